From an optimization exercise on the open Yosys and OpenROAD flow, aimed at a short achievable clock period and few clock cycles; shortcuts taken in it are not production practice.
Only simulation tests tie the RTL to the original design; equivalence was not proved.
Order is by start time. A run may have started before the one above it ended, and the first run may already hold edits.
Some runs may be left out. An edit can pass the tests and still lose a function that they never use.
Power is estimated from default activity; no workload was simulated.

`run.sh`:
```
#!/bin/bash
# synth_recipe.tcl (not shown) runs the flow's synth.tcl, then flattens the netlist and writes it again
# the make line also repeats each setting of config.mk as NAME=value (left out here)
make -C /OpenROAD-flow-scripts/flow DESIGN_CONFIG=/design/flow/config.mk WORK_HOME=/design/flow/orfs CLKGATE_MAP_FILE= SYNTH_SCRIPT=/design/flow/synth_recipe.tcl finish
```
`config.mk`:
```
export PLATFORM = sky130hd
export DESIGN_NAME = control_unit
export DESIGN_NICKNAME = control_unit
export VERILOG_FILES = /design/flow/design.v
export SDC_FILE = /design/flow/constraint.sdc
export NUM_CORES = 4
export LEC_CHECK = 0
export CAP_MARGIN = 20
export CORE_MARGIN = 2
export CORE_UTILIZATION = 40
export PLACE_DENSITY = 0.6
export SLEW_MARGIN = 20
```
`constraint.sdc`:
```
create_clock -name core_clock -period 19.0 [get_ports {clk}]
set_input_delay 3.8000 -clock core_clock [delete_from_list [all_inputs] [get_ports {clk}]]
set_output_delay 3.8000 -clock core_clock [all_outputs]
set_load 0.01 [all_outputs]
```
`design.v`:
```
module left_shift(in1,in2,enable,out);   
    input [31:0]in1,in2;
    input enable;
    output [31:0] out;
    wire [31:0] out;
    assign out=enable?((in2[0]==1'b1)?{in1[30:0],1'b0}:in1):32'b0; 
endmodule
module right_shift_logical(in1,in2,enable,out); 
    input [31:0]in1,in2;
    input enable;
    output [31:0] out;
    wire [31:0] out;
    wire temp;
    assign temp=0;
    assign out=enable?((in2[0]==1)?{temp,in1[31:1]}:in1):32'b0; 
endmodule
module right_shift_arithmetic(in1,in2,enable,out); 
    input [31:0]in1,in2;
    input enable;
    output [31:0] out;
    wire [31:0] out;
    assign out=enable?((in2[0]==1)?{in1[31],in1[31:1]}:in1):32'b0; 
endmodule
module and_op(in1,in2,enable,out);   
    input [31:0]in1,in2;
    input enable;
    output [31:0] out;
    wire [31:0] out;
    assign out=enable?in1&in2:32'b0; 
endmodule
module or_op(in1,in2,enable,out); 
    input [31:0]in1,in2;
    input enable;
    output [31:0] out;
    wire [31:0] out;
    assign out=enable?in1|in2:32'b0; 
endmodule
module not_op(in1,in2,enable,out);   
    input [31:0]in1,in2;
    input enable;
    output [31:0] out;
    wire [31:0] out;
    assign out=enable?~in1:32'b0; 
endmodule
module cla(in1,in2,carry_in,carry_out,enable,sum_output); 
    input [7:0] in1;
    input [7:0] in2;
    output carry_out;
    input enable;
    input carry_in;
    output [7:0] sum_output;
    wire [7:0] sum_output;
    wire carry_out;
    wire [7:0] p; 
    wire [7:0] g; 
    assign p=in1^in2;
    assign g=in1&in2;
    wire [8:0] c; 
    assign c[0]=carry_in; 
    assign c[1]=g[0]|p[0]&carry_in;
        assign c[2]=g[1]|p[1]&(g[0]|p[0]&carry_in);
        assign c[3]=g[2]|p[2]&(g[1]|p[1]&(g[0]|p[0]&carry_in));
        assign c[4]=g[3]|p[3]&(g[2]|p[2]&(g[1]|p[1]&(g[0]|p[0]&carry_in)));
        assign c[5]=g[4]|p[4]&(g[3]|p[3]&(g[2]|p[2]&(g[1]|p[1]&(g[0]|p[0]&carry_in))));
        assign c[6]=g[5]|p[5]&(g[4]|p[4]&(g[3]|p[3]&(g[2]|p[2]&(g[1]|p[1]&(g[0]|p[0]&carry_in)))));
        assign c[7]=g[6]|p[6]&(g[5]|p[5]&(g[4]|p[4]&(g[3]|p[3]&(g[2]|p[2]&(g[1]|p[1]&(g[0]|p[0]&carry_in))))));
        assign c[8]=g[7]|p[7]&(g[6]|p[6]&(g[5]|p[5]&(g[4]|p[4]&(g[3]|p[3]&(g[2]|p[2]&(g[1]|p[1]&(g[0]|p[0]&carry_in)))))));
    assign sum_output=enable?p^c[7:0]:8'b0;
    assign carry_out=enable?c[8]:1'b0;
endmodule
module large_adder(input [31:0] in1,input [31:0] in2,output wire [31:0] out,input carry_in,input enable);
    wire [5:0]carry;
    cla C1(in1[7:0],in2[7:0],carry_in,carry[1],enable,out[7:0]);
    cla C2(in1[15:8],in2[15:8],carry[1],carry[2],enable,out[15:8]);
    cla C3(in1[23:16],in2[23:16],carry[2],carry[3],enable,out[23:16]);
    cla C4(in1[31:24],in2[31:24],carry[3],carry[4],enable,out[31:24]);
endmodule
module subtractor(in1,in2,enable,diff_output); 
    input [31:0] in1;
    input [31:0] in2;
    input enable;
    output [31:0] diff_output;
    wire [31:0] diff_output;
    wire [31:0] temp;
    wire carry_in;
    assign carry_in=1'b1;
    assign temp=~in2;
    large_adder A1 (in1,temp,diff_output,carry_in,enable); 
endmodule
module xor_op(in1,in2,enable,out); 
    input [31:0]in1,in2;
    input enable;
    output [31:0] out;
    wire [31:0] out;
    assign out=enable?in1^in2:32'b0; 
endmodule
module my_decoder(inp,outp); 
    input [3:0] inp; 
    output [8:0] outp; 
    reg [8:0] outp;
    always @(inp)
    begin
        case (inp) 
            4'b0000: outp=9'b000000001;
            4'b0001: outp=9'b000000010;
            4'b0010: outp=9'b000000100;
            4'b0011: outp=9'b000001000;
            4'b0100: outp=9'b000010000;
            4'b0101: outp=9'b000100000;
            4'b0110: outp=9'b001000000;
            4'b0111: outp=9'b010000000;
            4'b1000: outp=9'b100000000;
            default: outp=9'b000000000;
    endcase
    end
endmodule
module ALU(in1,in2,sel,out);
    input [31:0]in1,in2;
    output [31:0] out;
    input [3:0] sel;
    wire [8:0] enable;
    wire carry_in;
    wire [31:0] o0,o1,o2,o3,o4,o5,o6,o7,o8;
    assign carry_in=1'b0;
    my_decoder M(sel,enable); 
    large_adder M1(in1,in2,o0,carry_in,enable[0]); 
    subtractor M2(in1,in2,enable[1],o1);
    right_shift_arithmetic M3(in1,in2,enable[2],o2);
    left_shift M4(in1,in2,enable[3],o3);
    right_shift_logical M5(in1,in2,enable[4],o4);
    and_op M6(in1,in2,enable[5],o5);
    not_op M7(in1,in2,enable[6],o6);
    or_op M8(in1,in2,enable[7],o7);
    xor_op M9(in1,in2,enable[8],o8);
    assign out=o0|o1|o2|o3|o4|o5|o6|o7|o8;
endmodule
module reg_bank(read_addr1, read_addr2, write_addr, write_data, write_enable, read_data1, read_data2, clk);
    input [3:0] read_addr1, read_addr2, write_addr;
    input [31:0] write_data;
    input write_enable;
    output [31:0] read_data1, read_data2;
    wire [31:0] read_data1, read_data2;
    reg [31:0] reg_bank [0:15];
    input clk;
    always @(posedge clk)
    begin
        if(write_enable)
            reg_bank[write_addr] <= write_data;
    end
    assign read_data1 = reg_bank[read_addr1];
    assign read_data2 = reg_bank[read_addr2];
endmodule
module pos_edge_det (input sig,  
                     input clk,  
                     input rst,
                     output pe);  
   reg sig_dly;  
   always @ (posedge clk) begin
      if (rst)
         sig_dly <= 1'b1;
      else
         sig_dly <= sig;
   end
   assign pe = sig & ~sig_dly;
endmodule
module two_to_one_mux(in1, in2, sel, out);
    input [31:0] in1;
    input[31:0] in2;
    input sel;
    output wire[31:0] out;
    assign out = sel?in2:in1;
endmodule
module two_to_one_mux_small(in1, in2, sel, out);
    input [3:0] in1;
    input [3:0] in2;
    input sel;
    output wire[3:0] out;
    assign out = sel?in2:in1;
endmodule
module three_to_one_mux(
    input [31:0] in1, in2, in3,
    input [1:0] sel,
    output reg [31:0] out
);
    always @(in1 or in2 or in3 or sel)
    begin
        case(sel)
        0: out=in1;
        1: out=in2;
        2: out=in3;
        3: out=0;
        endcase
    end
endmodule
module three_to_one_mux_small(
    input [9:0] in1, in2, in3,
    input [1:0] sel,
    output reg [9:0] out
);
    always @(in1 or in2 or in3 or sel)
    begin
        case(sel)
        0: out=in1;
        1: out=in2;
        2: out=in3;
        3: out=0;
        endcase
    end
endmodule
module four_to_one_mux(
    input [31:0] in1, in2, in3,in4,
    input [1:0] sel,
    output reg [31:0] out
);
    always @(in1 or in2 or in3 or sel or in4)
    begin
        case(sel)
        0: out=in1;
        1: out=in2;
        2: out=in3;
        3: out=in4;
        endcase
    end
endmodule
module datapath(
    input wire clk,
    input wire rst,
    output wire [9:0] addra,
    output wire [31:0] dina,
    input wire [31:0] douta,
    input wire [3:0] read_addr1,read_addr2,
    input wire write_enable,
    output wire [31:0] read_data1, read_data2,
    input wire [3:0] sel,
    output wire [31:0] out,
    input wire [31:0] pc,
    output reg [31:0] stackpointer,
    input wire [1:0] alusrc_1,alusrc_2,memsrc,
    input wire [31:0] instruction,
    input wire reg_addr_src,
    input wire [1:0] reg_write_src,
    input wire [1:0] mem_addr_src,
    input wire stack_addr,
    input wire update_sp,
    input [31:0] immediate
);
    wire [31:0] in1,in2;
    wire [31:0] write_data;
    wire [3:0] write_addr;
    wire [31:0] temp;
    assign temp = 32'd1;
    reg_bank M1(read_addr1, read_addr2, write_addr, write_data, write_enable, read_data1, read_data2, clk);
    wire [31:0] stack_temp;
    three_to_one_mux mux1(read_data1, stackpointer, pc, alusrc_1, in1);
    three_to_one_mux mux2(read_data2, immediate, temp, alusrc_2, in2);
    four_to_one_mux mux3(read_data1,read_data2,pc,stackpointer,memsrc,dina);
    two_to_one_mux_small mux4(instruction[14:11],instruction[19:16],reg_addr_src,write_addr);
    four_to_one_mux mux5(out,read_data1,douta,immediate, reg_write_src, write_data);
    three_to_one_mux_small mux6(out[9:0],stackpointer[9:0],pc[9:0],mem_addr_src,addra);
    two_to_one_mux mux7 (out,douta,stack_addr,stack_temp);
    ALU M2 (in1,in2,sel,out);
    always @(posedge clk)
    begin
        if (rst)
            stackpointer <= 32'd0;
        else if (update_sp)
            stackpointer <= stack_temp;
    end
endmodule
module control_unit(
    input  wire        clk,
    input  wire        rst,
    input  wire        button1,
    output wire        mem_en,
    output wire        mem_we,
    output wire [9:0]  mem_addr,
    output wire [31:0] mem_wdata,
    input  wire [31:0] mem_rdata,
    output wire        halted
);
    reg [3:0] counter;
    reg [31:0] instruction;
    reg halt;
    reg [31:0] pc;
    wire [31:0] read_data1, read_data2;
    wire [31:0] stackpointer;
    wire [31:0] out;
    wire p1;
    wire [5:0] opcode = instruction[31:26];
    wire [5:0] func = instruction[5:0];
    wire [31:0] immediate = { {16{instruction[15]}}, instruction[15:0] };
    wire [3:0] read_addr1 = instruction[24:21];
    wire [3:0] read_addr2 = instruction[19:16];
    wire op_r    = (opcode == 6'd0);
    wire r_alu   = op_r && (func <= 6'd8);
    wire r_move  = op_r && (func == 6'd10);
    wire r_push  = op_r && (func == 6'd11);
    wire r_pop   = op_r && (func == 6'd12);
    wire r_ret   = op_r && (func == 6'd13);
    wire i_alu   = (opcode >= 6'd1) && (opcode <= 6'd9);
    wire i_br    = (opcode >= 6'd10) && (opcode <= 6'd13);
    wire i_ld    = (opcode == 6'd14);
    wire i_st    = (opcode == 6'd15);
    wire i_ldsp  = (opcode == 6'd16);
    wire i_stsp  = (opcode == 6'd17);
    wire i_call  = (opcode == 6'd18);
    wire i_li    = (opcode == 6'd19);
    reg [3:0] sel;
    reg [1:0] alusrc_1, alusrc_2;
    always @(*)
    begin
        sel = 4'd0;
        alusrc_1 = 2'd0;
        alusrc_2 = 2'd0;
        if (r_alu)
            sel = func[3:0];
        if (r_push)
        begin
            sel = 4'd1;
            alusrc_1 = 2'd1;
            alusrc_2 = 2'd2;
        end
        if (r_pop || r_ret)
        begin
            alusrc_1 = 2'd1;
            alusrc_2 = 2'd2;
        end
        case (opcode)
            6'd2: sel = 4'd1;
            6'd3: sel = 4'd5;
            6'd4: sel = 4'd7;
            6'd5: sel = 4'd8;
            6'd6: sel = 4'd6;
            6'd7: sel = 4'd3;
            6'd8: sel = 4'd4;
            6'd9: sel = 4'd2;
            default: ;
        endcase
        if (i_alu || i_ld || i_st || i_ldsp || i_stsp)
        begin
            alusrc_1 = 2'd0;
            alusrc_2 = 2'd1;
        end
        if (i_br)
        begin
            alusrc_1 = 2'd2;
            alusrc_2 = 2'd1;
        end
        if (i_call)
        begin
            alusrc_1 = 2'd1;
            alusrc_2 = 2'd2;
            sel = 4'd1;
        end
    end
    wire st_fetch = (counter == 4'd1);
    wire st_mem   = (counter == 4'd5);
    wire st_wb    = (counter == 4'd6);
    wire mem_op   = r_push | r_pop | r_ret | i_ld | i_st | i_ldsp | i_stsp | i_call;
    wire mem_wr   = r_push | i_st | i_stsp | i_call;
    wire [1:0] mem_addr_src = st_fetch ? 2'd2 : ((r_pop | r_ret) ? 2'd1 : 2'd0);
    wire [1:0] memsrc = i_st ? 2'd1 : (i_stsp ? 2'd3 : (i_call ? 2'd2 : 2'd0));
    wire reg_addr_src = ~op_r;
    wire [1:0] reg_write_src = (r_alu | i_alu) ? 2'd0 :
                               r_move ? 2'd1 :
                               (r_pop | i_ld) ? 2'd2 : 2'd3;
    wire write_enable = st_wb & ~halt & (r_alu | r_move | r_pop | i_alu | i_ld | i_li);
    wire stack_addr = i_ldsp;
    wire update_sp = ~halt & ((st_mem & (r_push | r_pop | r_ret | i_call)) | (st_wb & i_ldsp));
    assign mem_en = ~halt & (st_fetch | (st_mem & mem_op));
    assign mem_we = ~halt & st_mem & mem_wr;
    assign halted = halt;
    datapath M10 (clk, rst, mem_addr, mem_wdata, mem_rdata, read_addr1, read_addr2, write_enable,
                  read_data1, read_data2, sel, out, pc, stackpointer, alusrc_1, alusrc_2, memsrc,
                  instruction, reg_addr_src, reg_write_src, mem_addr_src, stack_addr, update_sp,
                  immediate);
    pos_edge_det P1(button1, clk, rst, p1);
    wire taken = (opcode == 6'd10) ||
                 ((opcode == 6'd11) && $signed(read_data1) < 0) ||
                 ((opcode == 6'd12) && $signed(read_data1) > 0) ||
                 ((opcode == 6'd13) && (read_data1 == 32'd0));
    always @(posedge clk)
    begin
        if (rst)
        begin
            counter <= 4'd0;
            pc <= 32'd0;
            halt <= 1'b0;
        end
        else if (halt)
        begin
            if (p1)
                halt <= 1'b0;
        end
        else
        begin
            case (counter)
            4'd0: counter <= 4'd1;
            4'd1: counter <= 4'd2;
            4'd2:
            begin
                counter <= 4'd3;
                instruction <= mem_rdata;
                if (mem_rdata[31:26] == 6'd62)
                    halt <= 1'b1;
            end
            4'd3: counter <= 4'd4;
            4'd4:
            begin
                counter <= 4'd5;
                if (i_br && taken)
                    pc <= out;
                else
                    pc <= pc + 32'd1;
            end
            4'd5: counter <= 4'd6;
            4'd6:
            begin
                counter <= 4'd8;
                if (r_ret)
                    pc <= mem_rdata;
                if (i_call)
                    pc <= pc + immediate;
            end
            4'd8: counter <= 4'd9;
            4'd9: counter <= 4'd7;
            4'd7: counter <= 4'd0;
            default: counter <= 4'd0;
            endcase
        end
    end
endmodule
```
==> results of run 1 <==
worst max path at each step:
| stage | slack [ns] | from | to |
|---|---|---|---|
| after floorplan | 1.33 | instruction[28]$_DFFE_PP_ | M10.M1.reg_bank[0][30]$_DFFE_PP_ |
| after global placement | 0.66 | instruction[30]$_DFFE_PP_ | M10.M1.reg_bank[6][30]$_DFFE_PP_ |
| after detailed placement | 0.65 | instruction[30]$_DFFE_PP_ | M10.M1.reg_bank[6][30]$_DFFE_PP_ |
| after CTS | 0.53 | instruction[30]$_DFFE_PP_ | M10.M1.reg_bank[1][30]$_DFFE_PP_ |
| after global routing | 0.01 | instruction[27]$_DFFE_PP_ | M10.M1.reg_bank[0][30]$_DFFE_PP_ |
| final | 0.69 | instruction[30]$_DFFE_PP_ | M10.M1.reg_bank[6][30]$_DFFE_PP_ |
cell type report:
class / count / area, µm² / share of cell area (%)
inverter: 102 / 383 / 0.886
tap: 1254 / 1570 / 3.63
sequential: 620 / 17900 / 41.3
multi-input combinational: 2015 / 19100 / 44.2
antenna: 4 / 10.0 / 0.0232
timing repair buffer: 229 / 1940 / 4.48
clock inverter: 47 / 478 / 1.11
clock buffer: 82 / 1870 / 4.33
state kept, by name, indices dropped and copies added (netlist names), named ones only:
| name | cells |
|---|---|
| M10.stackpointer | 32 |
| pc | 32 |
| instruction | 30 |
| counter | 4 |
| M10.M1.reg_bank | 512 |
| halt | 1 |
| P1.sig_dly | 1 |
power by group through the flow:
stage                     clock [W]  sequential [W]  combinational, W
final                       0.00139         0.00153           0.00104
after global routing        0.00146         0.00153           0.00110
after CTS                   0.00141         0.00153           0.00102
after detailed placement          0         0.00156           0.00102
after global placement            0         0.00156           0.00100
after floorplan                   0         0.00154          0.000614
critical path, delay by kind of cell, from the launching register on:
| family | cells | cell delay, ns |
|---|---|---|
| adders and majority gates | 31 | 13.55 |
| and+or+nand+nor | 6 | 1.94 |
| AOI/OAI and AO/OA | 5 | 1.14 |
| buffers and inverters | 5 | 0.63 |
| DFF | 1 | 0.52 |
| muxes | 1 | 0.13 |
synthesized netlist by cell type (20+ instances only):
| cell type | instances | area share [%] |
|---|---|---|
| a221oi_1 | 34 | 0.79 |
| and3_1 | 20 | 0.33 |
| and2_1 | 59 | 0.97 |
| xnor2_1 | 26 | 0.60 |
| clkbuf_1 | 175 | 1.7 |
| a2111oi_0 | 21 | 0.48 |
| a21oi_1 | 134 | 1.8 |
| edfxtp_1 | 542 | 43 |
| mux2i_1 | 55 | 1.5 |
| nor2_1 | 198 | 2.0 |
| mux4_2 | 287 | 17 |
| nor3_1 | 36 | 0.48 |
| nand2_1 | 233 | 2.3 |
| a222oi_1 | 32 | 0.84 |
| fa_1 | 61 | 3.2 |
| nand2b_1 | 27 | 0.45 |
| buf_1 | 24 | 0.24 |
| a32o_1 | 46 | 1.2 |
| a22o_1 | 29 | 0.67 |
| o211ai_1 | 38 | 0.75 |
| a221o_1 | 26 | 0.69 |
| buf_2 | 26 | 0.34 |
| dfxtp_1 | 78 | 4.1 |
| o21ai_0 | 85 | 1.1 |
| ha_1 | 98 | 3.2 |
| inv_1 | 102 | 1.0 |
| a211oi_1 | 31 | 0.61 |
| nand3_1 | 73 | 0.96 |
| a31oi_1 | 34 | 0.56 |
| xor2_1 | 22 | 0.51 |
| o21a_1 | 26 | 0.51 |
| a22oi_1 | 54 | 1.1 |
routing by layer:
metal | vias up | track usage (%)
li1 | 12100 | -
met1 | 15000 | 40.5
met2 | 1825 | 47.6
met3 | 359 | 6.04
met4 | 6 | 14.8
met5 | - | 0
through the flow:
stage	worst slack, ns	cell area, µm²	hold slack [ns]	util (%)	power [W]
after floorplan	1.33	37900	0.415	-	0.00216
after global placement	0.656	40800	0.437	43.5	0.00256
after detailed placement	0.647	40800	0.431	43.6	0.00258
after CTS	0.525	43100	0.448	46.1	0.00396
after global routing	0.0102	43200	0.480	46.1	0.00410
final	0.690	43200	0.448	46.2	0.00396
repair_timing:
action	in CTS	in global routing
resized for setup	0	3
hold endpoints to repair	0	0
setup endpoints to repair	0	32
kinds of logic (layout without fill, tap and decap cells):
group	count (synthesis)	count (layout)	share of synthesized area, %
AND/OR/NAND/NOR	755	755	9.51
adder cells (fa/ha/maj)	159	159	6.45
buffers and inverters	337	460	3.55
AO/OA/AOI/OAI	709	709	13.8
other	0	4	0
XOR/XNOR	48	48	1.11
multiplexers	344	344	18.6
flip-flops	620	620	47.0
cell usage in the layout (no fill, tap or decap), types with 71 or more instances in the layout:
| master | count |
|---|---|
| a21oi_1 | 124 |
| buf_4 | 146 |
| clkbuf_16 | 72 |
| clkdlybuf4s50_1 | 78 |
| dfxtp_1 | 71 |
| edfxtp_1 | 542 |
| ha_1 | 98 |
| inv_1 | 102 |
| mux4_2 | 287 |
| nand2_1 | 232 |
| nand3_1 | 71 |
| nor2_1 | 179 |
| o21ai_0 | 85 |
==> impl_metrics.yaml, run 1 <==
job:
  maxCapViolations: 0
placement:
  globalplace.congestion: 0.998
  numPortBuffers: 79
  place_inst: 4218
  dp_hpwl_um: 102000
clock_network:
  clock_latency_ns: 0.65
  htree_levels: 3
  cts_buffer_depth: 3
  cts_setup_buffers: 0
  clk_pin_slew_worst_paths_ns: 0.06
  cts_tree: "done"
  clk_root_buffer_cell: "clkbuf_16"
  cts_hold_buf: 0
  cts.sinks: 620
  numCtsBuffers: 71
floorplan:
  dieArea_um2: 97300
  coreArea_um2: 93600
  ios: 80
  fp.dieH_um: 312
  die_w_um: 312
  num_rows: 112
  start_util_pct: 40.5
critical_path:
  required_ns: 19.27
  critPathArrivalTime_ns: 18.58
  max_stage_delay_ns: 0.52
  worstReg2RegEnd: "M10.M1.reg_bank[6][30]$_DFFE_PP_"
  reg2reg_from: "instruction[30]$_DFFE_PP_"
  path_max_fanout: 16
  r2r_cells: 48
  worstSetupStartpointType: "register"
  crit_top_cell: "fa_1"
  endpoint_kind: "register"
  regToRegSetupSlack_ns: 0.69
  critical_path_class: "reg -> reg"
  cpMaxStageDelayCell: "edfxtp_1"
grt:
  grt_pass1_wl_um: 213000
  grt_overflow_total: 0
  grt_util_all_layers_pct: 30.4
  grt_max_degree: 79
  first_global_vias: 28500
  antenna_found_initial: 3
timing:
  clock_skew_ns: 0.0515
  relSlewSlack_pct: 22.2
  period_minus_slack_ns: 18.31
  fin_crit_sh_pct: 96.4
  finalSetupViolations: 0
  final.setup.tns_ns: 0
  hold_violations: 0
  report.final.slew_viol_count: 0
  worstMarginPinSlew_ns: 1.14
  rsz0062_at_grt: "no"
  fmax_ghz: 0.0546
pwr:
  pwr-share-seq_pct: 38.7
  power.net_switching_w: 0.00125
  cellInternalPower_w: 0.00271
  peakVddDrop_uv: 59.1
  combinationalPowerShare_pct: 26.2
  clkPwrFrac_pct: 35.1
  p_leak_nw: 14.4
  switching_share_pct: 31.6
  powerDensity_nw_per_um2: 91.6
routing:
  postRouteAntennaNets: 0
  drtPass1Iterations: 8
  viasPerCell: 6.71
  drt-total-wl_um: 150000
  met2_length_um: 68600
  drt-initial-drc-count: 3988
  routed.top_layer: "met5"
  wl_per_cell_um: 34.3
  wl_met1_um: 56900
  routed-wl-met3_um: 15200
  vias: 29200
  drc: 0
synthesis:
  synth_seq_cells: 620
  syn_area_um2: 37900
  synth_edf_count: 542
  yosysWarnings: 8
  yosysSeqAreaShare_pct: 47.0
  avgSynthCellArea_um2: 12.8
  syn-num-nets: 3166
  synthFlopType: "edfxtp_1"
  synth_cells: 2972
  async_flop_share_pct: 0
  ys_types: 77
final_layout:
  fillCellCount: 8450
  areaGrowthSynthToFinish_pct: 13.9
  drive_gt1_share_pct: 20.2
  layout.nets: 3233
  final_cells: 4353
outcome:
  status: "timing/DRC/antenna clean"
min_path:
  min_path_type: "reg -> reg"
  min_from: "instruction[24]$_DFFE_PP_"
  hold_depth: 2
Testbench counts, summed over its fixed seeds: cycles 332,912.
==> run 2, diff against run 1 <==
==> design.v (replaced) <==
module control_unit(
    input  wire        clk,
    input  wire        rst,
    input  wire        button1,
    output wire        mem_en,
    output wire        mem_we,
    output wire [9:0]  mem_addr,
    output wire [31:0] mem_wdata,
    input  wire [31:0] mem_rdata,
    output wire        halted
);
    reg        halt;
    reg        btn_dly;
    reg [31:0] sp;
    reg [31:0] R [0:15];
    reg [9:0]  flo;
    reg [21:0] fhi;
    reg        fpend;
    reg [5:0]  fimm6;
    reg        fc10;
    reg        fetch_ok;
    reg        f_valid;
    reg [31:0] f_pc;
    reg        qv0, qv1, qv2;
    reg [31:0] qw0, qw1, qw2;
    reg [31:0] qp0, qp1, qp2;
    reg        e_mem, e_we;
    reg [9:0]  e_addr;
    reg [31:0] e_wdata;
    reg        e_rwe, e_load, e_ldsp, e_ret;
    reg [3:0]  e_rd;
    reg [31:0] e_a, e_b;
    reg        e_cin;
    reg        e_add, e_and, e_or, e_xor, e_not, e_sra, e_sll, e_srl;
    reg        w_rwe, w_load, w_ldsp, w_ret;
    reg [3:0]  w_rd;
    reg [31:0] w_res;
    reg        ret_pending;
    wire fetch_issue = fetch_ok & ~e_mem;
    assign mem_en    = fetch_ok | e_mem;
    assign mem_we    = e_we;
    assign mem_addr  = e_mem ? e_addr : flo;
    assign mem_wdata = e_wdata;
    assign halted    = halt;
    wire p1 = button1 & ~btn_dly;
    wire [31:0] e_sum = e_a + e_b + {31'd0, e_cin};
    wire [31:0] e_res = ({32{e_add}} & e_sum) |
                        ({32{e_and}} & (e_a & e_b)) |
                        ({32{e_or}}  & (e_a | e_b)) |
                        ({32{e_xor}} & (e_a ^ e_b)) |
                        ({32{e_not}} & ~e_a) |
                        ({32{e_sra}} & {e_a[31], e_a[31:1]}) |
                        ({32{e_sll}} & {e_a[30:0], 1'b0}) |
                        ({32{e_srl}} & {1'b0, e_a[31:1]});
    wire e_fwd = e_rwe & ~e_load;
    wire [31:0] w_val = w_load ? mem_rdata : w_res;
    wire [31:0] dw  = qw0;
    wire [31:0] dpc = qp0;
    wire [5:0] d_op   = dw[31:26];
    wire [5:0] d_func = dw[5:0];
    wire [3:0] d_rs = dw[24:21];
    wire [3:0] d_rt = dw[19:16];
    wire [3:0] d_rdf = dw[14:11];
    wire [31:0] d_imm = {{16{dw[15]}}, dw[15:0]};
    wire d_opr   = (d_op == 6'd0);
    wire d_ralu  = d_opr & (d_func <= 6'd8);
    wire d_move  = d_opr & (d_func == 6'd10);
    wire d_push  = d_opr & (d_func == 6'd11);
    wire d_pop   = d_opr & (d_func == 6'd12);
    wire d_ret   = d_opr & (d_func == 6'd13);
    wire d_ialu  = (d_op >= 6'd1) & (d_op <= 6'd9);
    wire d_bc    = (d_op >= 6'd11) & (d_op <= 6'd13);
    wire d_ld    = (d_op == 6'd14);
    wire d_st    = (d_op == 6'd15);
    wire d_ldsp  = (d_op == 6'd16);
    wire d_stsp  = (d_op == 6'd17);
    wire d_call  = (d_op == 6'd18);
    wire d_li    = (d_op == 6'd19);
    wire d_halt  = (d_op == 6'd62);
    wire d_use_rs_data = d_ralu | d_ialu | d_move | d_push;
    wire d_use_rt_data = d_ralu | d_st;
    wire d_use_rs_addr = d_ld | d_st | d_ldsp | d_stsp | d_bc;
    wire d_use_sp      = d_push | d_pop | d_call | d_ret | d_stsp | d_ldsp;
    wire d_wr_rd = d_ralu | d_move | d_pop;
    wire d_wr_rt = d_ialu | d_ld | d_li;
    wire [3:0] d_dst = d_wr_rd ? d_rdf : d_rt;
    wire e_hit_rs = e_rwe & (e_rd == d_rs);
    wire e_hit_rt = e_rwe & (e_rd == d_rt);
    wire w_hit_rs = w_rwe & (w_rd == d_rs);
    wire w_hit_rt = w_rwe & (w_rd == d_rt);
    wire [31:0] r_rs = R[d_rs];
    wire [31:0] r_rt = R[d_rt];
    wire [31:0] v_rs = (e_hit_rs & ~e_load) ? e_res : w_hit_rs ? w_val : r_rs;
    wire [31:0] v_rt = (e_hit_rt & ~e_load) ? e_res : w_hit_rt ? w_val : r_rt;
    wire [31:0] a_rs = (e_hit_rs & ~e_load) ? e_res : (w_hit_rs & ~w_load) ? w_res : r_rs;
    wire sp_busy = e_ldsp | w_ldsp;
    wire d_stall_dep = (d_use_rs_data & e_hit_rs & e_load) |
                       (d_use_rt_data & e_hit_rt & e_load) |
                       (d_use_rs_addr & ((e_hit_rs & e_load) | (w_hit_rs & w_load))) |
                       (d_use_sp & sp_busy);
    wire d_stall = halt | ret_pending | d_stall_dep;
    wire d_fire  = qv0 & ~d_stall;
    wire a_neg  = a_rs[31];
    wire a_zero = (a_rs == 32'd0);
    wire d_taken = ((d_op == 6'd11) & a_neg) |
                   ((d_op == 6'd12) & ~a_neg & ~a_zero) |
                   ((d_op == 6'd13) & a_zero);
    wire d_pred  = dw[15];
    wire d_redirect = d_fire & d_bc & (d_taken != d_pred);
    wire [31:0] d_pc1 = dpc + 32'd1;
    wire [31:0] d_tgt = d_taken ? (dpc + d_imm) : d_pc1;
    wire [9:0] d_addr_rs = a_rs[9:0] + dw[9:0];
    wire [31:0] sp_m1 = sp - 32'd1;
    wire [31:0] sp_p1 = sp + 32'd1;
    wire [9:0] d_addr = (d_push | d_call) ? sp_m1[9:0] :
                        (d_pop | d_ret) ? sp[9:0] : d_addr_rs;
    wire d_mem = d_ld | d_st | d_ldsp | d_stsp | d_push | d_pop | d_call | d_ret;
    wire d_mwe = d_st | d_stsp | d_push | d_call;
    wire [31:0] d_wdata = d_st ? v_rt : d_stsp ? sp : d_call ? d_pc1 : v_rs;
    reg [3:0] d_k;
    always @(*) begin
        d_k = 4'd0;
        if (d_ralu) d_k = d_func[3:0];
        case (d_op)
            6'd2: d_k = 4'd1;
            6'd3: d_k = 4'd5;
            6'd4: d_k = 4'd7;
            6'd5: d_k = 4'd8;
            6'd6: d_k = 4'd6;
            6'd7: d_k = 4'd3;
            6'd8: d_k = 4'd4;
            6'd9: d_k = 4'd2;
            default: ;
        endcase
    end
    wire [31:0] d_A = d_li ? 32'd0 : v_rs;
    wire [31:0] d_B = d_ralu ? v_rt : (d_ialu | d_li) ? d_imm : 32'd0;
    wire d_alu = d_ralu | d_ialu;
    wire d_sh  = d_B[0];
    wire d_sub = d_alu & (d_k == 4'd1);
    wire d_is_add = ~d_alu | (d_k == 4'd0) | d_sub | (~d_sh & ((d_k == 4'd2) | (d_k == 4'd3) | (d_k == 4'd4)));
    wire d_shz = d_alu & ~d_sh & ((d_k == 4'd2) | (d_k == 4'd3) | (d_k == 4'd4));
    wire [31:0] iw = mem_rdata;
    wire [5:0] i_op = iw[31:26];
    wire i_call = (i_op == 6'd18);
    wire i_take = (i_op == 6'd10) | i_call |
                  (((i_op == 6'd11) | (i_op == 6'd12) | (i_op == 6'd13)) & iw[15]);
    wire i_pred = f_valid & i_take;
    wire [10:0] i_tlo = {1'b0, f_pc[9:0]} + {1'b0, iw[9:0]} + {10'd0, i_call};
    wire w_redirect = w_ret;
    wire squash_all = w_redirect | d_redirect;
    wire squash_f   = squash_all | i_pred;
    wire [21:0] fhi_eff = fpend ? (fhi + {{16{fimm6[5]}}, fimm6} + {21'd0, fc10}) : fhi;
    wire [31:0] fpc_eff = {fhi_eff, flo};
    reg        nv0, nv1, nv2;
    reg [31:0] nw0, nw1, nw2, np0, np1, np2;
    always @(*) begin
        if (d_fire) begin
            nv0 = qv1; nw0 = qw1; np0 = qp1;
            nv1 = qv2; nw1 = qw2; np1 = qp2;
            nv2 = 1'b0; nw2 = qw2; np2 = qp2;
        end else begin
            nv0 = qv0; nw0 = qw0; np0 = qp0;
            nv1 = qv1; nw1 = qw1; np1 = qp1;
            nv2 = qv2; nw2 = qw2; np2 = qp2;
        end
        if (f_valid) begin
            if (!nv0) begin nv0 = 1'b1; nw0 = iw; np0 = f_pc; end
            else if (!nv1) begin nv1 = 1'b1; nw1 = iw; np1 = f_pc; end
            else begin nv2 = 1'b1; nw2 = iw; np2 = f_pc; end
        end
        if (squash_all) begin
            nv0 = 1'b0; nv1 = 1'b0; nv2 = 1'b0;
        end
    end
    wire nf_valid = fetch_issue & ~squash_f;
    wire [1:0] ncnt = {1'b0, nv0} + {1'b0, nv1} + {1'b0, nv2};
    wire nfetch_ok = ({1'b0, ncnt} + {2'b0, nf_valid}) <= 3'd2;
    always @(posedge clk) begin
        if (rst) btn_dly <= 1'b1;
        else btn_dly <= button1;
    end
    always @(posedge clk) begin
        if (w_rwe)
            R[w_rd] <= w_val;
    end
    always @(posedge clk) begin
        if (rst) begin
            halt <= 1'b0;
            sp <= 32'd0;
            flo <= 10'd0; fhi <= 22'd0; fpend <= 1'b0;
            fetch_ok <= 1'b1;
            f_valid <= 1'b0;
            qv0 <= 1'b0; qv1 <= 1'b0; qv2 <= 1'b0;
            e_mem <= 1'b0; e_we <= 1'b0; e_rwe <= 1'b0; e_load <= 1'b0;
            e_ldsp <= 1'b0; e_ret <= 1'b0;
            w_rwe <= 1'b0; w_load <= 1'b0; w_ldsp <= 1'b0; w_ret <= 1'b0;
            ret_pending <= 1'b0;
        end else begin
            if (halt) begin
                if (p1) halt <= 1'b0;
            end else if (d_fire & d_halt)
                halt <= 1'b1;
            if (w_redirect) begin
                {fhi, flo} <= mem_rdata; fpend <= 1'b0;
            end else if (d_redirect) begin
                {fhi, flo} <= d_tgt; fpend <= 1'b0;
            end else if (i_pred) begin
                flo <= i_tlo[9:0];
                fhi <= f_pc[31:10];
                fimm6 <= iw[15:10];
                fc10 <= i_tlo[10];
                fpend <= 1'b1;
            end else if (fetch_issue) begin
                {fhi, flo} <= fpc_eff + 32'd1; fpend <= 1'b0;
            end else begin
                fhi <= fhi_eff; fpend <= 1'b0;
            end
            f_valid <= nf_valid;
            f_pc <= fpc_eff;
            fetch_ok <= nfetch_ok;
            qv0 <= nv0; qv1 <= nv1; qv2 <= nv2;
            qw0 <= nw0; qw1 <= nw1; qw2 <= nw2;
            qp0 <= np0; qp1 <= np1; qp2 <= np2;
            if (w_ldsp)
                sp <= mem_rdata;
            else if (d_fire & (d_push | d_call))
                sp <= sp_m1;
            else if (d_fire & (d_pop | d_ret))
                sp <= sp_p1;
            if (w_redirect)
                ret_pending <= 1'b0;
            else if (d_fire & d_ret)
                ret_pending <= 1'b1;
            e_mem  <= d_fire & d_mem;
            e_we   <= d_fire & d_mwe;
            e_rwe  <= d_fire & (d_wr_rd | d_wr_rt);
            e_load <= d_fire & (d_pop | d_ld);
            e_ldsp <= d_fire & d_ldsp;
            e_ret  <= d_fire & d_ret;
            e_rd   <= d_dst;
            e_addr <= d_addr;
            e_wdata <= d_wdata;
            e_a    <= d_A;
            e_b    <= d_sub ? ~d_B : (d_shz ? 32'd0 : d_B);
            e_cin  <= d_sub;
            e_add  <= d_is_add;
            e_and  <= d_alu & (d_k == 4'd5);
            e_or   <= d_alu & (d_k == 4'd7);
            e_xor  <= d_alu & (d_k == 4'd8);
            e_not  <= d_alu & (d_k == 4'd6);
            e_sra  <= d_alu & d_sh & (d_k == 4'd2);
            e_sll  <= d_alu & d_sh & (d_k == 4'd3);
            e_srl  <= d_alu & d_sh & (d_k == 4'd4);
            w_rwe  <= e_rwe;
            w_load <= e_load;
            w_ldsp <= e_ldsp;
            w_ret  <= e_ret;
            w_rd   <= e_rd;
            w_res  <= e_res;
        end
    end
endmodule
==> run 2 against run 1 <==
  * Die area up 46%
  * Maximum frequency up 100%
  * Total power up 120%
  * Flip-flop and latch count up 363
  * Clock power up 58%
  * Highest routed layer unchanged
  * Non-clock buffer count down 53
  * Critical path type unchanged
  * Critical path depth down 27
  * Still clean on timing, DRC and antenna
==> impl_metrics.yaml, run 2 <==
outcome:
  status: "timing/DRC/antenna clean"
pwr:
  power_w: 0.00853
  powerDensity_nw_per_um2: 137
  p_leak_nw: 21.3
  peakVddDrop_uv: 81.7
routing:
  drt-initial-drc-count: 5900
  viasPerCell: 6.39
  vias: 41200
  postRouteAntennaNets: 0
  drtPass1Iterations: 9
  wl_per_cell_um: 29.5
  drt-total-wl_um: 190000
  drc: 0
clock_network:
  cts.sinks: 983
  clk_root_buffer_cell: "clkbuf_16"
  numCtsBuffers: 107
  htree_levels: 3
  cts_hold_buf: 0
  cts_buffer_depth: 3
  cts_setup_buffers: 0
  cts_tree: "done"
  clock_latency_ns: 0.77
  cts_resized: 0
  clk_pin_slew_worst_paths_ns: 0.07
synthesis:
  syn-num-nets: 4766
  synth_seq_cells: 983
  yosysSeqAreaShare_pct: 51.3
  synth_edf_count: 892
  post-synth-top-count-cell: "edfxtp_1"
  synth_top_area_cell: "edfxtp_1"
  async_flop_share_pct: 0
  ys_types: 82
  syn_area_um2: 55700
  synth_cells: 4582
  avgSynthCellArea_um2: 12.2
  ys_top_cells_by_area: "edfxtp_1 48%, mux4_2 12%, mux2i_1 4.2%"
  synthFlopType: "edfxtp_1"
  yosysWarnings: 1
  yosys-top-cells-count: "892 x edfxtp_1, 470 x nor2_1, 380 x a21oi_1, 296 x mux4_2, 269 x nand2_1"
  yosysTopAreaCellShare_pct: 48.1
timing:
  rsz0062_at_grt: "no"
  period_minus_slack_ns: 8.97
  hold_violations: 0
  worstMarginPinSlew_ns: 1.21
  report.final.slew_viol_count: 0
  whs_ns: 0.457
  clock_skew_ns: 0.0877
  finalSetupViolations: 0
  fin_crit_sh_pct: 47.2
  layout_setup_ws_ns: 10.03
  final.setup.tns_ns: 0
  relSlewSlack_pct: 18.7
  fmax_ghz: 0.111
grt:
  grt_max_degree: 172
  grt_util_all_layers_pct: 26.4
  grt_pass1_wl_um: 276000
  grt_overflow_total: 0
  antenna_found_initial: 12
  first_global_vias: 38900
critical_path:
  endpoint_kind: "register"
  critical_path_class: "reg -> reg"
  r2r_cells: 21
  regToRegSetupSlack_ns: 10.03
  critPathArrivalTime_ns: 9.61
  required_ns: 19.64
  worstSetupStartpointType: "register"
  worstReg2RegEnd: "fetch_ok$_SDFF_PP1_"
  path_max_fanout: 36
floorplan:
  fp.dieH_um: 377
  coreArea_um2: 138000
  die_w_um: 377
  num_rows: 136
  start_util_pct: 40.4
  dieArea_um2: 142000
  ios: 80
placement:
  dp_slack_ns: 10.16
  numPortBuffers: 79
  globalplace.congestion: 0.986
  dp_hpwl_um: 127000
final_layout:
  largest_reg_flops: 512
  final_cell_mix: "892 x edfxtp_1, 455 x nor2_1, 379 x a21oi_1"
  final_common_cell: "edfxtp_1"
  multi_input_area_um2: 25400
  layout.nets: 4740
  largest_register: "R"
  regArea_um2: 28600
  fillCellCount: 12400
  drive_gt1_share_pct: 14.9
  areaGrowthSynthToFinish_pct: 11.7
min_path:
  min_from: "e_ldsp$_SDFF_PP0_"
  hold_depth: 1
  whs_endpoint: "w_ldsp$_SDFF_PP0_"
  min_path_type: "reg -> reg"
job:
  maxCapViolations: 0
run 2: cell count changes in the layout (fill, tap and decap cells not counted), moves of 47 or more:
cell / before / now
edfxtp_1: 542 / 892
nor2_1: 179 / 455
a21oi_1: 124 / 379
mux2i_1: 54 / 236
o21ai_0: 85 / 170
inv_1: 102 / 168
xnor2_1: 25 / 87
mux2_2: 2 / 63
fa_1: 61 / 9
buf_4: 146 / 95
nor3_1: 31 / 79
a211oi_1: 30 / 77
run 2: cell families (layout without fill, tap and decap cells):
| group | Yosys count | count (layout) | share of synthesized area, % |
|---|---|---|---|
| compound gates | 1043 | 1043 | 12.2 |
| xor+xnor | 150 | 150 | 2.36 |
| fa+ha+maj | 149 | 149 | 3.47 |
| buf+inv | 482 | 548 | 3.38 |
| flops | 983 | 983 | 51.3 |
| mux | 595 | 595 | 17.5 |
| other cells | 0 | 2 | 0 |
| simple gates | 1180 | 1180 | 9.75 |
run 2: final cells by class:
class                           count  area share [%]
Inverter                          171            1.04
Antenna cell                        2         0.00804
Clock inverter                     52            1.08
Multi-Input combinational cell   3117            40.9
Clock buffer                      149            4.88
Sequential cell                   983            46.0
Timing Repair Buffer              176            2.47
Tap cell                         1794            3.61
run 2: worst max-delay path by stage:
stage | end | slack (ns) | depth (start not counted)
after global placement | fetch_ok$_SDFF_PP1_ | 10.20 | 21
after global routing | fetch_ok$_SDFF_PP1_ | 9.72 | 21
after CTS | fetch_ok$_SDFF_PP1_ | 10.10 | 21
after detailed placement | fetch_ok$_SDFF_PP1_ | 10.16 | 21
after floorplan | fhi[7]$_SDFF_PP0_ | 5.26 | 4
final | fetch_ok$_SDFF_PP1_ | 10.03 | 21
run 2: critical path: stages, from the launching register on:
cell and delay, ns:
dfxtp_4 0.87, buf_4 0.55, buf_4 0.59, mux4_2 0.58
a22o_1 0.23, a221oi_1 0.33, o2111ai_1 0.19, nor4_1 0.90
nand4_1 0.19, nand3_1 0.19, nand4_1 0.25, or4_1 0.65
o211a_1 0.26, a21o_1 0.28, or2_2 0.59, or4b_1 0.62
fa_1 0.52, inv_1 0.04, ha_1 0.20, ha_1 0.27
nor3b_1 0.13, or3_1 0.29
run 2: per-layer routing:
metal	vias to the layer above	global-route usage (%)	routed length, µm
li1	17800	-	-
met1	20700	36.9	77300
met2	2289	39.5	84000
met3	393	5.87	19900
met4	10	11.4	9110
met5	-	0	115
run 2: power by group:
part | switching (W) | total, W | internal (W)
registers | 0.000309 | 0.00304 | 0.00274
clock network | 0.000915 | 0.00220 | 0.00128
logic | 0.00199 | 0.00329 | 0.00130
total | 0.00321 | 0.00853 | 0.00532
run 2: stage by stage:
stage / std cells / utilization (%) / instance area, µm²
finish: 6444 / 45.1 / 62200
global route: 6442 / 45.1 / 62200
CTS: 6442 / 45.1 / 62200
detailed placement: 6241 / 42.4 / 58500
global placement: 6240 / 42.4 / 58500
floorplan: 4582 / - / 55700
Testbench counts for the RTL of run 2, summed over its fixed seeds: cycles 54,157.
==> run 3, diff against run 2 <==
--- a/design.v
+++ b/design.v
@@ -1,4 +1,4 @@
-module control_unit(
+module control_unit #(parameter IK = 6) (
     input  wire        clk,
     input  wire        rst,
     input  wire        button1,
@@ -19,12 +19,21 @@
     reg [5:0]  fimm6;
     reg        fc10;
     reg        fetch_ok;
-    reg        f_valid;
+    reg        f_valid;    
+    reg        f_cache;    
+    reg        f_fill;     
     reg [31:0] f_pc;
+    reg [31:0] c_word;
+    localparam IN = 1 << IK;
+    reg [31:0]   ic_d [0:IN-1];
+    reg [9-IK:0] ic_t [0:IN-1];
+    reg [IN-1:0] ic_v;
+    reg [31:0] ras [0:3];
+    reg [1:0]  ras_p;
     reg        qv0, qv1, qv2;
     reg [31:0] qw0, qw1, qw2;
     reg [31:0] qp0, qp1, qp2;
-    reg        e_mem, e_we;
+    reg        e_mem, e_we, e_stk;
     reg [9:0]  e_addr;
     reg [31:0] e_wdata;
     reg        e_rwe, e_load, e_ldsp, e_ret;
@@ -35,8 +44,16 @@
     reg        w_rwe, w_load, w_ldsp, w_ret;
     reg [3:0]  w_rd;
     reg [31:0] w_res;
-    reg        ret_pending;
-    wire fetch_issue = fetch_ok & ~e_mem;
+    reg        ret_pending;    
+    reg        exp_v;          
+    reg [31:0] exp_pc;
+    reg [31:0] sc_d [0:15];
+    reg [5:0]  sc_t [0:15];
+    reg [15:0] sc_v;
+    wire [IK-1:0] ic_i = flo[IK-1:0];
+    wire ic_hit = ic_v[ic_i] & (ic_t[ic_i] == flo[9:IK]);
+    wire [31:0] ic_w = ic_d[ic_i];
+    wire fetch_issue = fetch_ok & (ic_hit | ~e_mem);
     assign mem_en    = fetch_ok | e_mem;
     assign mem_we    = e_we;
     assign mem_addr  = e_mem ? e_addr : flo;
@@ -52,7 +69,6 @@
                         ({32{e_sra}} & {e_a[31], e_a[31:1]}) |
                         ({32{e_sll}} & {e_a[30:0], 1'b0}) |
                         ({32{e_srl}} & {1'b0, e_a[31:1]});
-    wire e_fwd = e_rwe & ~e_load;
     wire [31:0] w_val = w_load ? mem_rdata : w_res;
     wire [31:0] dw  = qw0;
     wire [31:0] dpc = qp0;
@@ -98,23 +114,29 @@
                        (d_use_rt_data & e_hit_rt & e_load) |
                        (d_use_rs_addr & ((e_hit_rs & e_load) | (w_hit_rs & w_load))) |
                        (d_use_sp & sp_busy);
-    wire d_stall = halt | ret_pending | d_stall_dep;
+    wire d_badpc = exp_v & (dpc != exp_pc);
+    wire d_stall = halt | ret_pending | d_stall_dep | d_badpc;
     wire d_fire  = qv0 & ~d_stall;
+    wire d_fix   = qv0 & ~halt & ~ret_pending & d_badpc;
+    wire [3:0]  sc_i   = sp[3:0];
+    wire        sc_efw = e_we & (e_addr == sp[9:0]);
+    wire        sc_hit = sc_efw | (sc_v[sc_i] & (sc_t[sc_i] == sp[9:4]));
+    wire [31:0] sc_val = sc_efw ? e_wdata : sc_d[sc_i];
     wire a_neg  = a_rs[31];
     wire a_zero = (a_rs == 32'd0);
     wire d_taken = ((d_op == 6'd11) & a_neg) |
                    ((d_op == 6'd12) & ~a_neg & ~a_zero) |
                    ((d_op == 6'd13) & a_zero);
     wire d_pred  = dw[15];
-    wire d_redirect = d_fire & d_bc & (d_taken != d_pred);
+    wire d_redirect = (d_fire & d_bc & (d_taken != d_pred)) | d_fix;
     wire [31:0] d_pc1 = dpc + 32'd1;
-    wire [31:0] d_tgt = d_taken ? (dpc + d_imm) : d_pc1;
+    wire [31:0] d_tgt = d_fix ? exp_pc : d_taken ? (dpc + d_imm) : d_pc1;
     wire [9:0] d_addr_rs = a_rs[9:0] + dw[9:0];
     wire [31:0] sp_m1 = sp - 32'd1;
     wire [31:0] sp_p1 = sp + 32'd1;
     wire [9:0] d_addr = (d_push | d_call) ? sp_m1[9:0] :
                         (d_pop | d_ret) ? sp[9:0] : d_addr_rs;
-    wire d_mem = d_ld | d_st | d_ldsp | d_stsp | d_push | d_pop | d_call | d_ret;
+    wire d_mem = d_ld | d_st | d_ldsp | d_stsp | d_push | ((d_pop | d_ret) & ~sc_hit) | d_call;
     wire d_mwe = d_st | d_stsp | d_push | d_call;
     wire [31:0] d_wdata = d_st ? v_rt : d_stsp ? sp : d_call ? d_pc1 : v_rs;
     reg [3:0] d_k;
@@ -133,25 +155,40 @@
             default: ;
         endcase
     end
-    wire [31:0] d_A = d_li ? 32'd0 : v_rs;
+    wire [31:0] d_A = d_li ? 32'd0 : d_pop ? sc_val : v_rs;
     wire [31:0] d_B = d_ralu ? v_rt : (d_ialu | d_li) ? d_imm : 32'd0;
     wire d_alu = d_ralu | d_ialu;
     wire d_sh  = d_B[0];
     wire d_sub = d_alu & (d_k == 4'd1);
     wire d_is_add = ~d_alu | (d_k == 4'd0) | d_sub | (~d_sh & ((d_k == 4'd2) | (d_k == 4'd3) | (d_k == 4'd4)));
     wire d_shz = d_alu & ~d_sh & ((d_k == 4'd2) | (d_k == 4'd3) | (d_k == 4'd4));
-    wire [31:0] iw = mem_rdata;
-    wire [5:0] i_op = iw[31:26];
+    wire [31:0] iw = f_cache ? c_word : mem_rdata;
+    wire [5:0] i_op = mem_rdata[31:26];
     wire i_call = (i_op == 6'd18);
-    wire i_take = (i_op == 6'd10) | i_call |
-                  (((i_op == 6'd11) | (i_op == 6'd12) | (i_op == 6'd13)) & iw[15]);
-    wire i_pred = f_valid & i_take;
-    wire [10:0] i_tlo = {1'b0, f_pc[9:0]} + {1'b0, iw[9:0]} + {10'd0, i_call};
+    wire i_ret  = (i_op == 6'd0) & (mem_rdata[5:0] == 6'd13);
+    wire i_jmp  = (i_op == 6'd10) | i_call |
+                  (((i_op == 6'd11) | (i_op == 6'd12) | (i_op == 6'd13)) & mem_rdata[15]);
+    wire i_mem  = f_valid & ~f_cache;
+    wire [10:0] i_tlo = {1'b0, f_pc[9:0]} + {1'b0, mem_rdata[9:0]} + {10'd0, i_call};
+    wire [5:0] c_op = ic_w[31:26];
+    wire c_call = (c_op == 6'd18);
+    wire c_ret  = (c_op == 6'd0) & (ic_w[5:0] == 6'd13);
+    wire c_jmp  = (c_op == 6'd10) | c_call |
+                  (((c_op == 6'd11) | (c_op == 6'd12) | (c_op == 6'd13)) & ic_w[15]);
+    wire [10:0] c_tlo = {1'b0, flo} + {1'b0, ic_w[9:0]} + {10'd0, c_call};
     wire w_redirect = w_ret;
     wire squash_all = w_redirect | d_redirect;
-    wire squash_f   = squash_all | i_pred;
+    wire i_predj = ~squash_all & i_mem & i_jmp;
+    wire i_predr = ~squash_all & i_mem & i_ret;
+    wire i_pred  = i_predj | i_predr;
+    wire f_go    = ~squash_all & ~i_pred & fetch_issue & ic_hit;
+    wire f_predj = f_go & c_jmp;
+    wire f_predr = f_go & c_ret;
+    wire squash_f = squash_all | i_pred;
     wire [21:0] fhi_eff = fpend ? (fhi + {{16{fimm6[5]}}, fimm6} + {21'd0, fc10}) : fhi;
     wire [31:0] fpc_eff = {fhi_eff, flo};
+    wire [31:0] ras_top = ras[ras_p];
+    wire [31:0] ras_tgt = ras_top + 32'd1;
     reg        nv0, nv1, nv2;
     reg [31:0] nw0, nw1, nw2, np0, np1, np2;
     always @(*) begin
@@ -185,17 +222,58 @@
             R[w_rd] <= w_val;
     end
     always @(posedge clk) begin
+        if (e_we & (e_stk | (sc_t[e_addr[3:0]] == e_addr[9:4]))) begin
+            sc_d[e_addr[3:0]] <= e_wdata;
+            sc_t[e_addr[3:0]] <= e_addr[9:4];
+        end
+    end
+    always @(posedge clk) begin
+        if (rst)
+            sc_v <= 16'd0;
+        else if (e_we & e_stk)
+            sc_v[e_addr[3:0]] <= 1'b1;
+    end
+    wire [IK-1:0] fl_i = f_pc[IK-1:0];
+    wire [IK-1:0] st_i = e_addr[IK-1:0];
+    wire st_fill_same = f_fill & (e_addr == f_pc[9:0]);
+    always @(posedge clk) begin
+        if (f_fill) begin
+            ic_d[fl_i] <= (e_we & st_fill_same) ? e_wdata : mem_rdata;
+            ic_t[fl_i] <= f_pc[9:IK];
+        end
+        if (e_we & (ic_t[st_i] == e_addr[9:IK]) & ~(f_fill & (fl_i == st_i)))
+            ic_d[st_i] <= e_wdata;
+    end
+    always @(posedge clk) begin
+        if (rst)
+            ic_v <= {IN{1'b0}};
+        else if (f_fill)
+            ic_v[fl_i] <= 1'b1;
+    end
+    always @(posedge clk) begin
+        if (rst)
+            ras_p <= 2'd0;
+        else if ((i_predj & i_call) | (f_predj & c_call)) begin
+            ras[ras_p + 2'd1] <= i_predj ? f_pc : fpc_eff;
+            ras_p <= ras_p + 2'd1;
+        end else if (i_predr | f_predr)
+            ras_p <= ras_p - 2'd1;
+    end
+    always @(posedge clk) begin
         if (rst) begin
             halt <= 1'b0;
             sp <= 32'd0;
             flo <= 10'd0; fhi <= 22'd0; fpend <= 1'b0;
             fetch_ok <= 1'b1;
             f_valid <= 1'b0;
+            f_cache <= 1'b0;
+            f_fill <= 1'b0;
             qv0 <= 1'b0; qv1 <= 1'b0; qv2 <= 1'b0;
             e_mem <= 1'b0; e_we <= 1'b0; e_rwe <= 1'b0; e_load <= 1'b0;
             e_ldsp <= 1'b0; e_ret <= 1'b0;
             w_rwe <= 1'b0; w_load <= 1'b0; w_ldsp <= 1'b0; w_ret <= 1'b0;
             ret_pending <= 1'b0;
+            exp_v <= 1'b0;
         end else begin
             if (halt) begin
                 if (p1) halt <= 1'b0;
@@ -205,19 +283,30 @@
                 {fhi, flo} <= mem_rdata; fpend <= 1'b0;
             end else if (d_redirect) begin
                 {fhi, flo} <= d_tgt; fpend <= 1'b0;
-            end else if (i_pred) begin
+            end else if (i_predr | f_predr) begin
+                {fhi, flo} <= ras_tgt; fpend <= 1'b0;
+            end else if (i_predj) begin
                 flo <= i_tlo[9:0];
                 fhi <= f_pc[31:10];
-                fimm6 <= iw[15:10];
+                fimm6 <= mem_rdata[15:10];
                 fc10 <= i_tlo[10];
                 fpend <= 1'b1;
+            end else if (f_predj) begin
+                flo <= c_tlo[9:0];
+                fhi <= fhi_eff;
+                fimm6 <= ic_w[15:10];
+                fc10 <= c_tlo[10];
+                fpend <= 1'b1;
             end else if (fetch_issue) begin
                 {fhi, flo} <= fpc_eff + 32'd1; fpend <= 1'b0;
             end else begin
                 fhi <= fhi_eff; fpend <= 1'b0;
             end
             f_valid <= nf_valid;
+            f_cache <= ic_hit;
+            f_fill  <= fetch_issue & ~ic_hit;
             f_pc <= fpc_eff;
+            c_word <= ic_w;
             fetch_ok <= nfetch_ok;
             qv0 <= nv0; qv1 <= nv1; qv2 <= nv2;
             qw0 <= nw0; qw1 <= nw1; qw2 <= nw2;
@@ -230,14 +319,20 @@
                 sp <= sp_p1;
             if (w_redirect)
                 ret_pending <= 1'b0;
-            else if (d_fire & d_ret)
+            else if (d_fire & d_ret & ~sc_hit)
                 ret_pending <= 1'b1;
+            if (d_fire & d_ret & sc_hit) begin
+                exp_v <= 1'b1;
+                exp_pc <= sc_val;
+            end else if (d_fire | d_fix)
+                exp_v <= 1'b0;
             e_mem  <= d_fire & d_mem;
             e_we   <= d_fire & d_mwe;
+            e_stk  <= d_push | d_call;
             e_rwe  <= d_fire & (d_wr_rd | d_wr_rt);
-            e_load <= d_fire & (d_pop | d_ld);
+            e_load <= d_fire & ((d_pop & ~sc_hit) | d_ld);
             e_ldsp <= d_fire & d_ldsp;
-            e_ret  <= d_fire & d_ret;
+            e_ret  <= d_fire & d_ret & ~sc_hit;
             e_rd   <= d_dst;
             e_addr <= d_addr;
             e_wdata <= d_wdata;
==> run 3 against run 2 <==
  * Sequential share of layout area increased by 8.1 points
  * Global-route usage grew 0.70 points
  * Count of clock-buffer cells in the layout rose by 377
  * Total power rose to 2.8 times the previous value
  * Maximum frequency grew 2.4%
  * Via count grew to 3.3 times the previous value
  * Die area grew to 3.5 times the previous value
  * First-iteration DRC count grew to 3.7 times the previous value
  * Flip-flop and latch count increased by 3078
  * Core utilization down 0.47 points
  * Combinational power grew 52%
  * Critical path type unchanged
==> impl_metrics.yaml, run 3 <==
outcome:
  status: "timing/DRC/antenna clean"
timing:
  worstMarginPinSlew_ns: 1.40
  final.setup.tns_ns: 0
  relSlewSlack_pct: 6.91
  period_minus_slack_ns: 8.76
  report.final.slew_viol_count: 0
  finalSetupViolations: 0
  clock_skew_ns: 0.0560
  fmax_ghz: 0.114
  fin_crit_sh_pct: 46.1
  hold_violations: 0
  rsz0062_at_grt: "no"
pwr:
  clkPwrFrac_pct: 35.5
  combinationalPowerShare_pct: 20.9
  pwr-share-seq_pct: 43.6
  peakVddDrop_uv: 87.9
  switching_share_pct: 30.2
  power.net_switching_w: 0.00722
  powerDensity_nw_per_um2: 108
  p_leak_nw: 72.3
  cellInternalPower_w: 0.0167
critical_path:
  path_cells: "buf_4, buf_4, mux4_2, a22oi_1, o21ai_0, nor4_1, o21bai_1, nor4_1, o211a_1, a31oi_1, o21ai_4, a21boi_1, nor2_1, nand2_1, a211oi_1, fa_1, ha_1, inv_1, ha_1, nor3b_1, or3_1"
  required_ns: 19.92
  critical_path_class: "reg -> reg"
  worst-path-buf-inv: 3
  max_stage_delay_ns: 0.80
  path_max_fanout: 45
  crit_cells: 21
  cpMaxStageDelayCell: "buf_4"
  r2r_cells: 21
  critPathArrivalTime_ns: 9.68
  cp_top_family: "simple AND/OR/NAND/NOR gates"
  endpoint_kind: "register"
  worstSetupStartpointType: "register"
  regToRegSetupSlack_ns: 10.24
final_layout:
  layout.nets: 14700
  final_cell_mix: "3867 x edfxtp_1, 2579 x nor2_1, 2244 x a21oi_1"
  final_common_cell: "edfxtp_1"
  largest_register: "ic_d"
  drive_gt1_share_pct: 19.4
  areaGrowthSynthToFinish_pct: 11.5
  largest_reg_flops: 1920
  post-route-util_pct: 44.7
grt:
  grt_pass1_wl_um: 979000
  first_global_vias: 127000
  antenna_found_initial: 55
  grt_util_all_layers_pct: 27.1
  grt_overflow_total: 0
  grt_max_degree: 120
synthesis:
  synth_seq_cells: 4061
  yosysWarnings: 1
  yosys-top-cells-count: "3867 x edfxtp_1, 2606 x nor2_1, 2245 x a21oi_1, 1338 x mux4_2, 1143 x clkbuf_1"
  synth_cells: 15000
  ys_top_cells_by_area: "edfxtp_1 58%, mux4_2 15%, a21oi_1 5.6%"
  async_flop_share_pct: 0
  yosysTopAreaCellShare_pct: 58.3
  ys_types: 94
  synth_top_area_cell: "edfxtp_1"
  post-synth-top-count-cell: "edfxtp_1"
  syn-num-nets: 15200
  synthFlopType: "edfxtp_1"
  avgSynthCellArea_um2: 13.3
  syn_area_um2: 199000
  yosysSeqAreaShare_pct: 60.3
  synth_edf_count: 3867
floorplan:
  start_util_pct: 40.1
  dieArea_um2: 503000
  ios: 80
  num_rows: 259
  fp.dieH_um: 710
  die_w_um: 710
  coreArea_um2: 497000
routing:
  drt-initial-drc-count: 22100
  drc: 0
  wl_met1_um: 266000
  viasPerCell: 6.28
  vias: 135000
  routed.top_layer: "met5"
  drt-total-wl_um: 698000
  routed-wl-met3_um: 78800
  wl_per_cell_um: 32.4
  postRouteAntennaNets: 0
  drtPass1Iterations: 7
  met2_length_um: 311000
placement:
  globalplace.congestion: 0.958
  numPortBuffers: 79
  dp_hpwl_um: 430000
clock_network:
  htree_levels: 5
  clk_root_buffer_cell: "clkbuf_16"
  clock_latency_ns: 1.05
  cts_buffer_depth: 4
  numCtsBuffers: 424
  cts_tree: "done"
  cts_hold_buf: 0
  cts_setup_buffers: 0
  cts.sinks: 4061
  cts_resized: 0
  clk_pin_slew_worst_paths_ns: 0.07
min_path:
  min_path_type: "reg -> reg"
  hold_depth: 1
job:
  maxCapViolations: 0
==> run 3: cell count changes in the layout (fill, tap and decap cells not counted), moves of 141 or more <==
cell | previous run | this run
a21oi_1 | 379 | 2244
a31oi_1 | 26 | 167
buf_4 | 95 | 475
clkbuf_16 | 110 | 429
edfxtp_1 | 892 | 3867
mux4_2 | 296 | 1338
nand2_1 | 268 | 623
nor2_1 | 455 | 2579
==> run 3: path summary, 6_finish.rpt <==
kind,end,from
setup reg to reg,fetch_ok$_SDFF_PP1_,register
setup / recovery,fetch_ok$_SDFF_PP1_,register
hold reg to reg,w_ret$_SDFF_PP0_,e_ret$_SDFF_PP0_
hold / removal,w_ret$_SDFF_PP0_,e_ret$_SDFF_PP0_
==> run 3: worst register-to-register path, stage by stage, from the launching register on <==
cell and delay (ns):
dfxtp_4 0.64, buf_4 0.81, buf_4 0.72, mux4_2 0.59, a22oi_1 0.20, o21ai_0 0.26, nor4_1 0.67, o21bai_1 0.15
nor4_1 0.24, o211a_1 0.32, a31oi_1 0.20, o21ai_4 0.40, a21boi_1 0.43, nor2_1 0.75, nand2_1 0.46, a211oi_1 0.43
fa_1 0.49, ha_1 0.21, inv_1 0.06, ha_1 0.21, nor3b_1 0.13, or3_1 0.29
==> run 3: per-layer routing <==
layer	track usage (%)	vias up
li1	-	56400
met5	0	-
met2	41.0	8876
met1	37.4	68400
met4	13.8	16
met3	5.23	1590
==> run 3: metrics by stage <==
step / setup WS (ns) / hold WS [ns] / power [W] / std cells / area [µm²]
after global routing: 9.81 / 0.461 / 0.0245 / 21500 / 222000
after floorplan: 3.76 / 0.414 / 0.0135 / 15000 / 199000
final: 10.24 / 0.443 / 0.0239 / 21500 / 222000
after global placement: 10.45 / 0.422 / 0.0155 / 20700 / 208000
after CTS: 10.42 / 0.445 / 0.0239 / 21500 / 222000
after detailed placement: 10.42 / 0.431 / 0.0155 / 20700 / 208000
==> run 3: cell families (layout without fill, tap and decap cells) <==
family / Yosys count / count (layout) / synth area share (%)
AOI/OAI and AO/OA: 3269 / 3269 / 9.26
xor gates and xnor gates: 243 / 243 / 1.07
adders and majority gates: 174 / 174 / 1.13
buffers and inverters: 1643 / 1540 / 3.20
DFF: 4061 / 4061 / 60.3
muxes: 1671 / 1671 / 16.9
other: 0 / 20 / 0
and+or+nand+nor: 3913 / 3913 / 8.11
==> run 3: power by group through the flow <==
stage / combinational (W) / clock (W) / sequential, W
after floorplan: 0.00294 / 0 / 0.0105
after global placement: 0.00486 / 0 / 0.0106
after detailed placement: 0.00489 / 0 / 0.0106
after CTS: 0.00490 / 0.00855 / 0.0104
after global routing: 0.00515 / 0.00889 / 0.0104
final: 0.00500 / 0.00849 / 0.0104
==> run 3: final cells by class <==
class / count / area (µm²)
Fill cell: 43700 / 275000
Sequential cell: 4061 / 120000
Multi-Input combinational cell: 9270 / 74300
Clock buffer: 526 / 11200
Tap cell: 6655 / 8330
Timing Repair Buffer: 563 / 4550
Clock inverter: 257 / 2670
Inverter: 194 / 738
Antenna cell: 20 / 50.0
Testbench counts for the RTL of run 3, summed over its fixed seeds: cycles 46,218.
==> run 4, diff against run 3 <==
==> flow/run.sh (new file) <==
#!/bin/bash
# Own flow: the standard layout (standard synthesis, same SDC and
# period), with ORFS's timing repair asked to leave a larger setup margin.
set -euo pipefail
bash standard.sh SETUP_SLACK_MARGIN=12 finish > standard_run.log 2>&1
==> standard.sh (new file) <==
#!/bin/bash
# synth_recipe.tcl (not shown) runs the flow's synth.tcl, then flattens the netlist and writes it again
# the make line also repeats each setting of config.mk as NAME=value (left out here)
make -C /OpenROAD-flow-scripts/flow DESIGN_CONFIG=/design/flow/config.mk WORK_HOME=/design/flow/orfs CLKGATE_MAP_FILE= SYNTH_SCRIPT=/design/flow/synth_recipe.tcl "${@:-finish}"
removed: run.sh
==> run 4 against run 3 <==
  * Still clean
  * Total power down 0.48%
  * Sequential share of layout area shrank 0.070 points
  * Critical path depth is 3 lower
  * Final cell count grew 0.13%
  * Synthesized cell count did not move
  * Largest power group unchanged
  * Highest routed layer unchanged
==> impl_metrics.yaml, run 4 <==
outcome:
  status: "timing/DRC/antenna clean"
floorplan:
  ios: 80
  dieArea_um2: 503000
  start_util_pct: 40.1
  fp.dieH_um: 710
  num_rows: 259
  coreArea_um2: 497000
  die_w_um: 710
routing:
  drt-initial-drc-count: 23600
  viasPerCell: 6.31
  vias: 136000
  drc: 0
  postRouteAntennaNets: 0
  drt-total-wl_um: 702000
  drtPass1Iterations: 10
  wl_per_cell_um: 32.5
pwr:
  cellInternalPower_w: 0.0166
  clkPwrFrac_pct: 34.9
  peakVddDrop_uv: 96.0
  combinationalPowerShare_pct: 21.3
  switching_share_pct: 30.4
  p_leak_nw: 72.4
  power_w: 0.0238
  powerDensity_nw_per_um2: 107
  pwr-share-seq_pct: 43.8
  power.net_switching_w: 0.00723
critical_path:
  critical_path_class: "reg -> reg"
  max_stage_delay_ns: 0.85
  endpoint_kind: "register"
  cp_top_family: "multiplexers"
  critPathArrivalTime_ns: 7.99
  cpMaxStageDelayCell: "o211ai_1"
  crit_top_cell: "buf_6"
  worstSetupStartpointType: "register"
  worst-path-buf-inv: 4
  path_max_fanout: 35
  required_ns: 19.95
  path_cells: "buf_16, buf_6, buf_6, buf_6, mux4_2, mux4_2, mux2i_2, mux2_2, nor3_1, o211ai_1, and2_1, o21ai_1, nand4_1, mux2_2, nand4_2, or4b_2, mux2i_1, a211oi_1"
synthesis:
  yosys-top-cells-count: "3867 x edfxtp_1, 2606 x nor2_1, 2245 x a21oi_1, 1338 x mux4_2, 1143 x clkbuf_1"
  synth_top_area_cell: "edfxtp_1"
  avgSynthCellArea_um2: 13.3
  post-synth-top-count-cell: "edfxtp_1"
  yosysTopAreaCellShare_pct: 58.3
  synth_cells: 15000
  yosysSeqAreaShare_pct: 60.3
  synth_seq_cells: 4061
  async_flop_share_pct: 0
  synth_edf_count: 3867
  yosysWarnings: 1
  syn_area_um2: 199000
  ys_top_cells_by_area: "edfxtp_1 58%, mux4_2 15%, a21oi_1 5.6%"
  ys_types: 94
  synthFlopType: "edfxtp_1"
  syn-num-nets: 15200
grt:
  grt_overflow_total: 0
  first_global_vias: 128000
  grt_use_met1_pct: 37.0
  antenna_found_initial: 64
  use_met3_pct: 6.20
  grt.busiest_layer: "met2"
  grt_pass1_wl_um: 982000
  grt_use_met2_pct: 41.4
  grt_max_degree: 133
  grt_util_all_layers_pct: 27.2
clock_network:
  htree_levels: 5
  numCtsBuffers: 425
  cts_tree: "done"
  cts_buffer_depth: 4
  cts.sinks: 4061
  clk_pin_slew_worst_paths_ns: 0.06
  clock_latency_ns: 1.06
  cts_hold_buf: 0
  clk_root_buffer_cell: "clkbuf_16"
timing:
  period_minus_slack_ns: 7.04
  fin_crit_sh_pct: 37.0
  hold_violations: 0
  layout_setup_ws_ns: 11.96
  finalSetupViolations: 0
  clock_skew_ns: 0.0542
  report.final.slew_viol_count: 0
  worstMarginPinSlew_ns: 1.31
  fmax_ghz: 0.142
  rsz0062_at_grt: "yes"
  relSlewSlack_pct: 10.4
  final.setup.tns_ns: 0
final_layout:
  layout.nets: 14700
  areaGrowthSynthToFinish_pct: 11.6
  final_common_cell: "edfxtp_1"
  final_cell_mix: "3867 x edfxtp_1, 2578 x nor2_1, 2243 x a21oi_1"
  largest_reg_flops: 1920
  drive_gt1_share_pct: 19.6
  largest_register: "ic_d"
  fillCellCount: 43800
placement:
  globalplace.congestion: 0.962
  dp_hpwl_um: 424000
  dp_slack_ns: 10.48
  numPortBuffers: 79
job:
  maxCapViolations: 0
min_path:
  min_path_type: "reg -> reg"
## run 4: cell count changes in the layout (fill, tap and decap cells not counted), moves of 5 or more
cell / delta
buf_4: -10
buf_6: +13
clkbuf_8: +5
buf_12: +6
bufinv_16: -14
diode_2: +5
buf_8: +5
clkbuf_1: +10
## run 4: repair_timing
action | in CTS | in global routing
gates resized for setup | 72 | 20
pin swaps | 3 | 2
cloned | 4 | 0
endpoints found under the setup margin | 788 | 381
buffers inserted | 12 | 2
## run 4: final timing paths
| kind | start | endpoint | slack [ns] | depth (start not counted) |
|---|---|---|---|---|
| worst max-delay path | register | fhi[20]$_SDFF_PP0_ | 11.96 | 18 |
| worst min-delay path | e_ret$_SDFF_PP0_ | w_ret$_SDFF_PP0_ | 0.44 | 1 |
| worst max register to register | register | fhi[20]$_SDFF_PP0_ | 11.96 | 18 |
| worst min register to register | e_ret$_SDFF_PP0_ | w_ret$_SDFF_PP0_ | 0.44 | 1 |
## run 4: power groups by stage
stage	clock [W]	combinational, W	sequential [W]
2_1_floorplan	0	0.00294	0.0105
4_1_cts	0.00837	0.00496	0.0104
5_1_grt	0.00869	0.00523	0.0104
3_5_place_dp	0	0.00487	0.0106
3_3_place_gp	0	0.00483	0.0106
6_report	0.00831	0.00508	0.0104
## run 4: final cells by class
type | count | area (µm²) | area share [%]
Sequential cell | 4061 | 120000 | 54.0
Clock buffer | 542 | 11400 | 5.12
Multi-Input combinational cell | 9271 | 74500 | 33.5
Clock inverter | 242 | 2150 | 0.969
Tap cell | 6655 | 8330 | 3.75
Antenna cell | 25 | 62.6 | 0.0282
Inverter | 194 | 738 | 0.332
Timing Repair Buffer | 584 | 4990 | 2.24
## run 4: metrics by stage
| step | cell area [µm²] | utilization, % | hold slack [ns] | cells |
|---|---|---|---|---|
| after floorplan | 199000 | - | 0.414 | 15000 |
| after global placement | 208000 | 41.9 | 0.425 | 20700 |
| after detailed placement | 208000 | 41.9 | 0.423 | 20700 |
| after CTS | 222000 | 44.7 | 0.437 | 21500 |
| after global routing | 222000 | 44.7 | 0.468 | 21600 |
| final | 222000 | 44.7 | 0.439 | 21600 |
## run 4: routing by layer
metal	wire length, µm	vias to the layer above
li1	-	56400
met1	261000	68700
met2	314000	9238
met3	86100	1708
met4	40200	38
met5	253	-
## run 4: cells by family (layout without fill, tap and decap cells)
| group | count (synthesis) | after routing | synth area share (%) |
|---|---|---|---|
| other | 0 | 25 | 0 |
| AO/OA/AOI/OAI | 3269 | 3269 | 9.26 |
| AND/OR/NAND/NOR | 3913 | 3914 | 8.11 |
| multiplexers | 1671 | 1671 | 16.9 |
| XOR/XNOR | 243 | 243 | 1.07 |
| adder cells (fa/ha/maj) | 174 | 174 | 1.13 |
| flip-flops | 4061 | 4061 | 60.3 |
| buffers and inverters | 1643 | 1562 | 3.20 |
## run 4: worst reg2reg max path: stages, from the launching register on
cell and delay [ns]:
dfxtp_4 0.39, buf_16 0.26, buf_6 0.41, buf_6 0.42
buf_6 0.42, mux4_2 0.42, mux4_2 0.55, mux2i_2 0.46
mux2_2 0.32, nor3_1 0.07, o211ai_1 0.85, and2_1 0.33
o21ai_1 0.18, nand4_1 0.19, mux2_2 0.22, nand4_2 0.31
or4b_2 0.78, mux2i_1 0.14, a211oi_1 0.23
==> run 5, diff against run 4 <==
--- a/design.v
+++ b/design.v
@@ -1,4 +1,4 @@
-module control_unit #(parameter IK = 6) (
+module control_unit #(parameter IK = 6, parameter PW = 48) (
     input  wire        clk,
     input  wire        rst,
     input  wire        button1,
@@ -19,28 +19,42 @@
     reg [5:0]  fimm6;
     reg        fc10;
     reg        fetch_ok;
+    reg [9:0]  mem_addr_q;   
+    reg        mem_en_q;     
     reg        f_valid;    
-    reg        f_cache;    
-    reg        f_fill;     
     reg [31:0] f_pc;
-    reg [31:0] c_word;
+    reg [10:0] f_pc1;      
+    reg [9:0]  pf;         
+    reg [9:0]  fr;         
+    reg        pf_mode;    
+    reg        fill_v;     
+    reg [9:0]  fill_a;
+    reg        fw_v;       
+    reg [9:0]  fw_a;
+    reg [31:0] fw_d;
     localparam IN = 1 << IK;
     reg [31:0]   ic_d [0:IN-1];
     reg [9-IK:0] ic_t [0:IN-1];
     reg [IN-1:0] ic_v;
     reg [31:0] ras [0:3];
     reg [1:0]  ras_p;
+    reg        ras_pv;     
+    reg [31:0] ras_pd;
     reg        qv0, qv1, qv2;
     reg [31:0] qw0, qw1, qw2;
     reg [31:0] qp0, qp1, qp2;
     reg        e_mem, e_we, e_stk;
     reg [9:0]  e_addr;
     reg [31:0] e_wdata;
+    reg [31:0] e_wd_i;     
+    reg        e_we_i;     
     reg        e_rwe, e_load, e_ldsp, e_ret;
     reg [3:0]  e_rd;
     reg [31:0] e_a, e_b;
     reg        e_cin;
     reg        e_add, e_and, e_or, e_xor, e_not, e_sra, e_sll, e_srl;
+    reg        e_bmi, e_bpl, e_bz, e_pred;
+    reg [31:0] e_alt;      
     reg        w_rwe, w_load, w_ldsp, w_ret;
     reg [3:0]  w_rd;
     reg [31:0] w_res;
@@ -53,10 +67,12 @@
     wire [IK-1:0] ic_i = flo[IK-1:0];
     wire ic_hit = ic_v[ic_i] & (ic_t[ic_i] == flo[9:IK]);
     wire [31:0] ic_w = ic_d[ic_i];
-    wire fetch_issue = fetch_ok & (ic_hit | ~e_mem);
-    assign mem_en    = fetch_ok | e_mem;
+    wire fetch_mem   = fetch_ok & ~ic_hit & ~e_mem & ~pf_mode;
+    wire fetch_issue = fetch_ok & (ic_hit | (~e_mem & ~pf_mode));
+    wire pf_issue    = pf_mode & ~e_mem;
+    assign mem_en    = mem_en_q;
     assign mem_we    = e_we;
-    assign mem_addr  = e_mem ? e_addr : flo;
+    assign mem_addr  = mem_addr_q;
     assign mem_wdata = e_wdata;
     assign halted    = halt;
     wire p1 = button1 & ~btn_dly;
@@ -69,6 +85,9 @@
                         ({32{e_sra}} & {e_a[31], e_a[31:1]}) |
                         ({32{e_sll}} & {e_a[30:0], 1'b0}) |
                         ({32{e_srl}} & {1'b0, e_a[31:1]});
+    wire e_zero  = (e_a == 32'd0);
+    wire e_taken = (e_bmi & e_a[31]) | (e_bpl & ~e_a[31] & ~e_zero) | (e_bz & e_zero);
+    wire e_redirect = (e_bmi | e_bpl | e_bz) & (e_taken != e_pred);
     wire [31:0] w_val = w_load ? mem_rdata : w_res;
     wire [31:0] dw  = qw0;
     wire [31:0] dpc = qp0;
@@ -93,9 +112,9 @@
     wire d_call  = (d_op == 6'd18);
     wire d_li    = (d_op == 6'd19);
     wire d_halt  = (d_op == 6'd62);
-    wire d_use_rs_data = d_ralu | d_ialu | d_move | d_push;
+    wire d_use_rs_data = d_ralu | d_ialu | d_move | d_push | d_bc;
     wire d_use_rt_data = d_ralu | d_st;
-    wire d_use_rs_addr = d_ld | d_st | d_ldsp | d_stsp | d_bc;
+    wire d_use_rs_addr = d_ld | d_st | d_ldsp | d_stsp;
     wire d_use_sp      = d_push | d_pop | d_call | d_ret | d_stsp | d_ldsp;
     wire d_wr_rd = d_ralu | d_move | d_pop;
     wire d_wr_rt = d_ialu | d_ld | d_li;
@@ -108,29 +127,22 @@
     wire [31:0] r_rt = R[d_rt];
     wire [31:0] v_rs = (e_hit_rs & ~e_load) ? e_res : w_hit_rs ? w_val : r_rs;
     wire [31:0] v_rt = (e_hit_rt & ~e_load) ? e_res : w_hit_rt ? w_val : r_rt;
-    wire [31:0] a_rs = (e_hit_rs & ~e_load) ? e_res : (w_hit_rs & ~w_load) ? w_res : r_rs;
+    wire [31:0] a_rs = (w_hit_rs & ~w_load) ? w_res : r_rs;
     wire sp_busy = e_ldsp | w_ldsp;
     wire d_stall_dep = (d_use_rs_data & e_hit_rs & e_load) |
                        (d_use_rt_data & e_hit_rt & e_load) |
-                       (d_use_rs_addr & ((e_hit_rs & e_load) | (w_hit_rs & w_load))) |
+                       (d_use_rs_addr & (e_hit_rs | (w_hit_rs & w_load))) |
                        (d_use_sp & sp_busy);
     wire d_badpc = exp_v & (dpc != exp_pc);
-    wire d_stall = halt | ret_pending | d_stall_dep | d_badpc;
-    wire d_fire  = qv0 & ~d_stall;
-    wire d_fix   = qv0 & ~halt & ~ret_pending & d_badpc;
+    wire d_hold  = halt | ret_pending | e_redirect;
+    wire d_fire  = qv0 & ~d_hold & ~d_stall_dep & ~d_badpc;
+    wire d_fix   = qv0 & ~d_hold & d_badpc;
     wire [3:0]  sc_i   = sp[3:0];
     wire        sc_efw = e_we & (e_addr == sp[9:0]);
     wire        sc_hit = sc_efw | (sc_v[sc_i] & (sc_t[sc_i] == sp[9:4]));
-    wire [31:0] sc_val = sc_efw ? e_wdata : sc_d[sc_i];
-    wire a_neg  = a_rs[31];
-    wire a_zero = (a_rs == 32'd0);
-    wire d_taken = ((d_op == 6'd11) & a_neg) |
-                   ((d_op == 6'd12) & ~a_neg & ~a_zero) |
-                   ((d_op == 6'd13) & a_zero);
-    wire d_pred  = dw[15];
-    wire d_redirect = (d_fire & d_bc & (d_taken != d_pred)) | d_fix;
+    wire [31:0] sc_val = sc_efw ? e_wd_i : sc_d[sc_i];
     wire [31:0] d_pc1 = dpc + 32'd1;
-    wire [31:0] d_tgt = d_fix ? exp_pc : d_taken ? (dpc + d_imm) : d_pc1;
+    wire [31:0] d_pcimm = dpc + d_imm;
     wire [9:0] d_addr_rs = a_rs[9:0] + dw[9:0];
     wire [31:0] sp_m1 = sp - 32'd1;
     wire [31:0] sp_p1 = sp + 32'd1;
@@ -162,32 +174,37 @@
     wire d_sub = d_alu & (d_k == 4'd1);
     wire d_is_add = ~d_alu | (d_k == 4'd0) | d_sub | (~d_sh & ((d_k == 4'd2) | (d_k == 4'd3) | (d_k == 4'd4)));
     wire d_shz = d_alu & ~d_sh & ((d_k == 4'd2) | (d_k == 4'd3) | (d_k == 4'd4));
-    wire [31:0] iw = f_cache ? c_word : mem_rdata;
+    wire [31:0] iw = mem_rdata;
     wire [5:0] i_op = mem_rdata[31:26];
     wire i_call = (i_op == 6'd18);
     wire i_ret  = (i_op == 6'd0) & (mem_rdata[5:0] == 6'd13);
     wire i_jmp  = (i_op == 6'd10) | i_call |
                   (((i_op == 6'd11) | (i_op == 6'd12) | (i_op == 6'd13)) & mem_rdata[15]);
-    wire i_mem  = f_valid & ~f_cache;
-    wire [10:0] i_tlo = {1'b0, f_pc[9:0]} + {1'b0, mem_rdata[9:0]} + {10'd0, i_call};
+    wire i_mem  = f_valid;
+    wire [10:0] i_tlo0 = {1'b0, f_pc[9:0]} + {1'b0, mem_rdata[9:0]};
+    wire [10:0] i_tlo1 = {1'b0, f_pc1} + {1'b0, mem_rdata[9:0]};
+    wire [10:0] i_tlo = ({11{i_call}} & i_tlo1) | ({11{~i_call}} & i_tlo0);
     wire [5:0] c_op = ic_w[31:26];
     wire c_call = (c_op == 6'd18);
     wire c_ret  = (c_op == 6'd0) & (ic_w[5:0] == 6'd13);
     wire c_jmp  = (c_op == 6'd10) | c_call |
                   (((c_op == 6'd11) | (c_op == 6'd12) | (c_op == 6'd13)) & ic_w[15]);
-    wire [10:0] c_tlo = {1'b0, flo} + {1'b0, ic_w[9:0]} + {10'd0, c_call};
+    wire [10:0] c_tlo0 = {1'b0, flo} + {1'b0, ic_w[9:0]};
+    wire [10:0] c_tlo1 = {1'b0, flo} + {1'b0, ic_w[9:0]} + 11'd1;
+    wire [10:0] c_tlo = ({11{c_call}} & c_tlo1) | ({11{~c_call}} & c_tlo0);
     wire w_redirect = w_ret;
-    wire squash_all = w_redirect | d_redirect;
+    wire squash_all = w_redirect | e_redirect | d_fix;
     wire i_predj = ~squash_all & i_mem & i_jmp;
     wire i_predr = ~squash_all & i_mem & i_ret;
     wire i_pred  = i_predj | i_predr;
-    wire f_go    = ~squash_all & ~i_pred & fetch_issue & ic_hit;
+    wire f_hit   = fetch_issue & ic_hit;
+    wire f_go    = ~squash_all & ~i_pred & f_hit;
     wire f_predj = f_go & c_jmp;
     wire f_predr = f_go & c_ret;
     wire squash_f = squash_all | i_pred;
     wire [21:0] fhi_eff = fpend ? (fhi + {{16{fimm6[5]}}, fimm6} + {21'd0, fc10}) : fhi;
     wire [31:0] fpc_eff = {fhi_eff, flo};
-    wire [31:0] ras_top = ras[ras_p];
+    wire [31:0] ras_top = ras_pv ? ras_pd : ras[ras_p];
     wire [31:0] ras_tgt = ras_top + 32'd1;
     reg        nv0, nv1, nv2;
     reg [31:0] nw0, nw1, nw2, np0, np1, np2;
@@ -206,13 +223,92 @@
             else if (!nv1) begin nv1 = 1'b1; nw1 = iw; np1 = f_pc; end
             else begin nv2 = 1'b1; nw2 = iw; np2 = f_pc; end
         end
+        if (f_hit) begin
+            if (!nv0) begin nv0 = f_go; nw0 = ic_w; np0 = fpc_eff; end
+            else if (!nv1) begin nv1 = f_go; nw1 = ic_w; np1 = fpc_eff; end
+            else begin nv2 = f_go; nw2 = ic_w; np2 = fpc_eff; end
+        end
         if (squash_all) begin
             nv0 = 1'b0; nv1 = 1'b0; nv2 = 1'b0;
         end
     end
-    wire nf_valid = fetch_issue & ~squash_f;
-    wire [1:0] ncnt = {1'b0, nv0} + {1'b0, nv1} + {1'b0, nv2};
-    wire nfetch_ok = ({1'b0, ncnt} + {2'b0, nf_valid}) <= 3'd2;
+    wire nf_valid = fetch_mem & ~squash_f;
+    wire [1:0] cnt_now = {1'b0, qv0} + {1'b0, qv1} + {1'b0, qv2};
+    wire [2:0] ncnt_b = {1'b0, cnt_now} - {2'b0, d_fire} + {2'b0, f_valid};
+    wire nfetch_ok = squash_all | (fetch_issue ? (ncnt_b <= 3'd1) : (ncnt_b <= 3'd2));
+    wire [9:0] flo_p1 = flo + 10'd1;
+    wire [IK-1:0] ic_i1 = flo_p1[IK-1:0];
+    wire hit_p1 = ic_v[ic_i1] & (ic_t[ic_i1] == flo_p1[9:IK]);
+    wire [IK-1:0] ic_ip = pf[IK-1:0];
+    wire hit_pf = ic_v[ic_ip] & (ic_t[ic_ip] == pf[9:IK]);
+    wire f_seq  = ~squash_all & ~i_mem & ~f_predj & ~f_predr;
+    wire n_dhit = f_seq & (fetch_issue ? hit_p1 : ic_hit);
+    wire [9:0] pf_d = pf - flo;
+    wire pf_inw = (pf_d != 10'd0) & (pf_d <= PW);
+    wire [9:0] n_pf = fetch_mem ? (pf_inw ? pf : flo_p1) :
+                      (pf_issue | hit_pf) ? pf + 10'd1 : pf;
+    wire [9:0] n_fr = fetch_mem ? flo : fr;
+    wire [9:0] pf_dh = pf - fr;
+    wire [9:0] pf_da = pf + 10'd1 - fr;
+    wire ok_hold = (pf_dh != 10'd0) & (pf_dh <= PW);
+    wire ok_adv  = (pf_da != 10'd0) & (pf_da <= PW);
+    wire n_pf_ok = fetch_mem | ((pf_issue | hit_pf) ? ok_adv : ok_hold);
+    wire n_pf_mode = n_pf_ok & ~(nfetch_ok & ~n_dhit);
+    reg [9:0]  n_flo;
+    reg [21:0] n_fhi;
+    reg        n_fpend, n_fc10;
+    reg [5:0]  n_fimm6;
+    always @(*) begin
+        n_fpend = 1'b0;
+        n_fimm6 = fimm6;
+        n_fc10 = fc10;
+        if (i_sel & ~hi_pri) begin
+            if (i_ret)
+                {n_fhi, n_flo} = ras_tgt;
+            else begin
+                n_flo = i_tlo[9:0];
+                n_fhi = f_pc[31:10];
+                n_fimm6 = mem_rdata[15:10];
+                n_fc10 = i_tlo[10];
+                n_fpend = 1'b1;
+            end
+        end else if (hi_pri)
+            {n_fhi, n_flo} = hi_val;
+        else
+            {n_fhi, n_flo, n_fimm6, n_fc10, n_fpend} = {l_fhi, l_flo, l_fimm6, l_fc10, l_fpend};
+    end
+    wire        hi_pri = w_redirect | e_redirect | d_fix;
+    wire [31:0] hi_val = w_redirect ? mem_rdata : e_redirect ? e_alt : exp_pc;
+    wire        i_sel  = i_mem & (i_jmp | i_ret);
+    wire [9:0]  i_val  = i_ret ? ras_tgt[9:0] : i_tlo[9:0];
+    wire        ma_oth = (d_fire & d_mem) | n_pf_mode;
+    wire [9:0]  ma_base = ma_oth ? ((d_fire & d_mem) ? d_addr : n_pf) : hi_pri ? hi_val[9:0] : l_flo;
+    wire        ma_i   = i_sel & ~hi_pri & ~ma_oth;
+    reg [9:0]  l_flo;
+    reg [21:0] l_fhi;
+    reg        l_fpend, l_fc10;
+    reg [5:0]  l_fimm6;
+    always @(*) begin
+        l_fpend = 1'b0;
+        l_fimm6 = fimm6;
+        l_fc10 = fc10;
+        if (f_hit & c_ret)
+            {l_fhi, l_flo} = ras_tgt;
+        else if (f_hit & c_jmp) begin
+            l_flo = c_tlo[9:0];
+            l_fhi = fhi_eff;
+            l_fimm6 = ic_w[15:10];
+            l_fc10 = c_tlo[10];
+            l_fpend = 1'b1;
+        end else if (fetch_issue)
+            {l_fhi, l_flo} = fpc_eff + 32'd1;
+        else
+            {l_fhi, l_flo} = {fhi_eff, flo};
+    end
+    always @(posedge clk) begin
+        e_wd_i <= d_wdata;
+        e_we_i <= d_fire & d_mwe;
+    end
     always @(posedge clk) begin
         if (rst) btn_dly <= 1'b1;
         else btn_dly <= button1;
@@ -222,8 +318,8 @@
             R[w_rd] <= w_val;
     end
     always @(posedge clk) begin
-        if (e_we & (e_stk | (sc_t[e_addr[3:0]] == e_addr[9:4]))) begin
-            sc_d[e_addr[3:0]] <= e_wdata;
+        if (e_we_i & (e_stk | (sc_t[e_addr[3:0]] == e_addr[9:4]))) begin
+            sc_d[e_addr[3:0]] <= e_wd_i;
             sc_t[e_addr[3:0]] <= e_addr[9:4];
         end
     end
@@ -233,31 +329,46 @@
         else if (e_we & e_stk)
             sc_v[e_addr[3:0]] <= 1'b1;
     end
-    wire [IK-1:0] fl_i = f_pc[IK-1:0];
+    wire [IK-1:0] fl_i = fw_a[IK-1:0];
     wire [IK-1:0] st_i = e_addr[IK-1:0];
-    wire st_fill_same = f_fill & (e_addr == f_pc[9:0]);
     always @(posedge clk) begin
-        if (f_fill) begin
-            ic_d[fl_i] <= (e_we & st_fill_same) ? e_wdata : mem_rdata;
-            ic_t[fl_i] <= f_pc[9:IK];
+        fw_d <= (e_we_i & (e_addr == fill_a)) ? e_wd_i : mem_rdata;
+        fw_a <= fill_a;
+        if (fw_v) begin
+            ic_d[fl_i] <= (e_we_i & (e_addr == fw_a)) ? e_wd_i : fw_d;
+            ic_t[fl_i] <= fw_a[9:IK];
         end
-        if (e_we & (ic_t[st_i] == e_addr[9:IK]) & ~(f_fill & (fl_i == st_i)))
-            ic_d[st_i] <= e_wdata;
+        if (e_we_i & (ic_t[st_i] == e_addr[9:IK]) & ~(fw_v & (fl_i == st_i)))
+            ic_d[st_i] <= e_wd_i;
     end
     always @(posedge clk) begin
-        if (rst)
+        if (rst) begin
             ic_v <= {IN{1'b0}};
-        else if (f_fill)
-            ic_v[fl_i] <= 1'b1;
+            fw_v <= 1'b0;
+        end else begin
+            fw_v <= fill_v;
+            if (fw_v)
+                ic_v[fl_i] <= 1'b1;
+        end
     end
+    wire ras_push = (i_predj & i_call) | (f_predj & c_call);
+    wire ras_pop  = i_predr | f_predr;
     always @(posedge clk) begin
-        if (rst)
+        if (ras_pv)
+            ras[ras_p] <= ras_pd;
+        ras_pd <= i_predj ? f_pc : fpc_eff;
+    end
+    always @(posedge clk) begin
+        if (rst) begin
             ras_p <= 2'd0;
-        else if ((i_predj & i_call) | (f_predj & c_call)) begin
-            ras[ras_p + 2'd1] <= i_predj ? f_pc : fpc_eff;
-            ras_p <= ras_p + 2'd1;
-        end else if (i_predr | f_predr)
-            ras_p <= ras_p - 2'd1;
+            ras_pv <= 1'b0;
+        end else begin
+            ras_pv <= ras_push;
+            if (ras_push)
+                ras_p <= ras_p + 2'd1;
+            else if (ras_pop)
+                ras_p <= ras_p - 2'd1;
+        end
     end
     always @(posedge clk) begin
         if (rst) begin
@@ -265,12 +376,15 @@
             sp <= 32'd0;
             flo <= 10'd0; fhi <= 22'd0; fpend <= 1'b0;
             fetch_ok <= 1'b1;
+            mem_addr_q <= 10'd0;
+            mem_en_q <= 1'b1;
             f_valid <= 1'b0;
-            f_cache <= 1'b0;
-            f_fill <= 1'b0;
+            fill_v <= 1'b0;
+            pf <= 10'd1; fr <= 10'd0; pf_mode <= 1'b0;
             qv0 <= 1'b0; qv1 <= 1'b0; qv2 <= 1'b0;
             e_mem <= 1'b0; e_we <= 1'b0; e_rwe <= 1'b0; e_load <= 1'b0;
             e_ldsp <= 1'b0; e_ret <= 1'b0;
+            e_bmi <= 1'b0; e_bpl <= 1'b0; e_bz <= 1'b0;
             w_rwe <= 1'b0; w_load <= 1'b0; w_ldsp <= 1'b0; w_ret <= 1'b0;
             ret_pending <= 1'b0;
             exp_v <= 1'b0;
@@ -279,35 +393,22 @@
                 if (p1) halt <= 1'b0;
             end else if (d_fire & d_halt)
                 halt <= 1'b1;
-            if (w_redirect) begin
-                {fhi, flo} <= mem_rdata; fpend <= 1'b0;
-            end else if (d_redirect) begin
-                {fhi, flo} <= d_tgt; fpend <= 1'b0;
-            end else if (i_predr | f_predr) begin
-                {fhi, flo} <= ras_tgt; fpend <= 1'b0;
-            end else if (i_predj) begin
-                flo <= i_tlo[9:0];
-                fhi <= f_pc[31:10];
-                fimm6 <= mem_rdata[15:10];
-                fc10 <= i_tlo[10];
-                fpend <= 1'b1;
-            end else if (f_predj) begin
-                flo <= c_tlo[9:0];
-                fhi <= fhi_eff;
-                fimm6 <= ic_w[15:10];
-                fc10 <= c_tlo[10];
-                fpend <= 1'b1;
-            end else if (fetch_issue) begin
-                {fhi, flo} <= fpc_eff + 32'd1; fpend <= 1'b0;
-            end else begin
-                fhi <= fhi_eff; fpend <= 1'b0;
-            end
+            flo <= n_flo;
+            fhi <= n_fhi;
+            fpend <= n_fpend;
+            fimm6 <= n_fimm6;
+            fc10 <= n_fc10;
+            mem_addr_q <= ma_i ? i_val : ma_base;
+            mem_en_q <= nfetch_ok | (d_fire & d_mem) | n_pf_mode;
             f_valid <= nf_valid;
-            f_cache <= ic_hit;
-            f_fill  <= fetch_issue & ~ic_hit;
             f_pc <= fpc_eff;
-            c_word <= ic_w;
+            f_pc1 <= {1'b0, flo} + 11'd1;
             fetch_ok <= nfetch_ok;
+            fill_v <= fetch_mem | pf_issue;
+            fill_a <= pf_issue ? pf : flo;
+            pf <= n_pf;
+            fr <= n_fr;
+            pf_mode <= n_pf_mode;
             qv0 <= nv0; qv1 <= nv1; qv2 <= nv2;
             qw0 <= nw0; qw1 <= nw1; qw2 <= nw2;
             qp0 <= np0; qp1 <= np1; qp2 <= np2;
@@ -333,6 +434,11 @@
             e_load <= d_fire & ((d_pop & ~sc_hit) | d_ld);
             e_ldsp <= d_fire & d_ldsp;
             e_ret  <= d_fire & d_ret & ~sc_hit;
+            e_bmi  <= d_fire & (d_op == 6'd11);
+            e_bpl  <= d_fire & (d_op == 6'd12);
+            e_bz   <= d_fire & (d_op == 6'd13);
+            e_pred <= dw[15];
+            e_alt  <= dw[15] ? d_pc1 : d_pcimm;
             e_rd   <= d_dst;
             e_addr <= d_addr;
             e_wdata <= d_wdata;
==> flow/run.sh (replaced) <==
#!/bin/bash
# Own flow: the standard layout (the standard synthesis, unchanged, and
# the same SDC and period). Two changes after synthesis: ORFS's timing repair
# aims for a larger setup margin, and the port buffers start as buf_4.
set -euo pipefail
bash standard.sh synth > synth_run.log 2>&1
bash standard.sh SETUP_SLACK_MARGIN=14 'BUFFER_PORTS_ARGS=-buffer_cell sky130_fd_sc_hd__buf_4' finish > layout_run.log 2>&1
==> run 5 against run 4 <==
  * Critical path depth shrank 2
  * Highest routed layer unchanged
  * Count of clock-buffer cells in the layout grew 58
  * Worst hold slack lost 0.13 ns
  * Largest power group is now combinational cells
  * Clock power grew 8.3%
  * Die area grew 7.4%
  * The layout now fails its checks (capacitance limit, slew limit)
  * Register-to-register slack gained 1.5 ns
==> impl_metrics.yaml, run 5 <==
timing:
  report.final.slew_viol_count: 13
  clock_skew_ns: 0.141
  final.setup.tns_ns: 0
  worstMarginPinSlew_ns: 1.61
  finalSetupViolations: 0
  fmax_ghz: 0.180
  relSlewSlack_pct: -7.43
  period_minus_slack_ns: 5.56
  fin_crit_sh_pct: 29.3
  hold_violations: 0
  rsz0062_at_grt: "yes"
grt:
  grt_overflow_total: 0
  grt_util_all_layers_pct: 29.1
  grt_max_degree: 98
  grt_pass1_wl_um: 1130000
  antenna_found_initial: 62
  first_global_vias: 143000
synthesis:
  synth_edf_count: 3891
  synth_top_area_cell: "edfxtp_1"
  yosysWarnings: 1
  syn_area_um2: 214000
  avgSynthCellArea_um2: 12.9
  ys_types: 105
  async_flop_share_pct: 0
  synth_seq_cells: 4220
  yosysSeqAreaShare_pct: 57.7
  synthFlopType: "edfxtp_1"
  yosys-top-cells-count: "3891 x edfxtp_1, 2620 x nor2_1, 2444 x a21oi_1, 1424 x mux4_2, 1233 x clkbuf_1"
  syn-num-nets: 16800
  ys_top_cells_by_area: "edfxtp_1 55%, mux4_2 15%, a21oi_1 5.7%"
  yosysTopAreaCellShare_pct: 54.6
  post-synth-top-count-cell: "edfxtp_1"
  synth_cells: 16600
routing:
  postRouteAntennaNets: 0
  drt-initial-drc-count: 29900
  viasPerCell: 6.65
  drt-total-wl_um: 876000
  vias: 161000
  drc: 0
  wl_per_cell_um: 36.2
  drtPass1Iterations: 17
floorplan:
  fp.dieH_um: 735
  die_w_um: 735
  ios: 80
  coreArea_um2: 533000
  num_rows: 268
  start_util_pct: 40.2
  dieArea_um2: 541000
critical_path:
  max_stage_delay_ns: 0.33
  path_max_fanout: 3
  critPathArrivalTime_ns: 6.49
  required_ns: 19.93
  worstSetupStartpointType: "primary input"
  regToRegSetupSlack_ns: 13.49
  endpoint_kind: "register"
  path_cells: "buf_16, buf_8, buf_4, ha_4, a21o_1, a21oi_2, o21ai_2, a21oi_2, o21ai_2, xor2_1, a211oi_2, o21ai_1, o211ai_1, a211o_1, mux2_4, a211oi_2"
  cpMaxStageDelayCell: "a211o_1"
  critical_path_class: "in -> reg"
clock_network:
  clk_pin_slew_worst_paths_ns: 0.06
  cts_tree: "done"
  cts.sinks: 4220
  numCtsBuffers: 452
  cts_buffer_depth: 4
  cts_hold_buf: 0
  clock_latency_ns: 1.10
  htree_levels: 5
  clk_root_buffer_cell: "clkbuf_16"
final_layout:
  multi_input_area_um2: 88800
  layout.nets: 17000
  final_cell_mix: "3891 x edfxtp_1, 2418 x nor2_1, 2335 x a21oi_1"
  drive_gt1_share_pct: 25.4
  areaGrowthSynthToFinish_pct: 18.7
  fillCellCount: 45600
  post-route-util_pct: 47.7
  final_common_cell: "edfxtp_1"
  largest_reg_flops: 1920
  regArea_um2: 124000
  largest_register: "ic_d"
job:
  maxCapViolations: 1
pwr:
  power_w: 0.0330
  peakVddDrop_uv: 129
  powerDensity_nw_per_um2: 130
  p_leak_nw: 85.3
placement:
  globalplace.congestion: 0.956
  numPortBuffers: 79
  dp_hpwl_um: 479000
outcome:
  status: "finished with violations"
  so_faults: "capacitance limit, slew limit"
min_path:
  min_path_type: "reg -> reg"
==> run 5: cell count changes in the layout (fill, tap and decap cells not counted), sizes merged, moves of 139 or more <==
cell | previous run | this run
a21oi | 2245 | 2444
nand2 | 693 | 832
buf | 502 | 1075
clkbuf | 543 | 711
mux2i | 175 | 410
o21ai | 292 | 528
==> run 5: power by group <==
part	total, W	internal (W)	switching (W)
Combinational	0.0122	0.00473	0.00751
Sequential	0.0118	0.0110	0.000785
Clock	0.00900	0.00505	0.00395
Total	0.0330	0.0208	0.0122
==> run 5: repair_timing <==
item | CTS | global route
setup buffers | 229 | 231
pin swaps | 71 | 118
endpoints found under the setup margin | 4605 | 2097
resized for setup | 679 | 800
endpoints found under the hold margin | 0 | 0
cloned | 87 | 137
==> run 5: final timing paths <==
kind	cells past startpoint	from	endpoint
worst max-delay path	16	mem_rdata[1]	mem_addr_q[7]$_SDFF_PP0_
worst min-delay path	0	fill_a[7]$_DFFE_PN_	fw_a[7]$_DFF_P_
worst max register to register	20	flo[2]$_SDFF_PP0_	mem_addr_q[8]$_SDFF_PP0_
worst min register to register	0	fill_a[7]$_DFFE_PN_	fw_a[7]$_DFF_P_
==> run 5: cell families after synthesis <==
family | after synthesis | synth area share [%]
DFF | 4220 | 57.7
and+or+nand+nor | 4246 | 8.32
AOI/OAI and AO/OA | 3793 | 9.98
adders and majority gates | 212 | 1.28
muxes | 2016 | 18.1
xor gates and xnor gates | 315 | 1.30
buffers and inverters | 1781 | 3.39
==> run 5: layout make-up <==
cell class | count | area share [%]
Timing Repair inverter | 2 | 0.00985
Multi-Input combinational cell | 10600 | 35.0
Antenna cell | 63 | 0.0621
Timing Repair Buffer | 1216 | 6.61
Tap cell | 7020 | 3.46
Inverter | 227 | 0.373
Clock buffer | 600 | 4.79
Clock inverter | 244 | 1.03
Sequential cell | 4220 | 48.7
==> run 5: layer usage <==
metal  routed length, µm  track usage (%)
met5                 870                0
met3              133000             7.65
met4               65900             16.5
met2              372000             43.1
met1              305000             39.0
==> run 5: critical path, delay by kind of cell <==
kind / cells / cell delay, ns
buf+inv: 3 / 0.42
mux: 1 / 0.27
fa+ha+maj: 1 / 0.20
compound gates: 10 / 1.60
xor+xnor: 1 / 0.18
==> run 5: through the flow <==
stage	hold slack [ns]	setup slack, ns	cell area, µm²	instances
2_1_floorplan	0.369	13.01	215000	16600
3_3_place_gp	0.373	11.31	223000	22600
3_5_place_dp	0.375	11.23	223000	22600
4_1_cts	0.314	13.50	245000	23800
5_1_grt	0.327	13.37	254000	24200
6_report	0.306	13.44	254000	24200
Testbench counts for the RTL of run 5, summed over its fixed seeds: cycles 44,592.
==> run 6, diff against run 5 <==
==> flow/run.sh (replaced) <==
#!/bin/bash
# Own flow: the standard layout (the standard synthesis, unchanged, and
# the same SDC and period). Changes after synthesis: ORFS's timing repair
# aims for a larger setup margin (without gate cloning), and the port
# buffers start as buf_4.
set -euo pipefail
bash standard.sh synth > synth_run.log 2>&1
bash standard.sh SETUP_SLACK_MARGIN=14 SKIP_GATE_CLONING=1 CAP_MARGIN=30 SLEW_MARGIN=30 'BUFFER_PORTS_ARGS=-buffer_cell sky130_fd_sc_hd__buf_4' finish > layout_run.log 2>&1
==> config.mk (replaced) <==
export PLATFORM = sky130hd
export DESIGN_NAME = control_unit
export DESIGN_NICKNAME = control_unit
export VERILOG_FILES = /design/flow/design.v
export SDC_FILE = /design/flow/constraint.sdc
export NUM_CORES = 4
export LEC_CHECK = 0
export CAP_MARGIN = 30
export CORE_MARGIN = 2
export CORE_UTILIZATION = 50
export PLACE_DENSITY = 0.65
export SLEW_MARGIN = 30
==> run 6 against run 5 <==
  * The run now finishes clean
  * Wire length shrank 3.4%
  * Sequential power is essentially flat
  * Global-route usage grew 7.2 points
  * Count of clock-buffer cells in the layout shrank 43
  * Setup slack gained 0.017 ns
  * Die area shrank 20%
  * Critical path depth is the same
  * Combinational power is essentially flat
  * First-iteration DRC count grew 5.4%
  * Clock skew shrank 0.026 ns
  * Clock power shrank 2.7%
  * Highest routed layer unchanged
==> impl_metrics.yaml, run 6 <==
floorplan:
  ios: 80
  fp.dieH_um: 658
  num_rows: 240
  die_w_um: 658
  dieArea_um2: 433000
  start_util_pct: 50.2
  coreArea_um2: 427000
pwr:
  peakVddDrop_uv: 99.3
  powerDensity_nw_per_um2: 130
  power_w: 0.0323
  p_leak_nw: 84.4
placement:
  globalplace.congestion: 0.987
  dp_slack_ns: 10.76
  numPortBuffers: 79
  dp_hpwl_um: 471000
critical_path:
  path_max_fanout: 20
  crit_top_cell: "buf_12"
  critPathArrivalTime_ns: 6.51
  max_stage_delay_ns: 0.78
  endpoint_kind: "register"
  worstSetupStartpointType: "register"
  path_cells: "buf_12, buf_12, buf_16, mux4_2, mux2i_1, o221ai_1, a221oi_2, and3_1, nand4_1, buf_4, or2_1, nand3_4, a31oi_1, a211o_1, mux2_4, a211oi_2"
  critical_path_class: "reg -> reg"
  cpMaxStageDelayCell: "a221oi_2"
  cp_top_family: "compound AO/OA/AOI/OAI gates"
  worst-path-buf-inv: 4
  required_ns: 19.97
timing:
  relSlewSlack_pct: 19.7
  rsz0062_at_grt: "yes"
  hold_violations: 0
  worstMarginPinSlew_ns: 1.20
  report.final.slew_viol_count: 0
  layout_setup_ws_ns: 13.46
  final.setup.tns_ns: 0
  period_minus_slack_ns: 5.54
  clock_skew_ns: 0.114
  finalSetupViolations: 0
  fmax_ghz: 0.180
  fin_crit_sh_pct: 29.2
clock_network:
  clk_pin_slew_worst_paths_ns: 0.07
  cts_tree: "done"
  cts_buffer_depth: 4
  cts.sinks: 4220
  clk_root_buffer_cell: "clkbuf_16"
  clock_latency_ns: 1.10
  htree_levels: 5
  numCtsBuffers: 439
final_layout:
  drive_gt1_share_pct: 24.6
  final_common_cell: "edfxtp_1"
  layout.nets: 16900
  largest_register: "ic_d"
  areaGrowthSynthToFinish_pct: 16.5
  largest_reg_flops: 1920
  fillCellCount: 32700
  final_cell_mix: "3891 x edfxtp_1, 2516 x nor2_1, 2363 x a21oi_1"
routing:
  drt-total-wl_um: 847000
  drt-initial-drc-count: 31500
  postRouteAntennaNets: 0
  drc: 0
  viasPerCell: 7.10
  drtPass1Iterations: 17
  wl_per_cell_um: 37.2
  vias: 162000
synthesis:
  ys_top_cells_by_area: "edfxtp_1 55%, mux4_2 15%, a21oi_1 5.7%"
  avgSynthCellArea_um2: 12.9
  yosysWarnings: 1
  yosysSeqAreaShare_pct: 57.7
  yosysTopAreaCellShare_pct: 54.6
  synth_edf_count: 3891
  synth_top_area_cell: "edfxtp_1"
  async_flop_share_pct: 0
  yosys-top-cells-count: "3891 x edfxtp_1, 2620 x nor2_1, 2444 x a21oi_1, 1424 x mux4_2, 1233 x clkbuf_1"
  syn-num-nets: 16800
  syn_area_um2: 214000
  post-synth-top-count-cell: "edfxtp_1"
  synth_cells: 16600
  ys_types: 105
  synthFlopType: "edfxtp_1"
  synth_seq_cells: 4220
grt:
  antenna_found_initial: 85
  grt_max_degree: 95
  first_global_vias: 146000
  grt_util_all_layers_pct: 36.3
  grt_pass1_wl_um: 1120000
  grt_overflow_total: 0
job:
  maxCapViolations: 0
outcome:
  status: "timing/DRC/antenna clean"
min_path:
  min_path_type: "reg -> reg"
-- run 6: cell counts after synthesis --
Identical to the previous run, type by type.
-- run 6: power by group --
group | internal [W] | switching [W] | total [W] | leakage [nW]
Combinational | 0.00463 | 0.00723 | 0.0119 | 39.4
Clock | 0.00489 | 0.00387 | 0.00876 | 6.96
Sequential | 0.0110 | 0.000747 | 0.0117 | 38.0
Total | 0.0205 | 0.0119 | 0.0323 | 84.4
-- run 6: kinds of logic after synthesis --
family | synth area share, %
and+or+nand+nor | 8.32
DFF | 57.7
AOI/OAI and AO/OA | 9.98
muxes | 18.1
buffers and inverters | 3.39
xor gates and xnor gates | 1.30
adders and majority gates | 1.28
-- run 6: timing repair --
item,4_1_cts,5_1_grt
gates cloned,0,0
hold buffers,0,0
pin swaps,76,101
setup buffers,292,333
setup endpoints to repair,4509,2490
gates resized for setup,649,533
-- run 6: area by class of cell --
cell class,instances,area [µm²],share of cell area (%)
sequential,4220,124000,49.6
inverter,227,932,0.374
antenna,49,123,0.0492
timing repair buffer,1189,15500,6.20
clock buffer,557,11700,4.69
tap,5687,7120,2.85
clock inverter,261,2600,1.04
multi-input combinational,10600,87700,35.2
-- run 6: through the flow --
stage                     hold slack [ns]  util, %  area (µm²)  cells
after floorplan                     0.369        -      215000  16600
after global routing                0.412     58.4      249000  22700
after CTS                           0.397     56.9      243000  22400
after detailed placement            0.388     51.9      222000  21300
after global placement              0.375     51.9      221000  21300
final                               0.396     58.4      249000  22800
-- run 6: path summary, 6_finish.rpt --
| kind | from | end | slack [ns] | cells past startpoint |
|---|---|---|---|---|
| setup / recovery | flo[0]$_SDFF_PP0_ | mem_addr_q[7]$_SDFF_PP0_ | 13.46 | 16 |
| setup reg to reg | flo[0]$_SDFF_PP0_ | mem_addr_q[7]$_SDFF_PP0_ | 13.46 | 16 |
| hold reg to reg | fill_a[9]$_DFFE_PN_ | fw_a[9]$_DFF_P_ | 0.40 | 0 |
| hold / removal | fill_a[9]$_DFFE_PN_ | fw_a[9]$_DFF_P_ | 0.40 | 0 |
-- run 6: metal layers --
metal  up-vias  wire [µm]  part of all wire, %  GRT usage, %
met4        76      66800                  7.9          21.2
met3      3364     139000                   16          11.3
met5         -       1150                 0.14        0.0665
met2     14600     355000                   42          52.4
li1      63600          -                    -             -
met1     79900     285000                   34          48.5

[static timing again, ports no longer ideal]
Ports are ideal in the flow. The routed layouts listed here were re-timed in OpenROAD.
Step 1: set_driving_cell puts a clkbuf_16 on clk and a buf_2 on each other input, an assumption about the parent block.
Step 2 moves the port delays by t, midway between the first and last clock arrival at a register: inputs arrive t later, outputs are due t later. That takes back most of the time a late clock gives input paths.
a / b / c = ideal / step 1 / step 2; a / b = the first two.
run	shift t [ns]	setup WS [ns]	worst setup path at the end
run 1	0.696	0.690 / 0.690 / 0.690	register to register
run 2	0.805	10.028 / 10.028 / 10.028	register to register
run 3	1.144	10.240 / 10.240 / 10.155	input to register
run 4	1.156	11.961 / 11.890 / 10.820	input to register
run 5	1.166	13.441 / 13.404 / 12.277	input to register
run 6	1.158	13.459 / 13.415 / 12.457	input to register
The setup slack of run 5, which loses most, moves by -0.037 ns with the drivers and by -1.164 ns with both steps.
